This is an optimization exercise on Yosys and OpenROAD, whose aim is small area, not a production implementation. At most, simulation tests tie the RTL to the original design; equivalence was not proved. Order is by start time. A run may have started before the one above it ended, and the first run may already hold edits. Not every run is shown, and edits may drop behaviour that the tests do not exercise. No functional check of the RTL was part of runs 1 to 6. In runs 7 to 10 the design's own scripts or RTL, not TritonCTS, make the clock network. The clock port is modelled as an ideal driver, which makes a skipped or thinned clock tree look cheaper than it is; a real chip needs a root buffer or a tree. Power figures rest on the tool's default switching activity, not on a simulated workload.

==> flow/design.v <==
module uart(
            input       clk,
            input       reset,
            input [7:0] data,
            input       dataReady,
            output reg  busy,
            output reg  tx);
   parameter CLK_FREQ = 50000000;
   parameter BAUD = 9600;
   parameter BAUD_GEN_ACC_WIDTH = 16;
   parameter BAUD_GEN_INC = ((BAUD << (BAUD_GEN_ACC_WIDTH - 4)) + (CLK_FREQ >> 5)) / (CLK_FREQ >> 4);
   reg [BAUD_GEN_ACC_WIDTH:0] baudGenAcc;
   always @(posedge clk or posedge reset)
     if (reset)
       baudGenAcc <= 0;
     else
       baudGenAcc <= baudGenAcc[BAUD_GEN_ACC_WIDTH - 1 : 0] + BAUD_GEN_INC;
   wire baudClk = baudGenAcc[BAUD_GEN_ACC_WIDTH];
   reg [3:0] state;
   reg [7:0] dataBuf;
   always @(posedge clk or posedge reset)
     if (reset) begin
        state <= 4'h0;
     end else
       case (state)
         4'h0:
           if (dataReady) begin
              state <= 4'h1;
              dataBuf <= data;
           end
         4'h1: if (baudClk) state <= 4'h2;
         4'h2: if (baudClk) state <= 4'h3;
         4'h3: if (baudClk) state <= 4'h4;
         4'h4: if (baudClk) state <= 4'h5;
         4'h5: if (baudClk) state <= 4'h6;
         4'h6: if (baudClk) state <= 4'h7;
         4'h7: if (baudClk) state <= 4'h8;
         4'h8: if (baudClk) state <= 4'h9;
         4'h9: if (baudClk) state <= 4'ha;
         4'ha: if (baudClk) state <= 4'h0;
         default: if(baudClk) state <= 4'hb;
       endcase
   always @(state or dataBuf)
     case (state)
       4'h1: tx <= 0;
       4'h2: tx <= dataBuf[0];
       4'h3: tx <= dataBuf[1];
       4'h4: tx <= dataBuf[2];
       4'h5: tx <= dataBuf[3];
       4'h6: tx <= dataBuf[4];
       4'h7: tx <= dataBuf[5];
       4'h8: tx <= dataBuf[6];
       4'h9: tx <= dataBuf[7];
       default: tx <= 1;
     endcase
   always @(state)
     case (state)
       4'h0: busy <= 0;
       4'hb: busy <= 0;
       default: busy <= 1;
     endcase
endmodule
module hello(
             input  clk_50,
             input  reset_n,
             output tx);
   reg [7:0] data;
   reg       dataReady;
   wire      busy;
   reg [0:20 * 8 - 1] message;
   reg [1:0] state;
   always @(posedge clk_50 or negedge reset_n)
     if (reset_n == 1'b0) begin
        data <= 0;
        dataReady <= 0;
        message <= {"Hello, everyweeks!", 8'h0d, 8'h0a};
        state <= 3'h0;
     end else begin
        case (state)
          3'h0:
            if (message[0:7] != 0) begin
               data <= message[0:7];
               message <= {message[8:20 * 8 - 1], 8'd0};
               dataReady <= 1;
               state <= 3'h1;
            end else
              state <= 3'h3;
          3'h1:
            if (busy) begin
               dataReady <= 0;
               state <= 3'h2;
            end
          3'h2:
            if (!busy)
              state <= 3'h0;
          default: state <= 3'h3;
        endcase
     end
   uart yuart(
              .clk(clk_50),
              .reset(!reset_n),
              .data(data),
              .dataReady(dataReady),
              .busy(busy),
              .tx(tx)
              );
endmodule
==> flow/run.sh <==
#!/bin/bash
# synth_recipe.tcl (not shown) runs the flow's synth.tcl, then flattens the netlist and writes it again
# the make line also repeats each setting of config.mk as NAME=value (left out here)
make -C /OpenROAD-flow-scripts/flow DESIGN_CONFIG=/design/flow/config.mk WORK_HOME=/design/flow/orfs CLKGATE_MAP_FILE= SYNTH_SCRIPT=/design/flow/synth_recipe.tcl finish
==> flow/config.mk <==
export PLATFORM = sky130hd
export DESIGN_NAME = hello
export DESIGN_NICKNAME = hello
export VERILOG_FILES = /design/flow/design.v
export SDC_FILE = /design/flow/constraint.sdc
export NUM_CORES = 4
export LEC_CHECK = 0
export CAP_MARGIN = 20
export CORE_MARGIN = 2
export CORE_UTILIZATION = 40
export SLEW_MARGIN = 20
==> flow/constraint.sdc <==
create_clock -name core_clock -period 20.0 [get_ports {clk_50}]
set_input_delay 4.0000 -clock core_clock [delete_from_list [all_inputs] [get_ports {clk_50}]]
set_output_delay 4.0000 -clock core_clock [all_outputs]
set_load 0.01 [all_outputs]
==> flow_summary_export.csv, run 1 <==
group,metric,value,unit
global_route,grt_start_max_net_pins,90,
pwr,cellLeakagePower,2.91,nW
finish,mostFrequentLayoutCell,"dfrtp_1",
timing,clock_skew,0.00836,ns
clock_tree,clk_latency,0.41,ns
placed_design,pre_cts_ws,14.19,ns
timing,worstMarginPinSlew,1.05,ns
clock_tree,root_buffer,"clkbuf_16",
clock_tree,clock-sinks,136,
timing,rsz0062_at_grt,"false",
synth,yosysUniqueCellTypes,40,
global_route,grt_pass1_vias,2792,
pwr,vdd_drop_max,0.0000598,V
finish,num_antenna_cells,0,
finish,fill_cells,1178,
setup_path,r2r_slack,16.90,ns
global_route,grt-busiest-layer,"met2",
placed_design,dpl_cell_area,5570,um^2
timing,hold_violations,0,
global_route,grt_pass1_wl,13.2,mm
synth,yosysWarnings,2,
clock_tree,cts_max_path_buffers,2,
floorplan,num_io_pins,3,
routing,drc,0,
setup_path,start_kind,"flip-flop",
job,cap_viol_max_count,0,
hold_path,hold_path.class,"reg2reg",
routing,drt_first_pass_iters,5,
routing,ant_nets,0,
setup_path,worstPathCellList,"or2_2, a21oi_1, o32ai_1, o21ai_0, clkdlybuf4s50_1",
synth,synth_edf_count,7,
synth,syn_area,5400,um^2
synth,ys_seq_area_share,64.9,%
floorplan,coreArea,13200,um^2
synth,syn_nets,371,
routing,drt_wl_total,7.26,mm
floorplan,std_cell_rows,42,
timing,hold-worst-slack,0.445,ns
synth,ys_ff_latch,136,
setup_path,cp_max_fo,14,
clock_tree,cts_buffers,17,
global_route,grt-ovfl-total,0,
synth,async_flop_share,94.9,%
timing,setup_tns,0,ns
global_route,antenna_found_initial,0,
global_route,use_met1,15.3,%
global_route,grt_use_met3,3.85,%
timing,setup_viol,0,
timing,finalCritPeriodShare,31.1,%
clock_tree,cts_setup_buffers,0,
setup_path,critPathKind,"reg2out",
clock_tree,cts_tree,"done",
setup_path,required,16.00,ns
pwr,finalPower,0.589,mW
routing,via_count,2728,
floorplan,dieWidth,120,um
pwr,power.density,95.3,nW/um^2
synth,netlist_instances,364,
global_route,use_met2,16.9,%
floorplan,die_area,14400,um^2
finish,drive_above_1_share,40.3,%
setup_path,arrival,2.22,ns
placed_design,portBuffers,2,
timing,period_minus_slack,6.22,ns
routing,post_drt_wl_per_cell,12.9,um
clock_tree,cts_max_level,4,
floorplan,start_util,40.9,%
finish,mostFrequentLayoutCells,"dfrtp_1, mux2_2, dfstp_2",
outcome,outcome,"finished clean",
placed_design,hpwl,4.15,mm
floorplan,die_y,120,um
finish,fin_nets,379,
clock_tree,cts_resized,0,
setup_path,end_kind,"output port",
placed_design,place.gp.congestion,0.688,
finish,fin_area,6180,um^2
timing,fmax,0.161,GHz
synth,synth_area_per_cell,14.8,um^2
routing,first_iter_violations,175,
clock_tree,path_clk_slew,0.05,ns
setup_path,crit_path_max_incr_delay,0.58,ns
finish,syn_to_final_growth,14.4,%
timing,slew_violations,0,
routing,via_per_inst,4.86,
synth,ys.flop_type,"dfrtp_1",
timing,slew-limit-headroom,30.1,%
timing,finalWorstSetupSlack,13.78,ns
setup_path,crit_path_top_delay_cell,"clkdlybuf4s50_1",
global_route,grt_usage,11.8,%
clock_tree,cts_hold_buf,0,
routing by layer:
layer | part of all wire [%] | wire length, um
met3 | 3.0 | 216
met1 | 48 | 3490
met2 | 47 | 3380
met5 | 0 | 0
met4 | 2.5 | 178
sequential cells by signal (all words and copies together) (netlist names):
register,count
data,7
message,98
dataReady,1
yuart.baudGenAcc,17
yuart.state,4
yuart.dataBuf,7
state,2
per-stage QoR:
step,util (%),std cells
after floorplan,-,364
after global placement,42.2,528
after detailed placement,42.2,528
after global routing,46.8,561
after CTS,46.8,560
final,46.8,561
worst max-delay path: cells and delay by family (launching register included):
| kind | cells | cell delay (ns) |
|---|---|---|
| AO/OA/AOI/OAI | 3 | 0.33 |
| buffers and inverters | 1 | 0.58 |
| flip-flops | 1 | 0.52 |
| AND/OR/NAND/NOR | 1 | 0.39 |
worst paths after layout:
check,from,end,depth (start not counted)
worst max-delay path,yuart.state[0],tx,5
worst min-delay path,data[0],yuart.dataBuf[0],0
worst max register to register,message[153],message[113],4
worst min register to register,data[0],yuart.dataBuf[0],0
max in group asynchronous,reset_n,data[4],2
min in group asynchronous,reset_n,yuart.state[2],1
logic make-up after synthesis:
group	count (synthesis)	synth area share, %
flip-flops	136	64.9
multiplexers	101	21.0
AND/OR/NAND/NOR	57	4.98
AO/OA/AOI/OAI	28	3.62
buffers and inverters	23	2.09
XOR/XNOR	14	2.27
adder cells (fa/ha/maj)	5	1.16
final cells by class:
class                      count  area [um^2]  share of cell area [%]
inverter                       7         26.3                   0.425
tap                          176          220                    3.56
sequential                   136         3500                    56.7
multi-input combinational    205         1790                    29.0
clock inverter                 6         58.8                   0.952
clock buffer                  26          541                    8.75
timing repair buffer           5         40.0                   0.648
cell usage after synthesis, types with 2 or more instances:
cell type	n	area share (%)
buf_2	6	0.56
dfstp_2	51	25
and3_1	3	0.35
nand2_1	28	1.9
xnor2_1	8	1.3
mux2_1	31	6.5
dfrtp_1	78	36
nor3_1	2	0.19
ha_1	5	1.2
a21oi_1	8	0.74
clkbuf_1	5	0.35
mux2_2	67	14
a211oi_1	2	0.28
nor4_1	3	0.35
nand3_1	6	0.56
nor2_1	5	0.35
a31oi_1	2	0.23
mux2i_1	3	0.56
buf_4	5	0.70
inv_1	7	0.49
xor2_1	6	0.97
o21ai_0	7	0.65
or3_1	2	0.23
edfxtp_1	7	3.9
nand4_1	2	0.23
report_power, final:
group          leakage [nW]  internal [mW]  switching, mW
logic                 0.957       0.000242        0.00476
registers              1.65          0.278              0
clock network         0.301          0.198          0.108
total                  2.91          0.476          0.113
==> run 2, diff against run 1 <==
==> flow/design.v (replaced) <==
module uart_baud(
                 input  clk,
                 input  reset_n,
                 output tick);
   reg [15:0] acc;
   always @(posedge clk or negedge reset_n)
     if (!reset_n)
       acc <= 16'd0;
     else
       acc <= acc + 16'd13;
   assign tick = acc < 16'd13;
endmodule
module hello(
             input  clk_50,
             input  reset_n,
             output tx);
   wire       tick;
   reg  [3:0] phase;
   reg  [4:0] byte_idx;
   uart_baud baud(.clk(clk_50), .reset_n(reset_n), .tick(tick));
   wire done    = byte_idx[4] & byte_idx[2];
   wire in_gap  = ~phase[3] & phase[2] & ~(phase[1] & phase[0]);
   wire advance = (tick | in_gap) & ~done;
   wire wrap    = &phase;
   always @(posedge clk_50 or negedge reset_n)
     if (!reset_n) begin
        phase    <= 4'b0101;
        byte_idx <= 5'd0;
     end else if (advance) begin
        phase <= wrap ? 4'b0011 : phase + 4'd1;
        if (wrap)
          byte_idx <= byte_idx + 5'd1;
     end
   reg [7:0] char;
   always @*
     case (byte_idx)
       5'd0:  char = "H";
       5'd1:  char = "e";
       5'd2:  char = "l";
       5'd3:  char = "l";
       5'd4:  char = "o";
       5'd5:  char = ",";
       5'd6:  char = " ";
       5'd7:  char = "e";
       5'd8:  char = "v";
       5'd9:  char = "e";
       5'd10: char = "r";
       5'd11: char = "y";
       5'd12: char = "w";
       5'd13: char = "e";
       5'd14: char = "e";
       5'd15: char = "k";
       5'd16: char = "s";
       5'd17: char = "!";
       5'd18: char = 8'h0d;
       5'd19: char = 8'h0a;
       default: char = 8'hxx;
     endcase
   assign tx = phase[3] ? char[phase[2:0]] : ~(phase[2] & phase[1] & phase[0]);
endmodule
==> flow_summary_export.csv, run 2 <==
group,metric,value,unit
synth,yosysUniqueCellTypes,43,
clock_tree,cts_setup_buffers,0,
synth,synthTopCellsByArea,"dfrtp_1, ha_1, xnor2_1",
timing,finalCritPeriodShare,33.1,%
global_route,grt_start_max_net_pins,26,
global_route,grt_pass1_wl,5.04,mm
routing,drt_first_pass_iters,4,
timing,setup_tns,0,ns
timing,slew-limit-headroom,63.7,%
global_route,antenna_found_initial,0,
finish,largest_reg_flops,16,
placed_design,pre_cts_ws,13.67,ns
setup_path,critPathLaunch,"byte_idx[1]",
placed_design,portBuffers,2,
setup_path,required,16.00,ns
clock_tree,root_buffer,"clkbuf_8",
outcome,outcome,"finished clean",
routing,via_per_inst,5.51,
timing,period_minus_slack,6.62,ns
finish,mostFrequentLayoutCell,"dfrtp_1",
clock_tree,cts_max_path_buffers,2,
timing,setup_viol,0,
floorplan,dieWidth,65.8,um
job,cap_viol_max_count,0,
finish,fin_nets,156,
finish,syn_to_final_growth,5.56,%
clock_tree,clock-sinks,25,
synth,netlist_instances,143,
synth,ys_seq_area_share,41.1,%
clock_tree,cts_tree,"done",
synth,ys.flop_type,"dfrtp_1",
hold_path,hold_path.class,"reg2reg",
synth,yosysWarnings,2,
synth,synth_area_per_cell,10.7,um^2
floorplan,coreArea,3660,um^2
global_route,grt_usage,15.0,%
floorplan,die_area,4330,um^2
placed_design,hpwl,1.92,mm
setup_path,start_kind,"flip-flop",
global_route,grt-ovfl-total,0,
routing,post_drt_wl_per_cell,14.3,um
routing,ant_nets,0,
finish,num_antenna_cells,0,
synth,yosys.area.top_type_share,37.6,%
timing,clock_skew,0.00306,ns
clock_tree,path_clk_slew,0.09,ns
timing,fmax,0.151,GHz
synth,yosys.area.top_type,"dfrtp_1",
setup_path,cp_max_fo,10,
timing,rsz0062_at_grt,"false",
floorplan,std_cell_rows,22,
synth,async_flop_share,100,%
finish,drive_above_1_share,9.15,%
clock_tree,clk_latency,0.27,ns
setup_path,end_kind,"output port",
routing,first_iter_violations,38,
synth,synth_common_cells,"dfrtp_1, xnor2_1, ha_1, nand2_1, inv_1",
finish,top_regs,"baud.acc x16, byte_idx x5, phase x4",
clock_tree,cts_buffers,3,
timing,worstMarginPinSlew,0.544,ns
setup_path,r2r_slack,18.27,ns
placed_design,place.gp.congestion,0.882,
synth,syn_area,1530,um^2
finish,top_register,"baud.acc",
floorplan,start_util,41.8,%
floorplan,num_io_pins,3,
timing,finalWorstSetupSlack,13.38,ns
routing,via_count,1046,
global_route,grt_pass1_vias,1032,
timing,hold_violations,0,
setup_path,arrival,2.62,ns
setup_path,ff2ff_path_depth,4,
timing,slew_violations,0,
synth,synth_edf_count,0,
floorplan,die_y,65.8,um
clock_tree,cts_resized,0,
clock_tree,cts_max_level,1,
setup_path,r2r_end,"phase[0]",
clock_tree,cts_hold_buf,0,
synth,ys_ff_latch,25,
hold_path,holdCritStartpoint,"baud.acc[15]",
finish,mostFrequentLayoutCells,"dfrtp_1, xnor2_1, ha_1",
synth,synth.most_common_cell,"dfrtp_1",
setup_path,endpoint,"tx",
setup_path,rr_startpoint,"baud.acc[4]",
setup_path,critPathKind,"reg2out",
synth,syn_nets,156,
routing,drc,0,
routing,drt_wl_total,2.71,mm
==> run 2: logic make-up after synthesis <==
logic type,after synthesis,share of synthesized area (%)
simple gates,42,16.4
flops,25,41.1
compound gates,23,11.9
xor+xnor,18,10.3
buf+inv,16,4.75
fa+ha+maj,11,9.00
mux,8,6.47
==> run 2: area by class of cell <==
cell class	count	area [um^2]
fillers	337	2050
clock inverters	1	7.51
clock buffers	3	41.3
well taps	48	60.1
repair buffers	2	15.0
multi-input cells	102	828
flip-flops and latches	25	628
inverters	9	33.8
==> run 2: critical path, cell delays in order (launching register included) <==
cell and delay [ns]:
dfrtp_1 0.51, inv_1 0.16, ha_1 0.24, mux4_1 0.48, nor4_1 0.18, a211oi_1 0.07, a32oi_1 0.15, clkdlybuf4s50_1 0.55
==> run 2: routing by layer <==
metal,GRT usage (%),vias up,share of wire [%]
met3,3.58,4,3.8
met1,21.6,507,51
met2,23.0,21,44
met5,0,-,0
met4,3.13,0,0.70
li1,-,514,-
==> run 2: worst min path at each step <==
stage	to	slack, ns	depth (start not counted)
after global routing	baud.acc[12]	0.53	1
after CTS	baud.acc[12]	0.50	1
after global placement	baud.acc[15]	0.47	1
after detailed placement	baud.acc[12]	0.49	1
after floorplan	baud.acc[15]	0.45	1
final	baud.acc[15]	0.50	1
==> run 2: per-stage QoR <==
step / util, % / instance area, um^2 / cells / hold WS, ns
CTS: 44.2 / 1620 / 190 / 0.502
global placement: 42.9 / 1570 / 186 / 0.473
floorplan: - / 1530 / 143 / 0.446
detailed placement: 42.9 / 1570 / 186 / 0.485
global route: 44.1 / 1610 / 190 / 0.530
finish: 44.1 / 1610 / 190 / 0.500
Power of run 2 is not shown: the default activity estimate is doubtful for this run.
==> run 3, diff against run 2 <==
--- a/flow/design.v
+++ b/flow/design.v
@@ -2,13 +2,27 @@
                  input  clk,
                  input  reset_n,
                  output tick);
-   reg [15:0] acc;
+   reg  [15:0] a;
+   wire [16:4] c;
+   wire [15:0] n;
+   wire k2 = a[1] & a[0];
+   wire k3 = a[2] | k2;
+   assign n[0] = ~a[0];
+   assign n[1] = a[1] ^ a[0];
+   assign n[2] = ~(a[2] ^ k2);
+   assign n[3] = ~(a[3] ^ k3);
+   assign c[4] = a[3] | k3;
+   genvar i;
+   generate for (i = 4; i < 16; i = i + 1) begin : g
+      assign n[i]   = a[i] ^ c[i];
+      assign c[i+1] = a[i] & c[i];
+   end endgenerate
    always @(posedge clk or negedge reset_n)
      if (!reset_n)
-       acc <= 16'd0;
+       a <= 16'hfff3;
      else
-       acc <= acc + 16'd13;
-   assign tick = acc < 16'd13;
+       a <= n;
+   assign tick = c[16];
 endmodule
 module hello(
              input  clk_50,
==> flow/flow/run.sh (new file) <==
#!/bin/bash
# Own layout flow: the standard synthesis, then the combinational logic
# between the standard synthesis's flip-flops is mapped again by ABC for
# area (the flip-flop instances are kept exactly as synthesised), the result
# is proved equivalent to the standard netlist, and the standard ORFS flow
# lays it out. Each tool writes its full output to a log file here.
set -euo pipefail
W=$PWD
R=$W/orfs/results/$FLOW_PLATFORM/hello/base
LIB=$FLOW_HOME/platforms/$FLOW_PLATFORM/lib/sky130_fd_sc_hd__tt_025C_1v80.lib

bash standard.sh synth > $W/log_synth_standard.log 2>&1
cp $R/1_2_yosys.v $W/netlist_standard.v

python3 flow/gen_unmap.py $LIB > $W/unmap.v

# several ABC runs (different seeds), keep the smallest
best=""
bestarea=""
for seed in 1 2 3 4; do
  sed "s/@SEED@/$seed/" flow/area.abc > $W/area_$seed.abc
  cat > $W/resynth_$seed.ys <<EOF
read_liberty -lib $LIB
read_verilog $W/netlist_standard.v
hierarchy -top $FLOW_TOP
techmap -map $W/unmap.v
techmap
opt -purge
abc -script $W/area_$seed.abc -liberty $LIB -dont_use *probe* -dont_use *lpflow*
opt_clean -purge
hilomap -singleton -hicell sky130_fd_sc_hd__conb_1 HI -locell sky130_fd_sc_hd__conb_1 LO
splitnets
opt_clean -purge
tee -o $W/resynth_$seed.stat stat -liberty $LIB
write_verilog -noattr -nohex -nodec $W/netlist_$seed.v
EOF
  yosys -l $W/log_resynth_$seed.log $W/resynth_$seed.ys > /dev/null 2>&1 &
done
wait
for seed in 1 2 3 4; do
  [[ -f $W/netlist_$seed.v ]] || continue
  a=$(grep "Chip area" $W/resynth_$seed.stat | tail -1 | awk '{print $NF}')
  echo "seed $seed area $a"
  if [[ -z "$bestarea" ]] || awk "BEGIN{exit !($a < $bestarea)}"; then best=$seed; bestarea=$a; fi
done
echo "best seed $best area $bestarea"

# prove the new netlist computes the same next state and output
cat > $W/equiv.ys <<EOF
read_liberty -lib $LIB
read_verilog $W/netlist_standard.v
rename $FLOW_TOP gold
read_verilog $W/netlist_$best.v
rename $FLOW_TOP gate
hierarchy -check
techmap -map $W/unmap.v
techmap
opt_clean
rename -hide w:_*_
equiv_make gold gate equiv
hierarchy -top equiv
equiv_simple
equiv_status -assert
EOF
if yosys -l $W/log_equiv.log $W/equiv.ys > /dev/null 2>&1; then
  echo "equivalence proved; using the re-mapped netlist"
  cp $W/netlist_$best.v $R/1_2_yosys.v
  rm -f $R/1_synth.odb $R/1_synth.sdc
else
  echo "equivalence NOT proved; keeping the standard netlist"
fi

bash standard.sh finish > $W/log_layout.log 2>&1
==> flow/flow/area.abc (new file) <==
strash
&get -n
&deepsyn -T 20 -S @SEED@
&dch -f
&nf -a -R 1000
&put
==> flow/flow/gen_unmap.py (new file) <==
# Writes a Yosys techmap file that turns each combinational sky130hd cell
# back into plain logic (from the liberty "function" strings).
import re, sys
lib = open(sys.argv[1]).read()
out = []
for c in re.split(r'\n\s*cell\s*\(', lib)[1:]:
    name = re.match(r'\s*"?(\w+)"?', c).group(1)
    if re.search(r'\b(ff|latch|statetable)\s*\(', c):
        continue
    pins = []
    for m in re.finditer(r'\n\s*pin\s*\(\s*"?(\w+)"?\s*\)\s*\{', c):
        body = c[m.end():]
        depth, i = 1, 0
        while depth:
            if body[i] == '{': depth += 1
            elif body[i] == '}': depth -= 1
            i += 1
        body = body[:i]
        d = re.search(r'direction\s*:\s*"?(\w+)"?', body).group(1)
        f = re.search(r'\n\s*function\s*:\s*"([^"]*)"', body)
        pins.append((m.group(1), d, f.group(1) if f else None))
    outs = [p for p in pins if p[1] == 'output']
    if not outs or any(f is None for _, _, f in outs):
        continue
    if any(p[1] not in ('input', 'output') for p in pins):
        continue
    ports = ', '.join(p[0] for p in pins)
    body = ''.join(f'  {p[1]} {p[0]};\n' for p in pins)
    for o, _, f in outs:
        e = f.replace('!', '~').replace('+', '|')
        body += f'  assign {o} = {e};\n'
    out.append(f'module {name}({ports});\n{body}endmodule\n')
print('\n'.join(out))
==> flow/standard.sh (new file) <==
#!/bin/bash
# synth_recipe.tcl (not shown) runs the flow's synth.tcl, then flattens the netlist and writes it again
# the make line also repeats each setting of config.mk as NAME=value (left out here)
make -C /OpenROAD-flow-scripts/flow DESIGN_CONFIG=/design/flow/config.mk WORK_HOME=/design/flow/orfs CLKGATE_MAP_FILE= SYNTH_SCRIPT=/design/flow/synth_recipe.tcl "${@:-finish}"
removed: flow/run.sh
==> flow_summary_export.csv, run 3 <==
group,metric,value,unit
finish,syn_to_final_growth,7.97,%
global_route,grt-ovfl-total,0,
finish,top_regs,"baud.a x16, byte_idx x5, phase x4",
clock_tree,root_buffer,"clkbuf_4",
hold_path,hold_depth,1,
timing,setup_tns,0,ns
synth,netlist_instances,110,
global_route,grt_start_max_net_pins,26,
setup_path,crit_family,"compound AO/OA/AOI/OAI gates",
setup_path,ff2ff_path_depth,15,
clock_tree,cts_setup_buffers,0,
setup_path,r2r_end,"byte_idx[3]",
floorplan,die_area,3350,um^2
synth,synth_area_per_cell,10.6,um^2
hold_path,hold_path.class,"reg2reg",
setup_path,required,16.00,ns
clock_tree,cts_buffers,3,
finish,top_register,"baud.a",
finish,mostFrequentLayoutCell,"dfstp_2",
timing,hold-worst-slack,0.471,ns
placed_design,place_inst,144,
pwr,cellLeakagePower,0.484,nW
clock_tree,clock-sinks,25,
routing,via_per_inst,5.16,
timing,worstMarginPinSlew,0.602,ns
synth,yosysWarnings,2,
routing,post_drt_wl_per_cell,11.9,um
clock_tree,cts_max_path_buffers,2,
global_route,grt_pass1_wl,3.17,mm
setup_path,path_buf_inv,1,
clock_tree,clk_latency,0.31,ns
global_route,antenna_found_initial,0,
setup_path,start_kind,"flip-flop",
routing,drt_wl_total,1.76,mm
finish,largest_reg_flops,16,
routing,first_iter_violations,25,
placed_design,pre_cts_ws,13.93,ns
setup_path,arrival,2.41,ns
clock_tree,cts_hold_buf,0,
setup_path,worstPathCellList,"or2_0, nand2_1, nand2_1, o21ai_0, a31oi_1, o31ai_1, a21oi_1, a31oi_1, clkdlybuf4s50_1",
routing,via_count,763,
floorplan,std_cell_rows,19,
hold_path,holdCritStartpoint,"baud.a[0]",
finish,drive_above_1_share,17.1,%
global_route,grt_usage,12.3,%
global_route,grt_pass1_vias,724,
outcome,outcome,"finished clean",
synth,syn_area,1160,um^2
finish,mostFrequentLayoutCells,"dfstp_2, xnor2_1, nand2_1",
timing,slew-limit-headroom,59.6,%
global_route,grt_use_met3,4.02,%
timing,finalCritPeriodShare,32.1,%
setup_path,crit_path_max_incr_delay,0.55,ns
clock_tree,cts_tree,"done",
clock_tree,cts_max_level,1,
synth,syn_nets,112,
timing,period_minus_slack,6.41,ns
hold_path,min_to,"baud.a[0]",
routing,ant_nets,0,
placed_design,hpwl,1.26,mm
pwr,vdd_drop_max,0.0000458,V
setup_path,end_kind,"output port",
global_route,grt-busiest-layer,"met2",
setup_path,r2r_slack,16.23,ns
routing,drc,0,
timing,slew_violations,0,
timing,setup_viol,0,
global_route,use_met1,16.4,%
floorplan,die_y,57.9,um
pwr,power.density,58.3,nW/um^2
setup_path,crit_path_top_delay_cell,"clkdlybuf4s50_1",
finish,final_cells,148,
floorplan,start_util,42.2,%
timing,rsz0062_at_grt,"false",
clock_tree,path_clk_slew,0.13,ns
placed_design,place.gp.congestion,0.835,
setup_path,cp_max_fo,8,
routing,drt_first_pass_iters,4,
timing,fmax,0.156,GHz
clock_tree,cts_resized,0,
setup_path,rr_startpoint,"baud.a[0]",
floorplan,coreArea,2760,um^2
timing,hold_violations,0,
floorplan,num_io_pins,3,
timing,finalWorstSetupSlack,13.59,ns
timing,clock_skew,0.00858,ns
finish,fin_nets,120,
job,cap_viol_max_count,0,
setup_path,critPathKind,"reg2out",
floorplan,dieWidth,57.9,um
placed_design,portBuffers,2,
finish,num_antenna_cells,0,
global_route,use_met2,19.2,%
-- run 3: cell type report --
class,instances,area [um^2]
multi-input combinational,79,494
tap,31,38.8
sequential,25,646
timing repair buffer,3,27.5
inverter,6,22.5
clock buffer,4,26.3
fill,261,1500
-- run 3: worst register-to-register path: stages (launching register included) --
cell      delay, ns
dfstp_2        0.58
a21oi_1        0.11
nor2b_1        0.16
nor2b_1        0.22
nand3_1        0.17
nor2_1         0.22
nand3_1        0.14
nor2_1         0.20
nand3_1        0.15
nor2_1         0.21
nand3_1        0.15
a211oi_1       0.55
nand3_1        0.23
nor2_1         0.31
nand2_1        0.11
xnor2_1        0.13
-- run 3: metrics by stage --
step / area (um^2) / util [%] / power, mW
after floorplan: 1160 / - / 0.0516
after global placement: 1230 / 44.6 / 0.0528
after detailed placement: 1230 / 44.6 / 0.0528
after CTS: 1250 / 45.5 / 0.0750
after global routing: 1250 / 45.5 / 0.0775
final: 1250 / 45.5 / 0.0732
-- run 3: power breakdown --
group	switching (mW)	internal [mW]	total (mW)
Combinational	0.000917	0.000300	0.00122
Clock	0.0135	0.00778	0.0213
Sequential	0	0.0507	0.0507
-- run 3: worst max-delay path by stage --
| stage | start | endpoint | slack (ns) | cells after the start |
|---|---|---|---|---|
| floorplan | byte_idx[3] | tx | 14.51 | 8 |
| global placement | byte_idx[2] | tx | 13.96 | 8 |
| detailed placement | byte_idx[3] | tx | 13.93 | 9 |
| CTS | byte_idx[4] | tx | 13.56 | 9 |
| global route | byte_idx[4] | tx | 13.31 | 9 |
| finish | byte_idx[4] | tx | 13.59 | 9 |
-- run 3: per-layer routing --
metal,vias up,part of all wire (%)
met2,13,45
li1,391,-
met3,2,3.6
met1,357,50
met4,0,0.85
met5,-,0
==> run 4, diff against run 3 <==
--- a/flow/flow/run.sh
+++ b/flow/flow/run.sh
@@ -70,4 +70,5 @@
   echo "equivalence NOT proved; keeping the standard netlist"
 fi
 
+[[ -f flow/knobs.sh ]] && source flow/knobs.sh
 bash standard.sh finish > $W/log_layout.log 2>&1
==> flow/flow/knobs.sh (new file) <==
export BUFFER_PORTS_ARGS="-buffer_cell sky130_fd_sc_hd__buf_2"
export CTS_ARGS="-sink_clustering_enable -repair_clock_nets -sink_clustering_size 30 -sink_clustering_max_diameter 200 -buf_list sky130_fd_sc_hd__clkbuf_4 -root_buf sky130_fd_sc_hd__clkbuf_4 -dont_use_dummy_load"
--- a/flow/config.mk
+++ b/flow/config.mk
@@ -8,4 +8,5 @@
 export CAP_MARGIN = 20
 export CORE_MARGIN = 2
 export CORE_UTILIZATION = 40
+export GPL_TIMING_DRIVEN = 0
 export SLEW_MARGIN = 20
==> flow_summary_export.csv, run 4 <==
group,metric,value,unit
clock_tree,root_buffer,"clkbuf_4",
timing,worstMarginPinSlew,0.602,ns
pwr,vdd_drop_max,0.0000432,V
timing,period_minus_slack,6.11,ns
synth,syn_nets,112,
timing,hold-worst-slack,0.467,ns
finish,regArea,646,um^2
routing,drt_wl_total,1.69,mm
finish,fin_area,1230,um^2
timing,setup_tns,0,ns
finish,final_cells,146,
placed_design,pre_cts_ws,14.25,ns
timing,rsz0062_at_grt,"false",
finish,largest_reg_flops,16,
placed_design,place_inst,143,
finish,drive_above_1_share,18.3,%
outcome,outcome,"finished clean",
setup_path,worstPathCellList,"or2_0, nand2_1, nand2_1, o21ai_0, a31oi_1, o31ai_1, a21oi_1, a31oi_1, buf_2",
global_route,grt_usage,12.2,%
floorplan,std_cell_rows,19,
routing,drc,0,
hold_path,hold_path.class,"reg2reg",
clock_tree,cts_max_level,1,
global_route,grt_pass1_vias,718,
synth,netlist_instances,110,
finish,mostFrequentLayoutCells,"dfstp_2, xnor2_1, nand2_1",
setup_path,critPathKind,"reg2out",
finish,syn_to_final_growth,6.14,%
clock_tree,cts_buffers,3,
synth,yosysWarnings,2,
finish,num_antenna_cells,0,
setup_path,arrival,2.11,ns
clock_tree,clk_latency,0.31,ns
timing,fmax,0.164,GHz
placed_design,place.gp.congestion,0.880,
synth,synth_area_per_cell,10.6,um^2
timing,clock_skew,0.00426,ns
routing,ant_nets,0,
clock_tree,cts_max_path_buffers,2,
floorplan,coreArea,2760,um^2
clock_tree,clock-sinks,25,
floorplan,dieWidth,57.9,um
global_route,grt_start_max_net_pins,26,
timing,hold_violations,0,
finish,fill_cells,277,
finish,multiInputGateArea,494,um^2
setup_path,cp_max_fo,8,
global_route,grt_pass1_wl,3.18,mm
placed_design,portBuffers,2,
setup_path,required,16.00,ns
finish,final_util,44.7,%
floorplan,die_y,57.9,um
global_route,grt-ovfl-total,0,
setup_path,crit_path_top_delay_cell,"dfrtp_1",
timing,slew_violations,0,
clock_tree,cts_tree,"done",
finish,fin_nets,119,
timing,finalCritPeriodShare,30.6,%
clock_tree,path_clk_slew,0.12,ns
floorplan,num_io_pins,3,
finish,top_register,"baud.a",
routing,first_iter_violations,26,
routing,via_per_inst,5.14,
timing,setup_viol,0,
timing,finalWorstSetupSlack,13.89,ns
setup_path,path_buf_inv,1,
setup_path,start_kind,"flip-flop",
setup_path,crit_family,"compound AO/OA/AOI/OAI gates",
clock_tree,cts_hold_buf,0,
clock_tree,cts_setup_buffers,0,
finish,top_regs,"baud.a x16, byte_idx x5, phase x4",
finish,mostFrequentLayoutCell,"dfstp_2",
floorplan,start_util,42.2,%
placed_design,dpl_cell_area,1210,um^2
placed_design,hpwl,1.21,mm
pwr,power.density,58.4,nW/um^2
setup_path,end_kind,"output port",
floorplan,die_area,3350,um^2
routing,post_drt_wl_per_cell,11.6,um
job,cap_viol_max_count,0,
pwr,finalPower,0.0720,mW
routing,via_count,750,
clock_tree,cts_resized,0,
pwr,cellLeakagePower,0.475,nW
synth,syn_area,1160,um^2
timing,slew-limit-headroom,59.7,%
setup_path,crit_path_max_incr_delay,0.49,ns
routing,drt_first_pass_iters,4,
global_route,antenna_found_initial,0,
-- run 4: path summary, 6_finish.rpt --
| path | from | to | slack (ns) | depth (start not counted) |
|---|---|---|---|---|
| worst min register to register | baud.a[0] | baud.a[0] | 0.47 | 1 |
| worst max register to register | baud.a[0] | byte_idx[3] | 16.36 | 15 |
| max in group asynchronous | reset_n | baud.a[7] | 15.99 | 1 |
| min in group asynchronous | reset_n | byte_idx[2] | 3.64 | 1 |
| worst max-delay path | byte_idx[4] | tx | 13.89 | 9 |
| worst min-delay path | baud.a[0] | baud.a[0] | 0.47 | 1 |
-- run 4: power breakdown --
group	internal (mW)	switching, mW
sequential	0.0507	0
clock	0.00704	0.0133
combinational	0.0000698	0.000864
-- run 4: layout make-up --
class	count	area share, %
Inverter	6	1.83
Timing Repair Buffer	2	0.811
Multi-Input combinational cell	79	40.1
Tap cell	31	3.14
Clock buffer	3	1.83
Sequential cell	25	52.3
-- run 4: layer usage --
layer  track usage (%)  vias to the layer above  part of all wire, %  wire length (um)
li1                  -                      389                    -                 -
met4              3.99                        0                  1.4                24
met3              4.02                        4                  3.3                56
met5                 0                        -                    0                 0
met1              15.5                      348                   48               818
met2              19.8                        9                   47               788
-- run 4: worst reg2reg max path, cell delays in order, from the launching register on --
cell      delay [ns]
dfstp_2         0.58
a21oi_1         0.11
nor2b_1         0.16
nor2b_1         0.20
nand3_1         0.14
nor2_1          0.21
nand3_1         0.14
nor2_1          0.21
nand3_1         0.15
nor2_1          0.20
nand3_1         0.13
a211oi_1        0.54
nand3_1         0.22
nor2_1          0.30
nand2_1         0.11
xnor2_1         0.13
==> run 5, diff against run 4 <==
==> flow/flow/knobs.sh (replaced) <==
export BUFFER_PORTS_ARGS="-buffer_cell sky130_fd_sc_hd__buf_2"
export CTS_ARGS="-sink_clustering_enable -sink_clustering_size 30 -sink_clustering_max_diameter 500 -repair_clock_nets -buf_list sky130_fd_sc_hd__clkbuf_8 -root_buf sky130_fd_sc_hd__clkbuf_4 -dont_use_dummy_load"
==> flow_summary_export.csv, run 5 <==
group,metric,value,unit
outcome,outcome,"finished clean",
clock_tree,cts_max_level,1,
finish,fill_cells,275,
clock_tree,cts_max_path_buffers,2,
clock_tree,cts_setup_buffers,0,
pwr,finalPower,0.0716,mW
setup_path,crit_path_top_delay_cell,"a2111oi_0",
clock_tree,cts_resized,0,
finish,drive_above_1_share,18.1,%
setup_path,start_kind,"flip-flop",
setup_path,cp_max_fo,11,
synth,synth_area_per_cell,10.5,um^2
setup_path,crit_family,"compound AO/OA/AOI/OAI gates",
clock_tree,root_buffer,"clkbuf_4",
clock_tree,clk_latency,0.30,ns
placed_design,portBuffers,2,
hold_path,hold_path.class,"reg2reg",
job,cap_viol_max_count,0,
placed_design,place.gp.congestion,0.887,
clock_tree,path_clk_slew,0.11,ns
timing,rsz0062_at_grt,"false",
clock_tree,cts_tree,"done",
finish,fin_nets,120,
timing,slew-limit-headroom,53.8,%
placed_design,dpl_cell_area,1220,um^2
floorplan,dieWidth,58.0,um
global_route,grt_start_max_net_pins,26,
setup_path,arrival,2.46,ns
routing,post_drt_wl_per_cell,12.4,um
timing,finalWorstSetupSlack,13.54,ns
placed_design,place_inst,144,
floorplan,die_area,3370,um^2
routing,ant_nets,0,
routing,via_count,805,
setup_path,ff2ff_path_depth,16,
synth,netlist_instances,111,
clock_tree,cts_buffers,3,
timing,fmax,0.155,GHz
setup_path,path_depth,8,
setup_path,crit_path_max_incr_delay,0.65,ns
global_route,antenna_found_initial,0,
synth,syn_nets,113,
global_route,use_met1,15.5,%
finish,top_register,"baud.a",
global_route,grt-busiest-layer,"met2",
finish,mostFrequentLayoutCells,"dfstp_2, xnor2_1, nor2_1",
global_route,grt_use_met3,2.01,%
finish,top_regs,"baud.a x16, byte_idx x5, phase x4",
synth,yosysWarnings,2,
floorplan,die_y,58.0,um
global_route,grt_usage,12.2,%
global_route,grt-ovfl-total,0,
synth,syn_area,1170,um^2
timing,worstMarginPinSlew,0.675,ns
timing,slew_violations,0,
setup_path,required,16.00,ns
timing,period_minus_slack,6.46,ns
hold_path,hold_depth,1,
floorplan,std_cell_rows,19,
pwr,cellLeakagePower,0.495,nW
timing,hold_violations,0,
routing,drt_wl_total,1.82,mm
setup_path,critPathKind,"reg2out",
timing,setup_viol,0,
setup_path,end_kind,"output port",
routing,first_iter_violations,24,
pwr,vdd_drop_max,0.0000472,V
routing,drt_first_pass_iters,4,
finish,syn_to_final_growth,6.11,%
global_route,use_met2,20.0,%
placed_design,hpwl,1.31,mm
placed_design,pre_cts_ws,13.97,ns
setup_path,path_buf_inv,1,
finish,largest_reg_flops,16,
floorplan,coreArea,2760,um^2
global_route,grt_pass1_wl,3.20,mm
floorplan,num_io_pins,3,
floorplan,start_util,42.3,%
timing,setup_tns,0,ns
finish,num_antenna_cells,0,
routing,drc,0,
pwr,power.density,57.8,nW/um^2
routing,via_per_inst,5.48,
finish,final_cells,147,
timing,clock_skew,0.0112,ns
global_route,grt_pass1_vias,771,
timing,finalCritPeriodShare,32.3,%
finish,fin_area,1240,um^2
setup_path,worstPathCellList,"xnor2_1, a2111oi_0, nor2_1, nor3_1, o21ai_0, a21oi_1, a311oi_1, buf_2",
finish,mostFrequentLayoutCell,"dfstp_2",
clock_tree,clock-sinks,25,
clock_tree,cts_hold_buf,0,
-- run 5: per-layer routing --
metal | routed length (um) | vias up | share of wire (%)
met1 | 869 | 386 | 48
met2 | 863 | 16 | 47
met4 | 41 | 0 | 2.3
met5 | 0 | - | 0
li1 | - | 395 | -
met3 | 47 | 8 | 2.6
-- run 5: stage by stage --
step                utilization, %  hold slack, ns
floorplan                        -           0.430
global placement              44.1           0.438
detailed placement            44.1           0.441
CTS                           44.9           0.471
global route                  44.9           0.492
finish                        44.9           0.467
-- run 5: worst paths after layout --
kind                             start          end  slack (ns)
min                          baud.a[0]    baud.a[0]        0.47
max in group asynchronous      reset_n    baud.a[6]       15.96
max reg2reg                  baud.a[0]  byte_idx[3]       16.24
min reg2reg                  baud.a[0]    baud.a[0]        0.47
min in group asynchronous      reset_n     phase[3]        3.66
max                        byte_idx[2]           tx       13.54
-- run 5: area by class of cell --
| cell class | count | area [um^2] | area share (%) |
|---|---|---|---|
| tap | 31 | 38.8 | 3.13 |
| sequential | 25 | 646 | 52.1 |
| inverter | 6 | 22.5 | 1.82 |
| clock buffer | 3 | 22.5 | 1.82 |
| timing repair buffer | 2 | 10.0 | 0.808 |
| multi-input combinational | 80 | 499 | 40.3 |
-- run 5: power breakdown --
group | switching, mW | internal (mW) | total, mW
logic | 0.000906 | 0.0000698 | 0.000976
registers | 0 | 0.0507 | 0.0507
clock network | 0.0129 | 0.00701 | 0.0199
total | 0.0138 | 0.0578 | 0.0716
==> run 6, diff against run 5 <==
==> flow/flow/knobs.sh (replaced) <==
export BUFFER_PORTS_ARGS="-buffer_cell sky130_fd_sc_hd__buf_2"
export CTS_ARGS="-repair_clock_nets -buf_list sky130_fd_sc_hd__clkbuf_8 -root_buf sky130_fd_sc_hd__clkbuf_8 -dont_use_dummy_load"
==> flow_summary_export.csv, run 6 <==
group,metric,value,unit
outcome,outcome,"finished clean",
routing,drc,0,
floorplan,die_area,3370,um^2
clock_tree,cts_resized,0,
timing,setup_viol,0,
floorplan,coreArea,2760,um^2
synth,synth_area_per_cell,10.5,um^2
synth,netlist_instances,111,
clock_tree,cts_tree,"done",
floorplan,dieWidth,58.0,um
global_route,grt_pass1_vias,771,
clock_tree,clk_latency,0.26,ns
timing,worstMarginPinSlew,0.676,ns
finish,syn_to_final_growth,7.72,%
pwr,power.density,62.7,nW/um^2
setup_path,arrival,2.40,ns
timing,slew_violations,0,
global_route,grt_start_max_net_pins,26,
global_route,grt_usage,12.3,%
finish,top_register,"baud.a",
routing,via_per_inst,5.54,
floorplan,num_io_pins,3,
timing,fmax,0.156,GHz
timing,setup_tns,0,ns
pwr,cellLeakagePower,0.503,nW
floorplan,start_util,42.3,%
pwr,vdd_drop_max,0.0000498,V
setup_path,required,16.00,ns
routing,via_count,814,
setup_path,worstPathCellList,"xnor2_1, a2111oi_0, nor2_1, nor3_1, o21ai_0, a21oi_1, a311oi_1, buf_2",
synth,yosysWarnings,2,
finish,mostFrequentLayoutCell,"dfstp_2",
routing,drt_wl_total,1.86,mm
global_route,grt_use_met3,1.34,%
placed_design,portBuffers,2,
synth,syn_nets,113,
routing,first_iter_violations,23,
global_route,antenna_found_initial,0,
finish,top_regs,"baud.a x16, byte_idx x5, phase x4",
clock_tree,clock-sinks,25,
placed_design,hpwl,1.31,mm
timing,slew-limit-headroom,53.8,%
routing,post_drt_wl_per_cell,12.6,um
routing,drt_first_pass_iters,4,
clock_tree,root_buffer,"clkbuf_8",
clock_tree,path_clk_slew,0.07,ns
floorplan,die_y,58.0,um
clock_tree,cts_max_level,1,
placed_design,place.gp.congestion,0.887,
clock_tree,cts_hold_buf,0,
global_route,grt-ovfl-total,0,
hold_path,hold_path.class,"reg2reg",
global_route,use_met2,20.1,%
setup_path,cp_max_fo,11,
global_route,grt_pass1_wl,3.19,mm
setup_path,crit_path_top_delay_cell,"a2111oi_0",
setup_path,start_kind,"flip-flop",
timing,finalCritPeriodShare,32.0,%
finish,fill_cells,275,
setup_path,end_kind,"output port",
clock_tree,cts_buffers,3,
finish,num_antenna_cells,0,
finish,largest_reg_flops,16,
synth,syn_area,1170,um^2
timing,period_minus_slack,6.40,ns
timing,rsz0062_at_grt,"false",
timing,hold_violations,0,
clock_tree,cts_setup_buffers,0,
finish,drive_above_1_share,18.1,%
setup_path,crit_path_max_incr_delay,0.65,ns
global_route,use_met1,14.9,%
timing,clock_skew,0.0101,ns
routing,ant_nets,0,
finish,final_util,45.6,%
job,cap_viol_max_count,0,
clock_tree,cts_max_path_buffers,2,
setup_path,critPathKind,"reg2out",
global_route,grt-busiest-layer,"met2",
floorplan,std_cell_rows,19,
finish,fin_nets,120,
finish,mostFrequentLayoutCells,"dfstp_2, xnor2_1, nor2_1",
==> run 6: metal layers <==
layer	vias to the layer above	part of all wire, %
li1	395	-
met2	22	48
met3	10	3.3
met5	-	0
met4	0	2.9
met1	387	46
==> run 6: worst max-delay path: cells and delay by family, from the launching register on <==
kind	cells	cell delay (ns)
simple gates	2	0.25
xor+xnor	1	0.21
flops	1	0.51
buf+inv	1	0.15
compound gates	4	1.03
==> run 6: final cells by class <==
| cell class | instances | area (um^2) | share of cell area (%) |
|---|---|---|---|
| Tap cell | 31 | 38.8 | 3.08 |
| Multi-Input combinational cell | 80 | 499 | 39.7 |
| Sequential cell | 25 | 646 | 51.3 |
| Timing Repair Buffer | 2 | 10.0 | 0.796 |
| Clock buffer | 3 | 41.3 | 3.28 |
| Inverter | 6 | 22.5 | 1.79 |
==> run 6: metrics by stage <==
| stage | hold WS [ns] | worst slack (ns) | instances | total power [mW] | cell area (um^2) |
|---|---|---|---|---|---|
| floorplan | 0.430 | 14.38 | 111 | 0.0516 | 1170 |
| global placement | 0.438 | 14.09 | 144 | 0.0526 | 1220 |
| detailed placement | 0.441 | 13.97 | 144 | 0.0526 | 1220 |
| CTS | 0.460 | 13.66 | 147 | 0.0806 | 1260 |
| global route | 0.479 | 13.47 | 147 | 0.0817 | 1260 |
| finish | 0.456 | 13.60 | 147 | 0.0788 | 1260 |
==> run 6: path summary, 6_finish.rpt <==
check / slack (ns) / endpoint / cells past startpoint / start
max: 13.60 / tx / 8 / byte_idx[2]
min: 0.46 / baud.a[0] / 1 / baud.a[0]
max reg2reg: 16.24 / byte_idx[3] / 16 / baud.a[0]
min reg2reg: 0.46 / baud.a[0] / 1 / baud.a[0]
max in group asynchronous: 15.91 / baud.a[4] / 1 / reset_n
min in group asynchronous: 3.71 / phase[3] / 1 / reset_n
==> run 6: power by group <==
| part | leakage (nW) | switching (mW) | total (mW) | internal, mW |
|---|---|---|---|---|
| Combinational | 0.199 | 0.000905 | 0.000975 | 0.0000698 |
| Sequential | 0.282 | 0 | 0.0507 | 0.0507 |
| Clock | 0.0216 | 0.0137 | 0.0271 | 0.0134 |
==> run 7, diff against run 6 <==
==> flow/design.v (replaced) <==
module uart_baud(
                 input  clk,
                 input  reset_n,
                 output tick);
   localparam [15:0] INV = 16'b0101010101010011;
   reg  [15:0] x;
   wire [15:0] a = x ^ INV;
   wire [16:4] c;
   wire [15:0] n;
   wire k2 = a[1] & a[0];
   wire k3 = a[2] | k2;
   assign n[0] = ~a[0];
   assign n[1] = a[1] ^ a[0];
   assign n[2] = ~(a[2] ^ k2);
   assign n[3] = ~(a[3] ^ k3);
   assign c[4] = a[3] | k3;
   genvar i;
   generate for (i = 4; i < 16; i = i + 1) begin : g
      assign n[i]   = a[i] ^ c[i];
      assign c[i+1] = a[i] & c[i];
   end endgenerate
   always @(posedge clk or negedge reset_n)
     if (!reset_n)
       x <= 16'hfff3 ^ INV;
     else
       x <= n ^ INV;
   assign tick = c[16];
endmodule
module hello(
             input  clk_50,
             input  reset_n,
             output tx);
   wire       tick;
   reg  [3:0] phase;
   reg  [4:0] byte_idx;
   uart_baud baud(.clk(clk_50), .reset_n(reset_n), .tick(tick));
   wire done    = &byte_idx[4:1];                
   wire in_gap  = ~phase[3] & phase[2] & ~(phase[1] & phase[0]);
   wire advance = (tick | in_gap) & ~done;
   wire wrap    = &phase;
   always @(posedge clk_50 or negedge reset_n)
     if (!reset_n) begin
        phase    <= 4'b0101;
        byte_idx <= 5'd10;
     end else if (advance) begin
        phase <= wrap ? 4'b0011 : phase + 4'd1;
        if (wrap)
          byte_idx <= byte_idx + 5'd1;
     end
   reg [7:0] char;
   always @*
     case (byte_idx)
       5'd10: char = "H";
       5'd11: char = "e";
       5'd12: char = "l";
       5'd13: char = "l";
       5'd14: char = "o";
       5'd15: char = ",";
       5'd16: char = " ";
       5'd17: char = "e";
       5'd18: char = "v";
       5'd19: char = "e";
       5'd20: char = "r";
       5'd21: char = "y";
       5'd22: char = "w";
       5'd23: char = "e";
       5'd24: char = "e";
       5'd25: char = "k";
       5'd26: char = "s";
       5'd27: char = "!";
       5'd28: char = 8'h0d;
       5'd29: char = 8'h0a;
       default: char = 8'h00;
     endcase
   assign tx = phase[3] ? char[phase[2:0]] : ~(phase[2] & phase[1] & phase[0]);
endmodule
==> flow/flow/run.sh (replaced) <==
#!/bin/bash
# Own layout flow: the standard synthesis, then the combinational logic
# between the standard synthesis's flip-flops is mapped again by ABC for area
# (the flip-flop instances are kept exactly as synthesised), the result is
# proved equivalent to the standard netlist, and the standard ORFS flow lays it
# out, with the port buffers and the clock tree set in flow/knobs.sh. Each tool
# writes its full output to a log file here.
set -euo pipefail
W=$PWD
R=$W/orfs/results/$FLOW_PLATFORM/hello/base
LIB=$FLOW_HOME/platforms/$FLOW_PLATFORM/lib/sky130_fd_sc_hd__tt_025C_1v80.lib
ROUNDS=${ROUNDS:-2}
SEEDS=${SEEDS:-8}
ABC_TIME=${ABC_TIME:-30}

bash standard.sh synth > $W/log_synth_standard.log 2>&1
cp $R/1_2_yosys.v $W/netlist_standard.v

python3 flow/gen_unmap.py $LIB > $W/unmap.v

# resynth IN OUT SEED: map the logic of netlist IN again, write OUT
resynth() {
  local in=$1 out=$2 seed=$3
  sed -e "s/@SEED@/$seed/" -e "s/@TIME@/$ABC_TIME/" flow/area.abc > $out.abc
  cat > $out.ys <<EOF
read_liberty -lib $LIB
read_verilog $in
hierarchy -top $FLOW_TOP
techmap -map $W/unmap.v
techmap
opt -purge
abc -script $out.abc -liberty $LIB -dont_use *probe* -dont_use *lpflow*
opt_clean -purge
hilomap -singleton -hicell sky130_fd_sc_hd__conb_1 HI -locell sky130_fd_sc_hd__conb_1 LO
splitnets
opt_clean -purge
tee -o $out.stat stat -liberty $LIB
write_verilog -noattr -nohex -nodec $out
EOF
  yosys -l $out.log $out.ys > /dev/null 2>&1 || rm -f $out
}

area_of() { grep "Chip area" $1.stat | tail -1 | awk '{print $NF}'; }

best=$W/netlist_standard.v
bestarea=$(grep "Chip area" $R/../../../../reports/$FLOW_PLATFORM/hello/base/synth_stat.txt | tail -1 | awk '{print $NF}')
echo "standard synthesis area $bestarea"
for round in $(seq 1 $ROUNDS); do
  src=$best
  for i in $(seq 1 $SEEDS); do
    seed=$(( (round - 1) * SEEDS + i ))
    resynth $src $W/netlist_r${round}_s${seed}.v $seed &
    if (( i % NUM_CORES == 0 )); then wait; fi
  done
  wait
  for i in $(seq 1 $SEEDS); do
    seed=$(( (round - 1) * SEEDS + i ))
    f=$W/netlist_r${round}_s${seed}.v
    [[ -f $f ]] || continue
    a=$(area_of $f)
    echo "round $round seed $seed area $a"
    if awk "BEGIN{exit !($a < $bestarea)}"; then best=$f; bestarea=$a; fi
  done
  echo "after round $round: $best area $bestarea"
done

# prove the chosen netlist computes the same next state and output as the
# standard one (same flip-flops, same names)
cat > $W/equiv.ys <<EOF
read_liberty -lib $LIB
read_verilog $W/netlist_standard.v
rename $FLOW_TOP gold
read_verilog $best
rename $FLOW_TOP gate
hierarchy -check
techmap -map $W/unmap.v
techmap
opt_clean
rename -hide w:_*_
equiv_make gold gate equiv
hierarchy -top equiv
equiv_simple
equiv_status -assert
EOF
if [[ $best != $W/netlist_standard.v ]] && yosys -l $W/log_equiv.log $W/equiv.ys > /dev/null 2>&1; then
  echo "equivalence proved; using $best"
  cp $best $R/1_2_yosys.v
  rm -f $R/1_synth.odb $R/1_synth.sdc
else
  echo "keeping the standard netlist"
fi

[[ -f flow/knobs.sh ]] && source flow/knobs.sh
bash standard.sh finish > $W/log_layout.log 2>&1
==> flow/flow/area.abc (replaced) <==
strash
&get -n
&deepsyn -T @TIME@ -S @SEED@
&dch -f
&nf -a -R 1000
&put
==> flow/flow/knobs.sh (replaced) <==
# port buffers: buf_2 (the reset input drives every register)
export BUFFER_PORTS_ARGS="-buffer_cell sky130_fd_sc_hd__buf_2"
# clock: TritonCTS runs as usual, then post_cts.tcl replaces its tree with
# MY_CLK_LEAVES buffers driven by the clock port, each driving a group of
# registers
export POST_CTS_TCL=$PWD/flow/post_cts.tcl
export MY_CLKBUF=sky130_fd_sc_hd__buf_4
export MY_CLK_LEAVES=2
==> flow/flow/post_cts.tcl (new file) <==
# Rebuilds the clock tree that TritonCTS made: the clock port drives
# MY_CLK_LEAVES clock buffers (MY_CLKBUF) directly, and each of them drives the
# clock pins of a group of nearby registers. TritonCTS's root buffer becomes the
# first of them; its other buffers and dummy loads are removed.
set block [ord::get_db_block]
set root [$block findInst clkbuf_0_clk_50]
set rootnet [[$root findITerm X] getNet]
set clknet [[$root findITerm A] getNet]
set bufmaster [[ord::get_db] findMaster $::env(MY_CLKBUF)]
set nleaves [expr {[info exists ::env(MY_CLK_LEAVES)] ? $::env(MY_CLK_LEAVES) : 1}]

# register clock pins and tree buffers below the root
set sinks {}
set dead {}
set todo [list $rootnet]
while {[llength $todo]} {
  set net [lindex $todo 0]
  set todo [lrange $todo 1 end]
  foreach it [$net getITerms] {
    if {[$it isOutputSignal]} continue
    set inst [$it getInst]
    set m [[$inst getMaster] getName]
    if {[string match "*clkbuf*" $m] || [string match "*clkinv*" $m] || [string match "clkload*" [$inst getName]]} {
      if {$inst eq $root} continue
      lappend dead $inst
      foreach o [$inst getITerms] {
        if {[$o isOutputSignal] && [$o getNet] ne "NULL"} { lappend todo [$o getNet] }
      }
    } else {
      lappend sinks $it
    }
  }
}
puts "clock rebuild: [llength $sinks] sinks, removing [llength $dead] buffers, $nleaves leaf buffers"

set deadnets {}
foreach inst $dead {
  foreach o [$inst getITerms] {
    if {[$o isOutputSignal] && [$o getNet] ne "NULL"} { lappend deadnets [$o getNet] }
  }
  odb::dbInst_destroy $inst
}
foreach n $deadnets {
  if {[llength [$n getITerms]] == 0} { odb::dbNet_destroy $n }
}

# sinks with their positions, split into groups along the wider side
set pts {}
set xmin 1e18; set xmax -1e18; set ymin 1e18; set ymax -1e18
foreach it $sinks {
  set bb [[$it getInst] getBBox]
  set x [expr {([$bb xMin] + [$bb xMax]) / 2}]
  set y [expr {([$bb yMin] + [$bb yMax]) / 2}]
  lappend pts [list $x $y $it]
  set xmin [expr {min($xmin, $x)}]; set xmax [expr {max($xmax, $x)}]
  set ymin [expr {min($ymin, $y)}]; set ymax [expr {max($ymax, $y)}]
}
set key [expr {($xmax - $xmin) >= ($ymax - $ymin) ? 0 : 1}]
set pts [lsort -integer -index $key $pts]
set n [llength $pts]

for {set g 0} {$g < $nleaves} {incr g} {
  set lo [expr {$g * $n / $nleaves}]
  set hi [expr {($g + 1) * $n / $nleaves - 1}]
  if {$g == 0} {
    set buf $root
    set net $rootnet
  } else {
    set buf [odb::dbInst_create $block $bufmaster "clkbuf_leaf_${g}_clk_50"]
    set net [odb::dbNet_create $block "clknet_leaf_${g}_clk_50"]
    $net setSigType CLOCK
    [$buf findITerm A] connect $clknet
    [$buf findITerm X] connect $net
  }
  $buf swapMaster $bufmaster
  set xs 0; set ys 0
  foreach p [lrange $pts $lo $hi] {
    lassign $p x y it
    set xs [expr {$xs + $x}]; set ys [expr {$ys + $y}]
    $it disconnect
    $it connect $net
  }
  set cnt [expr {$hi - $lo + 1}]
  $buf setLocation [expr {$xs / $cnt}] [expr {$ys / $cnt}]
  $buf setPlacementStatus PLACED
}
global_connect
detailed_placement
estimate_parasitics -placement
==> flow_summary_export.csv, run 7 <==
group,metric,value,unit
finish,final_util,43.7,%
finish,mostFrequentLayoutCells,"dfrtp_1, nor2_1, nand2_1, xnor2_1, dfstp_2",
finish,fin_nets,116,
pwr,cellLeakagePower,0.494,nW
setup_path,cp_max_fo,8,
placed_design,place.gp.congestion,0.840,
finish,top_register,"baud.x",
routing,via_per_inst,5.34,
pwr,pwr-share-comb,1.4,%
routing,drt_first_pass_iters,4,
routing,drc,0,
synth,syn_nets,108,
hold_path,holdCritStartpoint,"baud.x[1]",
routing,ant_nets,0,
pwr,p_switching,0.0133,mW
floorplan,die_area,3210,um^2
timing,setup_tns,0,ns
global_route,antenna_found_initial,0,
global_route,grt_pass1_vias,690,
clock_tree,clock-sinks,25,
setup_path,start_kind,"flip-flop",
floorplan,std_cell_rows,19,
global_route,grt-ovfl-total,0,
setup_path,crit_path_top_delay_cell,"dfstp_2",
setup_path,critPathLaunch,"byte_idx[3]",
setup_path,end_kind,"output port",
pwr,vdd_drop_max,0.0000271,V
finish,syn_to_final_growth,5.75,%
finish,fill_cells,271,
timing,worstMarginPinSlew,0.538,ns
floorplan,start_util,41.3,%
pwr,netSwitchingFraction,19.1,%
timing,finalCritPeriodShare,29.8,%
placed_design,portBuffers,2,
timing,hold-worst-slack,0.477,ns
hold_path,hold_path.class,"reg2reg",
finish,multiInputGateArea,457,um^2
timing,period_minus_slack,5.95,ns
timing,fmax,0.168,GHz
outcome,outcome,"finished clean",
finish,drive_above_1_share,12.7,%
placed_design,hpwl,1.23,mm
pwr,seqPwrFrac,73.1,%
finish,num_antenna_cells,0,
setup_path,crit_family,"flip-flops",
global_route,grt_usage,14.3,%
timing,slew_violations,0,
floorplan,dieWidth,56.7,um
clock_tree,path_clk_slew,0.11,ns
synth,netlist_instances,106,
synth,yosysWarnings,2,
global_route,grt_pass1_wl,3.16,mm
global_route,grt-busiest-layer,"met1",
setup_path,rr_startpoint,"baud.x[0]",
synth,syn_area,1110,um^2
routing,first_iter_violations,30,
routing,drt_wl_total,1.79,mm
clock_tree,clk_latency,0.15,ns
global_route,use_met1,21.3,%
job,cap_viol_max_count,0,
setup_path,worstPathCellList,"a21oi_1, nor3b_1, nor3_1, o22ai_1, a22o_1, a21oi_1, a211o_1, buf_2",
synth,synth_area_per_cell,10.5,um^2
setup_path,critPathKind,"reg2out",
pwr,p_clk_share,25.5,%
setup_path,crit_path_max_incr_delay,0.63,ns
pwr,p_int,0.0560,mW
setup_path,required,16.00,ns
finish,regArea,638,um^2
floorplan,coreArea,2690,um^2
timing,rsz0062_at_grt,"false",
setup_path,critPathMostFrequentCell,"a21oi_1",
timing,setup_viol,0,
finish,largest_reg_flops,16,
global_route,grt_start_max_net_pins,26,
global_route,grt_use_met3,2.07,%
timing,clock_skew,0.00446,ns
finish,top_regs,"baud.x x16, byte_idx x5, phase x4",
routing,via_count,753,
global_route,use_met2,20.9,%
timing,slew-limit-headroom,64.1,%
floorplan,die_y,56.7,um
setup_path,path_buf_inv,1,
setup_path,arrival,1.95,ns
routing,post_drt_wl_per_cell,12.7,um
pwr,power.density,59.0,nW/um^2
floorplan,num_io_pins,3,
finish,mostFrequentLayoutCell,"dfrtp_1",
timing,hold_violations,0,
==> run 7: power by group through the flow <==
stage / clock [mW] / sequential (mW) / combinational, mW
floorplan: 0 / 0.0515 / 0.000000173
global placement: 0 / 0.0515 / 0.00106
detailed placement: 0 / 0.0515 / 0.00109
global route: 0.0216 / 0.0507 / 0.00122
finish: 0.0176 / 0.0506 / 0.000985
==> run 7: path summary, 6_finish.rpt <==
check                              end  slack, ns  cells after the start
setup reg to reg           byte_idx[4]      16.28                     20
hold / removal               baud.x[1]       0.48                      1
max in group asynchronous   baud.x[11]      15.82                      1
hold reg to reg              baud.x[1]       0.48                      1
min in group asynchronous  byte_idx[4]       3.82                      1
setup / recovery                    tx      14.05                      8
==> run 7: layout make-up, clock buffers not listed <==
cell class	count	area share, %
buffer	1	0.640
sequential	25	54.4
inverter	4	1.28
timing repair buffer	2	0.853
tap	31	3.30
multi-input combinational	77	38.9
==> run 7: per-stage QoR <==
step                      instance area [um^2]  total power, mW  setup WS [ns]  std cells
after detailed placement                  1160           0.0526          14.26        139
after floorplan                           1110           0.0515          14.47        106
final                                     1170           0.0693          14.05        141
after global placement                    1160           0.0526          14.31        139
after global routing                      1170           0.0735          13.91        141
==> run 7: metal layers <==
| layer | vias to the layer above | wire (um) |
|---|---|---|
| met5 | - | 0 |
| met3 | 3 | 57 |
| met1 | 373 | 873 |
| met2 | 9 | 823 |
| met4 | 0 | 30 |
| li1 | 368 | - |
==> run 8, diff against run 7 <==
--- a/flow/config.mk
+++ b/flow/config.mk
@@ -6,7 +6,7 @@
 export NUM_CORES = 4
 export LEC_CHECK = 0
 export CAP_MARGIN = 20
-export CORE_MARGIN = 2
-export CORE_UTILIZATION = 40
+export CORE_AREA = 3 3 71 71
+export DIE_AREA = 0 0 74 74
 export GPL_TIMING_DRIVEN = 0
 export SLEW_MARGIN = 20
==> flow_summary_export.csv, run 8 <==
group,metric,value,unit
outcome,outcome,"finished clean",
finish,final_util,27.2,%
global_route,antenna_found_initial,0,
routing,drc,0,
timing,finalCritPeriodShare,30.6,%
setup_path,path_buf_inv,1,
timing,slew_violations,0,
finish,mostFrequentLayoutCell,"dfrtp_1",
timing,hold-worst-slack,0.477,ns
synth,netlist_instances,106,
floorplan,dieWidth,74,um
setup_path,required,16.00,ns
routing,drt_first_pass_iters,4,
finish,top_regs,"baud.x x16, byte_idx x5, phase x4",
global_route,grt_start_max_net_pins,26,
pwr,power.density,57.2,nW/um^2
timing,slew-limit-headroom,64.5,%
global_route,grt_pass1_vias,756,
floorplan,die_area,5480,um^2
timing,worstMarginPinSlew,0.533,ns
floorplan,coreArea,4410,um^2
finish,fin_nets,116,
placed_design,place.gp.congestion,0.908,
synth,syn_nets,108,
pwr,finalPower,0.0687,mW
floorplan,die_y,74,um
routing,via_count,791,
finish,drive_above_1_share,12.7,%
setup_path,cp_max_fo,8,
hold_path,hold_path.class,"reg2reg",
setup_path,start_kind,"flip-flop",
global_route,grt_usage,8.69,%
clock_tree,clock-sinks,25,
finish,num_antenna_cells,0,
placed_design,place_inst,160,
setup_path,crit_path_top_delay_cell,"dfstp_2",
setup_path,arrival,2.12,ns
global_route,grt_pass1_wl,3.42,mm
routing,drt_wl_total,1.94,mm
timing,setup_tns,0,ns
floorplan,start_util,25.1,%
floorplan,std_cell_rows,24,
setup_path,end_kind,"output port",
placed_design,portBuffers,2,
synth,syn_area,1110,um^2
routing,via_per_inst,4.88,
placed_design,hpwl,1.40,mm
finish,final_cells,162,
setup_path,crit_path_max_incr_delay,0.62,ns
finish,syn_to_final_growth,8.12,%
pwr,cellLeakagePower,0.494,nW
timing,clock_skew,0.00631,ns
timing,hold_violations,0,
routing,post_drt_wl_per_cell,12.0,um
finish,top_register,"baud.x",
finish,largest_reg_flops,16,
routing,ant_nets,0,
timing,rsz0062_at_grt,"false",
finish,mostFrequentLayoutCells,"dfrtp_1, nor2_1, nand2_1, xnor2_1, dfstp_2",
finish,fill_cells,462,
setup_path,worstPathCellList,"a21oi_1, nor3b_1, nor3_1, o22ai_1, a22o_1, a21oi_1, a211o_1, buf_2",
timing,setup_viol,0,
setup_path,critPathMostFrequentCell,"a21oi_1",
setup_path,critPathKind,"reg2out",
job,cap_viol_max_count,0,
clock_tree,clk_latency,0.15,ns
setup_path,crit_family,"compound AO/OA/AOI/OAI gates",
pwr,vdd_drop_max,0.0000164,V
timing,fmax,0.163,GHz
synth,yosysWarnings,2,
clock_tree,path_clk_slew,0.11,ns
synth,synth_area_per_cell,10.5,um^2
timing,period_minus_slack,6.12,ns
global_route,grt-ovfl-total,0,
routing,first_iter_violations,65,
floorplan,num_io_pins,3,
[run 8: cell counts in the layout (fill, tap and decap cells not counted)]
Identical to the previous run, type by type.
[run 8: area by class of cell, clock buffers not listed]
cell class | count | area (um^2) | share of cell area [%]
Multi-Input combinational cell | 77 | 457 | 38.1
Buffer | 1 | 7.51 | 0.626
Sequential cell | 25 | 638 | 53.2
Inverter | 4 | 15.0 | 1.25
Tap cell | 52 | 65.1 | 5.42
Timing Repair Buffer | 2 | 10.0 | 0.834
[run 8: worst register-to-register path, stage by stage, from the launching register on]
cell and delay, ns:
dfrtp_1 0.42, nor2_1 0.21, nor3_1 0.12, nor2_1 0.18
nand2_1 0.11, nor2_1 0.15, nand2_1 0.10, nor2_1 0.16
nand2_1 0.11, nor2_1 0.15, nand2_1 0.10, nor2_1 0.16
nand2_1 0.10, nor2_1 0.16, a21oi_1 0.10, a21oi_1 0.22
nor2b_1 0.30, nand3_1 0.23, nor2_1 0.25, nand2_1 0.12
o21ai_0 0.19
[run 8: where the power goes]
part           leakage, nW  internal, mW  switching (mW)
combinational        0.179     0.0000698        0.000902
sequential           0.305        0.0506               0
clock              0.00961       0.00529          0.0118
[run 8: worst paths after layout]
| kind | start | end | slack [ns] | cells after the start |
|---|---|---|---|---|
| max | byte_idx[3] | tx | 13.88 | 8 |
| min | baud.x[14] | baud.x[14] | 0.48 | 1 |
| max reg2reg | baud.x[0] | byte_idx[4] | 16.27 | 20 |
| min reg2reg | baud.x[14] | baud.x[14] | 0.48 | 1 |
| max in group asynchronous | reset_n | phase[2] | 15.81 | 1 |
| min in group asynchronous | reset_n | phase[3] | 3.82 | 1 |
[run 8: metal layers]
| metal | up-vias | GRT usage (%) | routed length [um] |
|---|---|---|---|
| met5 | - | 0 | 0 |
| met4 | 0 | 3.42 | 30 |
| met3 | 2 | 0.811 | 69 |
| met2 | 29 | 16.1 | 1030 |
| met1 | 389 | 10.2 | 808 |
| li1 | 371 | - | - |
[run 8: metrics by stage]
stage	setup slack (ns)	cell area [um^2]
global placement	14.31	1180
detailed placement	14.14	1180
floorplan	14.47	1110
finish	13.88	1200
global route	13.74	1200
==> run 9, diff against run 8 <==
--- a/flow/flow/run.sh
+++ b/flow/flow/run.sh
@@ -10,7 +10,7 @@
 R=$W/orfs/results/$FLOW_PLATFORM/hello/base
 LIB=$FLOW_HOME/platforms/$FLOW_PLATFORM/lib/sky130_fd_sc_hd__tt_025C_1v80.lib
 ROUNDS=${ROUNDS:-2}
-SEEDS=${SEEDS:-8}
+SEEDS=${SEEDS:-16}
 ABC_TIME=${ABC_TIME:-30}
 
 bash standard.sh synth > $W/log_synth_standard.log 2>&1
--- a/flow/flow/knobs.sh
+++ b/flow/flow/knobs.sh
@@ -6,3 +6,5 @@
 export POST_CTS_TCL=$PWD/flow/post_cts.tcl
 export MY_CLKBUF=sky130_fd_sc_hd__buf_4
 export MY_CLK_LEAVES=2
+# the output port's buffer: buf_1
+export POST_GLOBAL_PLACE_TCL=$PWD/flow/post_gpl.tcl
==> flow/flow/post_gpl.tcl (new file) <==
# The output port's buffer only drives the port's 0.01 pF load: use the
# smallest buffer for it.
set block [ord::get_db_block]
set small [[ord::get_db] findMaster sky130_fd_sc_hd__buf_1]
foreach bt [$block getBTerms] {
  if {[$bt getIoType] ne "OUTPUT"} continue
  foreach it [[$bt getNet] getITerms] {
    if {[$it isOutputSignal]} {
      set inst [$it getInst]
      puts "output port [$bt getName]: buffer [$inst getName] -> buf_1"
      $inst swapMaster $small
    }
  }
}
==> flow_summary_export.csv, run 9 <==
group,metric,value,unit
outcome,outcome,"finished clean",
routing,drt_wl_total,1.62,mm
timing,rsz0062_at_grt,"false",
timing,slew_violations,0,
clock_tree,clock-sinks,25,
synth,yosysWarnings,2,
finish,multiInputGateArea,454,um^2
floorplan,std_cell_rows,24,
global_route,grt_pass1_wl,2.99,mm
floorplan,coreArea,4410,um^2
timing,setup_viol,0,
timing,finalCritPeriodShare,29.3,%
floorplan,dieWidth,74,um
finish,mostFrequentLayoutCells,"nor2_1, dfrtp_1, nand2_1",
global_route,grt_usage,7.31,%
setup_path,path_buf_inv,1,
timing,setup_tns,0,ns
finish,regArea,638,um^2
finish,drive_above_1_share,11.8,%
floorplan,num_io_pins,3,
floorplan,start_util,25.0,%
pwr,vdd_drop_max,0.0000169,V
timing,hold_violations,0,
setup_path,start_kind,"flip-flop",
finish,fill_cells,452,
synth,synth_area_per_cell,10.4,um^2
setup_path,critPathKind,"reg2out",
pwr,power.density,57.7,nW/um^2
timing,clock_skew,0.00723,ns
finish,fin_area,1190,um^2
setup_path,cp_max_fo,9,
routing,post_drt_wl_per_cell,10.0,um
finish,num_antenna_cells,0,
setup_path,end_kind,"output port",
timing,fmax,0.171,GHz
routing,via_per_inst,4.60,
placed_design,hpwl,1.15,mm
timing,period_minus_slack,5.86,ns
finish,syn_to_final_growth,8.05,%
hold_path,hold_path.class,"reg2reg",
routing,drt_first_pass_iters,4,
timing,slew-limit-headroom,65.6,%
global_route,antenna_found_initial,0,
setup_path,required,16.00,ns
finish,top_regs,"baud.x x16, byte_idx x5, phase x4",
timing,worstMarginPinSlew,0.516,ns
clock_tree,path_clk_slew,0.11,ns
global_route,grt-ovfl-total,0,
finish,fin_nets,116,
placed_design,portBuffers,2,
global_route,grt_pass1_vias,716,
setup_path,crit_path_top_delay_cell,"dfstp_2",
job,cap_viol_max_count,0,
synth,netlist_instances,106,
finish,largest_reg_flops,16,
setup_path,worstPathCellList,"o21ai_0, a21o_1, a22oi_1, nor4_1, a31oi_1, o211ai_1, a32oi_1, buf_1",
floorplan,die_area,5480,um^2
placed_design,dpl_cell_area,1180,um^2
setup_path,crit_family,"compound AO/OA/AOI/OAI gates",
routing,drc,0,
routing,via_count,745,
pwr,cellLeakagePower,0.506,nW
setup_path,arrival,1.86,ns
finish,top_register,"baud.x",
synth,syn_nets,108,
routing,first_iter_violations,157,
synth,syn_area,1100,um^2
global_route,grt_start_max_net_pins,26,
routing,ant_nets,0,
floorplan,die_y,74,um
clock_tree,clk_latency,0.15,ns
setup_path,crit_path_max_incr_delay,0.62,ns
==> run 9: cell types whose count changed in the layout (fill, tap and decap cells not counted), sizes merged, moves of 2 or more <==
cell	change
a211o	-2
a32oi	+2
nand2	+2
nor2	+2
nor3	-2
o211ai	+2
o21ai	+2
o22ai	-4
==> run 9: cell type report, clock buffers not listed <==
| cell class | count | share of cell area [%] |
|---|---|---|
| Buffer | 1 | 0.630 |
| Inverter | 3 | 0.944 |
| Multi-Input combinational cell | 78 | 38.1 |
| Sequential cell | 25 | 53.5 |
| Tap cell | 52 | 5.46 |
| Timing Repair Buffer | 2 | 0.735 |
==> run 9: final timing paths <==
kind	startpoint	to	slack, ns	cells past startpoint
setup / recovery	byte_idx[1]	tx	14.14	8
hold / removal	baud.x[12]	baud.x[12]	0.48	1
setup reg to reg	baud.x[0]	byte_idx[3]	16.37	20
hold reg to reg	baud.x[12]	baud.x[12]	0.48	1
max in group asynchronous	reset_n	baud.x[7]	15.83	1
min in group asynchronous	reset_n	phase[1]	3.80	1
==> run 9: routing by layer <==
layer | vias up | part of all wire (%) | track usage [%]
li1 | 369 | - | -
met1 | 352 | 47 | 9.96
met2 | 19 | 46 | 11.7
met3 | 5 | 5.2 | 1.22
met4 | 0 | 1.8 | 2.62
met5 | - | 0 | 0
==> run 9: per-stage QoR <==
stage                     worst slack [ns]  cells  total power, mW  util, %  hold slack (ns)
after floorplan                      14.53    106           0.0515        -            0.446
after global placement               14.40    160           0.0525     26.7            0.460
after detailed placement             14.34    160           0.0526     26.7            0.464
after global routing                 14.00    162           0.0718     27.0            0.497
final                                14.14    162           0.0688     27.0            0.475
==> run 9: power by group <==
group | leakage [nW] | switching, mW | internal, mW
clock | 0.00961 | 0.0119 | 0.00529
sequential | 0.305 | 0 | 0.0506
combinational | 0.192 | 0.000874 | 0.0000697
total | 0.506 | 0.0128 | 0.0560
==> run 10, diff against run 9 <==
==> flow/flow/knobs.sh (replaced) <==
# port buffers: buf_1
export BUFFER_PORTS_ARGS="-buffer_cell sky130_fd_sc_hd__buf_1"
# clock: TritonCTS runs as usual, then post_cts.tcl replaces its tree with
# MY_CLK_LEAVES buffers driven by the clock port, each driving a group of
# registers
export POST_CTS_TCL=$PWD/flow/post_cts.tcl
export MY_CLKBUF=sky130_fd_sc_hd__buf_4
export MY_CLK_LEAVES=2
# the output port's buffer: buf_1
export POST_GLOBAL_PLACE_TCL=$PWD/flow/post_gpl.tcl
==> flow_summary_export.csv, run 10 <==
group,metric,value,unit
outcome,outcome,"finished clean",
hold_path,hold_path.class,"reg2reg",
setup_path,start_kind,"flip-flop",
clock_tree,clk_latency,0.15,ns
timing,rsz0062_at_grt,"false",
routing,wl_met2,869,um
timing,finalCritPeriodShare,29.2,%
job,cap_viol_max_count,0,
setup_path,crit_path_top_delay_cell,"dfstp_2",
setup_path,end_kind,"output port",
pwr,power.density,57.9,nW/um^2
routing,drt_wl_total,1.79,mm
placed_design,place_inst,160,
synth,syn_area,1100,um^2
global_route,grt_start_max_net_pins,26,
finish,drive_above_1_share,11.8,%
timing,slew_violations,0,
placed_design,pre_cts_ws,14.37,ns
floorplan,coreArea,4410,um^2
setup_path,cp_max_fo,9,
floorplan,start_util,25.0,%
finish,top_regs,"baud.x x16, byte_idx x5, phase x4",
finish,final_cells,162,
timing,setup_viol,0,
timing,hold_violations,0,
routing,first_iter_violations,99,
finish,fin_nets,116,
synth,netlist_instances,106,
synth,synth_area_per_cell,10.4,um^2
routing,drc,0,
pwr,vdd_drop_max,0.0000218,V
placed_design,hpwl,1.31,mm
clock_tree,clock-sinks,25,
setup_path,crit_path_max_incr_delay,0.62,ns
pwr,cellLeakagePower,0.506,nW
setup_path,crit_family,"compound AO/OA/AOI/OAI gates",
global_route,antenna_found_initial,0,
global_route,grt_pass1_wl,3.20,mm
finish,top_register,"baud.x",
timing,worstMarginPinSlew,0.520,ns
setup_path,worstPathCellList,"o21ai_0, a21o_1, a22oi_1, nor4_1, a31oi_1, o211ai_1, a32oi_1, buf_1",
floorplan,die_area,5480,um^2
routing,highest_layer,"met4",
synth,syn_nets,108,
global_route,grt_usage,7.76,%
finish,syn_to_final_growth,8.05,%
finish,fill_cells,458,
floorplan,die_y,74,um
global_route,grt-ovfl-total,0,
setup_path,r2r_slack,16.29,ns
timing,hold-worst-slack,0.480,ns
global_route,grt_pass1_vias,773,
timing,period_minus_slack,5.84,ns
synth,yosysWarnings,2,
finish,num_antenna_cells,0,
setup_path,arrival,1.84,ns
timing,clock_skew,0.0114,ns
routing,ant_nets,0,
finish,mostFrequentLayoutCells,"nor2_1, dfrtp_1, nand2_1",
finish,final_util,27.0,%
timing,setup_tns,0,ns
floorplan,num_io_pins,3,
setup_path,path_buf_inv,1,
timing,finalWorstSetupSlack,14.16,ns
timing,slew-limit-headroom,65.4,%
setup_path,critPathKind,"reg2out",
floorplan,std_cell_rows,24,
routing,drt_first_pass_iters,4,
setup_path,required,16.00,ns
routing,via_count,772,
clock_tree,path_clk_slew,0.12,ns
timing,fmax,0.171,GHz
routing,via_per_inst,4.77,
floorplan,dieWidth,74,um
routing,post_drt_wl_per_cell,11.0,um
finish,largest_reg_flops,16,
routing,wl_met3,100,um
routing,wl_met1,778,um
placed_design,portBuffers,2,
==> run 10: where the power goes <==
group,internal [mW],switching [mW],leakage (nW),total (mW)
registers,0.0506,0,0.305,0.0506
clock network,0.00529,0.0122,0.00961,0.0175
logic,0.0000697,0.000879,0.192,0.000949
==> run 10: area by class of cell, clock buffers not listed <==
type,instances,area (um^2),share of cell area (%)
repair buffers,2,8.76,0.735
inverters,3,11.3,0.944
plain buffers,1,7.51,0.630
flip-flops and latches,25,638,53.5
well taps,52,65.1,5.46
multi-input cells,78,454,38.1
==> run 10: metrics by stage <==
stage          area [um^2]  total power, mW
5_1_grt               1190           0.0717
2_1_floorplan         1100           0.0515
3_3_place_gp          1180           0.0525
3_5_place_dp          1180           0.0526
6_report              1190           0.0691
==> run 10: metal layers <==
layer	track usage [%]	vias to the layer above
li1	-	366
met1	10.5	373
met2	12.3	25
met3	1.35	8
met4	3.22	0
met5	0	-
==> run 10: final timing paths <==
path / startpoint / to / cells after the start
max in group asynchronous: reset_n / baud.x[5] / 1
hold / removal: baud.x[6] / baud.x[6] / 1
setup reg to reg: baud.x[0] / byte_idx[3] / 20
hold reg to reg: baud.x[6] / baud.x[6] / 1
setup / recovery: byte_idx[1] / tx / 8
min in group asynchronous: reset_n / phase[3] / 1

==> afterwards: timing with drivers on the ports <==
In the flow no input, the clock included, has a driving cell. The finished layouts below were timed again as built, in two steps.
Step 1, drivers: a clkbuf_16 drives clk_50 and a buf_2 each remaining input, both assumed.
Step 2, shift: input delay + t, output delay - t, t = (earliest + latest rising clock arrival at the registers) / 2. This alone moves slack from input paths to output paths.
Slacks: no drivers / after step 1 / after step 2; pairs: no drivers / after step 1.
| run | t (ns) | slack for setup (ns) | worst register clock-pin slew, ns | cell pins on the clock port's net |
|---|---|---|---|---|
| run 1 | 0.447 | 13.778 / 13.738 / 14.185 | 0.06 / 0.06 | 1 |
| run 2 | 0.294 | 13.379 / 13.356 / 13.651 | 0.09 / 0.09 | 1 |
| run 3 | 0.325 | 13.587 / 13.567 / 13.892 | 0.13 / 0.13 | 1 |
| run 4 | 0.326 | 13.886 / 13.866 / 14.191 | 0.12 / 0.12 | 1 |
| run 5 | 0.312 | 13.543 / 13.524 / 13.837 | 0.13 / 0.13 | 1 |
| run 6 | 0.278 | 13.597 / 13.574 / 13.852 | 0.08 / 0.08 | 1 |
| run 7 | 0.175 | 14.046 / 14.018 / 14.193 | 0.11 / 0.12 | 2 |
| run 8 | 0.172 | 13.883 / 13.857 / 14.029 | 0.11 / 0.11 | 2 |
| run 9 | 0.171 | 14.141 / 14.115 / 14.287 | 0.11 / 0.11 | 2 |
| run 10 | 0.173 | 14.163 / 14.137 / 14.310 | 0.12 / 0.12 | 2 |
After both steps every run listed still meets setup and hold.
